From an optimization exercise on the open Yosys and OpenROAD flow, aimed at small area; shortcuts taken in it are not production practice.
RTL that was checked went through simulation tests only; none was proved equivalent to the original.
Runs are listed by start time; runs that overlapped did not see each other's results, and the first one shown may already differ from the original design.
Some runs may be left out. An edit can pass the tests and still lose a function that they never use.
Function not checked in run 4: the RTL went through the layout flow alone.
The clock port is modelled as an ideal driver; clocking choices that lean on that would not hold on a real chip.
No activity file was given, so power comes from the tool's default toggle rates.

<file path="flow/design.v">
`timescale 1ns / 1ps
module key_debounce #(  
   parameter	DELAY_TIME = 250_000  
)(
		input wire	clk,		
		input wire  rstn,
		input wire	key_in,		
		output reg 	press_on			
);
reg		key_in_r0;		
reg		key_in_r1;		
reg 		key_in_nedge;		
reg	[$clog2(DELAY_TIME)-1:0]delay_cnt;		
reg		delay_flag;		 
always @(posedge clk or negedge rstn)
begin
    if(rstn == 1'b0) begin
        key_in_r0 <= 1'b0	;	
        key_in_r1 <= 1'b0	;	
    end
    else begin
       key_in_r0 <= key_in;
	   key_in_r1 <= key_in_r0;
    end
end
always @(posedge clk or negedge rstn)
begin
    if(rstn == 1'b0) begin
        key_in_nedge <= 1'b0;               
    end
    else begin
        key_in_nedge <= ~key_in_r0 & key_in_r1;
    end 
end
always @(posedge clk or negedge rstn)
begin
    if(rstn == 1'b0) begin
        delay_cnt  <= 'd0;	
    end
    else begin
        if((delay_flag == 1) && (delay_cnt == DELAY_TIME - 1))
				delay_cnt <= 0;
        else if ((delay_flag == 1) && (delay_cnt < DELAY_TIME - 1))
            delay_cnt <= delay_cnt + 1;
        else  
				delay_cnt <= 0;
    end
end
always @(posedge clk or negedge rstn)
begin
    if(rstn == 1'b0) begin
	 delay_flag <= 1'b0;		 
    end
    else begin
        if(key_in_nedge) begin	 
				delay_flag <= 1'b1;	 
        end
        else if (delay_cnt == DELAY_TIME - 1) begin
            delay_flag <= 1'b0;
        end
        else
            delay_flag <= delay_flag;
    end
end
always @(posedge clk or negedge rstn)
begin
    if(rstn == 1'b0) begin
        press_on <= 1'b0;
    end
    else begin
        if((delay_cnt == DELAY_TIME - 1) && (delay_flag == 1'b1)) begin		 
		    press_on <= 1'b1;
        end
        else begin
            press_on <= 1'b0;
        end
    end
end
endmodule
`timescale 1ns / 1ps
module Display(
    input	wire	clk,   
    input   wire  rstn,
    input	wire	[3:0]  sw_in,  
    input   wire  [2:0]  press_on,
    output	wire	[1:0]  reg_ab, 
    output  wire  [7:0]  led_time,
    output	wire 	[3:0]  seg_data_1, 
	 output	wire 	[3:0]  seg_data_2 
    );
localparam COUNT_1S = 12048;  
localparam Quarter_Time = 60; 	 
localparam Quarter_Time_rest = 10;	 
wire clk1h;
reg [13:0] counter ; 
reg [13:0] Qcounter ;
reg [6:0] scorer_A ; 
reg [6:0] scorer_B ; 
reg [6:0] Quarter_Time_Down ;	 
reg [2:0] Quarter_Time_rest_Down ;  
reg [4:0] AttackT_A ; 
reg [4:0] AttackT_B; 
reg [1:0] reg_ab_reg;
reg [7:0] led_time_reg ;
reg [3:0] seg_data_1_reg;
reg [3:0] seg_data_2_reg;
reg [1:0] DownCNT;	 
reg [6:0] countA_1;	 
reg [6:0] countA_2;	 
reg [6:0] countA_3;	 
reg [6:0] countB_1;	 
reg [6:0] countB_2;	 
reg [6:0] countB_3;	 
always @(posedge clk or negedge rstn)
begin
    if(rstn == 1'b0) begin	 
       led_time_reg <= 8'b0000_0000; 
       Qcounter <= 'd0; 
	    Quarter_Time_Down <= Quarter_Time;	
		 Quarter_Time_rest_Down <= Quarter_Time_rest;
	    DownCNT <= 'd0;
    end
    else begin
        if(Qcounter == COUNT_1S - 1) begin  
            Qcounter <= 'd0;
				if(Quarter_Time_Down == 0) begin        
						if(DownCNT == 2'd3) begin
						   DownCNT <= 2'd3;
							Quarter_Time_Down <=  0;
							Quarter_Time_rest_Down <= 0;
							led_time_reg <= {led_time_reg[5:0],1'b1,1'b1}; 
						end
						else begin
							if(Quarter_Time_rest_Down == 0)begin
								DownCNT <= DownCNT + 1'b1;
								Quarter_Time_Down <=  Quarter_Time;
								Quarter_Time_rest_Down <= Quarter_Time_rest;
								led_time_reg <= {led_time_reg[5:0],1'b1,1'b1}; 
							end
							else begin
								Quarter_Time_rest_Down <= Quarter_Time_rest_Down -1'b1;
							end
						end
				 end
				 else begin
					 Quarter_Time_Down <= Quarter_Time_Down - 1'b1;
				 end
        end
        else begin
           Qcounter <= Qcounter + 1; 
        end 
    end
end 
always @(posedge clk or negedge rstn)
begin
    if(rstn == 1'b0) begin
        scorer_A <= 'd0; 
        scorer_B <= 'd0; 
		  countA_1 <= 'd0;countA_2 <= 'd0;countA_3 <= 'd0;
		  countB_1 <= 'd0;countB_2 <= 'd0;countB_3 <= 'd0;
	 end
    else begin
        case(sw_in[3:1])
            3'b011:begin  
              case(press_on)  
                3'b001: begin
                    scorer_A <= scorer_A + 1;
						  countA_1 <= countA_1 + 1;
                end 
                3'b010: begin
                    scorer_A <= scorer_A + 2;
						  countA_2 <= countA_2 + 1;
                end 
                3'b100: begin
                    scorer_A <= scorer_A + 3;
						  countA_3 <= countA_3 + 1;
					 end
                default:begin
                    scorer_A <= scorer_A; 
                end
              endcase  
            end
            3'b111:begin  
               case(press_on)
                3'b001: begin
                    scorer_B <= scorer_B + 1;
						  countB_1 <= countB_1 + 1;
                end 
                3'b010: begin
                    scorer_B <= scorer_B + 2;
						  countB_2 <= countB_2 + 1;
                end 
                3'b100: begin
                    scorer_B <= scorer_B + 3;
						  countB_3 <= countB_3 + 1;
                end
                default:begin
                    scorer_B <= scorer_B; 
                end
              endcase     
            end			 
            default:begin
                scorer_A <= scorer_A; 
                scorer_B <= scorer_B; 
            end
        endcase
    end
end
always @(posedge clk or negedge rstn)
begin
    if(rstn == 1'b0) begin
        AttackT_A <= 5'd24;
        AttackT_B <= 5'd24;
        counter <=  'd0;
    end
    else begin
        case(sw_in[3:1])
		3'b000:begin    
              if(sw_in[0] == 1'b1) begin 
                    if(counter == COUNT_1S - 1) begin  
                            counter <= 'd0;
									 if(AttackT_A == 0) begin  
                                AttackT_A <= 0 ;
                            end
                            else begin
                               AttackT_A <= AttackT_A - 1'b1;
                            end
                    end
                    else begin
                       counter <= counter + 1;
                    end
             end
             else begin   
                counter <= counter;
             end   
		end
		3'b001:begin  
              if(sw_in[0] == 1'b1) begin  
                    if(counter == COUNT_1S - 1) begin  
                            counter <= 'd0;
                            if(AttackT_B == 0) begin 
                                AttackT_B <= 0 ;
                            end
                            else begin
                               AttackT_B <= AttackT_B - 1'b1;
                            end
                    end
                    else begin
                       counter <= counter + 1;
                    end
             end
             else begin   
                counter <= counter;
             end
		end
		3'b011:begin  
           counter <=  counter;
           AttackT_A <= AttackT_A;
		     AttackT_B <= AttackT_B;
		end
		3'b111:begin  
		     counter <=  counter;
           AttackT_A <= AttackT_A;
		     AttackT_B <= AttackT_B;
		end	
		default:begin
            counter <=  'd0;
            AttackT_A <= 5'd24;
		      AttackT_B <= 5'd24;
	    end
	   endcase
    end
end
always @(posedge clk or negedge rstn)
begin
    if(rstn == 1'b0) begin
		  seg_data_1_reg <= 4'd16; 
        seg_data_2_reg <= 4'd16;
		  reg_ab_reg <= 2'b11;
    end
    else begin
        case(sw_in[3:1])
		3'b000:begin    
            seg_data_2_reg <= AttackT_A%10; 
            seg_data_1_reg <= AttackT_A/10; 
			reg_ab_reg <= 2'b10;
		end
		3'b001:begin  
            seg_data_2_reg <= AttackT_B%10;
            seg_data_1_reg <= AttackT_B/10;
			reg_ab_reg <= 2'b01;
		end
		3'b011:begin  
            seg_data_2_reg <= scorer_A%10;
            seg_data_1_reg <= scorer_A/10;
			reg_ab_reg <= 2'b10;
		end
		3'b111:begin  
				seg_data_2_reg <= scorer_B%10;
				seg_data_1_reg <= scorer_B/10;
		   reg_ab_reg <= 2'b01;
		end			 
		3'b110:begin   
				if(Quarter_Time_Down == 0)begin
					seg_data_2_reg <= Quarter_Time_rest_Down%10;
					seg_data_1_reg <= Quarter_Time_rest_Down/10;end
				else begin
					seg_data_2_reg <= Quarter_Time_Down%10;
					seg_data_1_reg <= Quarter_Time_Down/10;end
		    reg_ab_reg <= 2'b00;
		end
		3'b100:begin   
            if(scorer_A > scorer_B) begin
					seg_data_2_reg <= 4'd10;   
					seg_data_1_reg <= scorer_A-scorer_B;   
					reg_ab_reg <= 2'b10;
			   end
				else if(scorer_A < scorer_B) begin
					seg_data_2_reg <= 4'd11;   
					seg_data_1_reg <= scorer_B-scorer_A;   
					reg_ab_reg <= 2'b01;
			   end 
				else begin	 
					seg_data_2_reg <= 4'd00;  
					seg_data_1_reg <= 4'd00;   
					reg_ab_reg <= 2'b00;
				end
		end
	   3'b010:begin
		case(press_on)	 
				3'b001:begin
					seg_data_2_reg <= countA_1%10;
					seg_data_1_reg <= countA_1/10;end
				3'b010:begin
					seg_data_2_reg <= countA_2%10;
					seg_data_1_reg <= countA_2/10;end
				3'b100:begin
					seg_data_2_reg <= countA_3%10;
					seg_data_1_reg <= countA_3/10;end
				endcase
		end
		3'b101:begin
				case(press_on)
				3'b001:begin
					seg_data_2_reg <= countB_1%10;
					seg_data_1_reg <= countB_1/10;end
				3'b010:begin
					seg_data_2_reg <= countB_2%10;
					seg_data_1_reg <= countB_2/10;end
				3'b100:begin
					seg_data_2_reg <= countB_3%10;
					seg_data_1_reg <= countB_3/10;end
				endcase
		end
		default:begin  
			seg_data_2_reg <= 4'd16;
			seg_data_1_reg <= 4'd16;
			reg_ab_reg <= 2'b11;
	    end
	endcase
    end
end    
assign reg_ab = reg_ab_reg;  
assign led_time = led_time_reg;
assign seg_data_1 = seg_data_1_reg;
assign seg_data_2 = seg_data_2_reg;
endmodule
`timescale 1ns / 1ps
module segment(
    input  [3:0] seg_data_1,
    input  [3:0] seg_data_2,
    output [8:0] seg_led_1,
    output [8:0] seg_led_2
);
function [8:0] seg;
    input [3:0] d;
    begin
        case (d)
            4'd0:  seg = 9'h3f;
            4'd1:  seg = 9'h06;
            4'd2:  seg = 9'h5b;
            4'd3:  seg = 9'h4f;
            4'd4:  seg = 9'h66;
            4'd5:  seg = 9'h6d;
            4'd6:  seg = 9'h7d;
            4'd7:  seg = 9'h07;
            4'd8:  seg = 9'h7f;
            4'd9:  seg = 9'h6f;
            4'd10: seg = 9'h77;  
            4'd11: seg = 9'h7c;  
            4'd12: seg = 9'h39;
            4'd13: seg = 9'h5e;
            4'd14: seg = 9'h79;
            default: seg = 9'h71;
        endcase
    end
endfunction
assign seg_led_1 = seg(seg_data_1);
assign seg_led_2 = seg(seg_data_2);
endmodule
`timescale 1ns / 1ps
module BallCompetition(
    input	wire clk,					 
    input   wire rstn,					 
    input	wire	[3:0]  sw_in,  	 
    input   wire  [2:0]  key_in,		 
    output	wire	[1:0]  reg_ab,  	 
    output  wire  [7:0]  led_time,	 
    output  [8:0]  seg_led_1,			 
	 output  [8:0]  seg_led_2			 
);
	localparam DelayTime = 250;   
   wire [2:0]	press_on;				 
	wire [3:0] seg_data_1;				 
	wire [3:0] seg_data_2;				 
    key_debounce	 
    #(.DELAY_TIME  (DelayTime))  
    key0
    (
		.clk(clk),		            
      .rstn(rstn),
      .key_in(key_in[0]),		
      .press_on(press_on[0])	       
    );
    key_debounce
    #(.DELAY_TIME  (DelayTime))  
    key1
    (
      .clk(clk),		           
      .rstn(rstn),
      .key_in(key_in[1]),		
      .press_on(press_on[1])	       
    );
    key_debounce
    #(.DELAY_TIME  (DelayTime))  
    key2
    (
      .clk(clk),		            
      .rstn(rstn),
      .key_in(key_in[2]),		
      .press_on(press_on[2])	      
    ); 
    Display u_Display(
      .clk(clk),  
      .rstn(rstn),
      .sw_in(sw_in),  
      .press_on(press_on),
      .reg_ab(reg_ab), 
      .led_time(led_time),
      .seg_data_1(seg_data_1),  
      .seg_data_2(seg_data_2)      
    );
    segment u_segment(
   .seg_data_1  (seg_data_1),	
	.seg_data_2  (seg_data_2),		
	.seg_led_1   (seg_led_1),		
	.seg_led_2	 (seg_led_2)
    );
endmodule
</file>
<file path="flow/run.sh">
#!/bin/bash
# synth_recipe.tcl (not shown) runs the flow's synth.tcl, then flattens the netlist and writes it again
# the make line also repeats each setting of config.mk as NAME=value (left out here)
make -C /OpenROAD-flow-scripts/flow DESIGN_CONFIG=/design/flow/config.mk WORK_HOME=/design/flow/orfs CLKGATE_MAP_FILE= SYNTH_SCRIPT=/design/flow/synth_recipe.tcl finish
</file>
<file path="flow/config.mk">
export PLATFORM = sky130hd
export DESIGN_NAME = BallCompetition
export DESIGN_NICKNAME = BallCompetition
export VERILOG_FILES = /design/flow/design.v
export SDC_FILE = /design/flow/constraint.sdc
export NUM_CORES = 4
export LEC_CHECK = 0
export CAP_MARGIN = 20
export CORE_MARGIN = 2
export CORE_UTILIZATION = 40
export SLEW_MARGIN = 20
</file>
<file path="flow/constraint.sdc">
create_clock -name core_clock -period 10.0 [get_ports {clk}]
set_input_delay 2.0000 -clock core_clock [delete_from_list [all_inputs] [get_ports {clk}]]
set_output_delay 2.0000 -clock core_clock [all_outputs]
set_load 0.01 [all_outputs]
</file>
==> key figures, run 1 <==
CTS
  – CTS Buf Count: 17
  – Clock root buffer master: clkbuf_16
  – Clk sinks: ~160
  – CTS resizes: 0
  – CTS clock-pin slew for the worst setup and hold paths: ~70 ps
  – CTS Buffer Depth: 2
  – Hold-fix buffers at CTS: 0
  – Clock Latency Late Sink: approximately 440 ps
  – Postcts setup bufs: 0
  – H-tree depth: 4
  – CTS tree: yes

Die
  – FP Rows: 56
  – # IOs: 37
  – Die footprint: roughly 0.025 mm2
  – Die Ht: 159 um
  – DIE WIDTH: between 150 and 200 um
  – Initial core utilization: 40.8%
  – Core box area: 0.0235 mm2

Job
  – # Max-Cap Violations: 0

Routing
  – WL final: between 20000 and 25000 um
  – Wirelength per Cell: 15.2 um
  – DRC: 0
  – Routed Antenna Nets: 0
  – DR iter-0 viols: 514
  – Vias per cell: between 5 and 6
  – DR vias: approximately 7200
  – DRT Pass-1 Iters: 7

Yosys
  – Mapped Cells: 1008
  – Compound-Gate Fraction of Synth Area: between 15 and 20%
  – Synthesized area: ~0.0096 mm2
  – Post-synthesis mux area share: between 2 and 3%
  – Simple-gate share of the synthesized area: between 10% and 20%
  – Post-synth EDFFs: 0
  – Ys async rst share: 100%
  – Main combinational cell family by area after synthesis: simple AND/OR/NAND/NOR gates
  – Area leader, netlist: dfrtp_1
  – Synth top area share: 38.7%
  – Ranking of synthesized cells by area: dfrtp_1, ha_1, nor2_1
  – Post-synthesis adder-cell area fraction: under 10%
  – Synth warn: 7
  – Synthesis-stage register bit count: around 160
  – Area share of xor/xnor cells in the synthesized design: 7.86%
  – Share of the yosys chip area belonging to registers: between 40% and 50%
  – Mean Syn Cell Area: 9.50 um2
  – Unique masters post-synth: 87
  – Ys flop type: dfrtp_1

Power and ir drop
  – Peak supply drop: roughly 120 uV
  – P_sw: around 0.54 mW
  – Clock network power share: a little under two fifths
  – P_int: between 1 and 1.5 mW
  – Power Total: 1.77 mW
  – Sequential group share of total power: between 40% and 50%
  – Pwr/cell area: around 160 mW/mm2
  – Leak: about 4.8 nW
  – Switching share of power: approximately 30%
  – Comb power frac: 19.0%

Worst hold path
  – Hold path depth: 0
  – Worst Hold End: key2.key_in_r1$_DFF_PN0_
  – HP Class: register to register
  – Hold Path Origin: key2.key_in_r0$_DFF_PN0_

Outcome
  – Status: finished clean

Critical path
  – CP max FO: 29
  – WP data arrival: around 7000 ps
  – CP Data Required Time: slightly above 10000 ps
  – Critical path startpoint category: primary input
  – Critical-path cell list: clkdlybuf4s50_1 -> nand3b_2 -> a221oi_1 -> a211o_1 -> nor2_1 -> o21ai_1 -> and2_1 -> ha_1 -> inv_1 -> o31a_1 -> o21bai_1 -> nand2b_2 -> xnor2_1 -> ha_1 -> o21ai_0 -> a211oi_1 -> o2bb2ai_1 -> or4_1 -> o211ai_1
  – CP Buf/Inv Count: 2
  – Slowest cell on crit path: clkdlybuf4s50_1
  – Critical path class: primary input to register
  – Family with the most delay on the worst path: compound AO/OA/AOI/OAI gates
  – Reg-to-reg endpoint: u_Display.seg_data_2_reg[2]$_DFFE_PN0P_
  – Slowest stage delay, CP: around 1100 ps
  – R2R depth: 20
  – Worst path most repeated cell: ha_1
  – Reg2reg setup slack: 4760 ps
  – Reg2reg start: key2.press_on$_DFF_PN0_
  – CP Capture Type: register

Finish
  – Proportion of layout cells with a drive suffix above 1: 9.22%
  – Most common cell after layout, fill and taps aside: dfrtp_1
  – ANT cells: 0
  – Commonest non-fill, non-tap cells in the layout: dfrtp_1, nor2_1, nand2_1, inv_1, ha_1
  – Largest registers: u_Display.Qcounter: 14 flops, u_Display.counter: 14 flops
  – Area Overhead vs Synth: 12.3%
  – NumNets Final: roughly 1100

Global routing
  – Antenna violations before repair: 0
  – Met1 GRT Util: 23.8%
  – Total GRT Usage: between 15 and 20%
  – Largest net degree at the start of global routing: between 90 and 100
  – GRT met2 Usage: 26.8%
  – GR Util met3: slightly above 3%
  – Gr busiest metal: met2
  – First-pass GRT wire length: around 35000 um
  – Grt ovf: 0
  – Number of global-route vias before repair: roughly 6900

Timing
  – Slew of the pin with the lowest slew margin: between 900 and 1000 ps
  – Slew Viols, Final: 0
  – RSZ-0062 raised after global routing: no
  – Endpoints failing hold: 0
  – Clk_skew: ~7 ps
  – Slew Limit Headroom: a little over a third
  – Final setup viols: 0
  – F_max: 147 MHz
  – Final min period: around 6800 ps
  – Fin crit share: 68.0%
  – Fin Setup TNS: 0 ps

Placement
  – Routability cong.: 0.906
  – Post-detail-place hpwl: ~15000 um
  – Port Buf Inserts: 32
==> layout make-up <==
type | count | area [um2]
clock buffers | 17 | 425
clock inverters | 15 | 186
inverters | 59 | 221
flip-flops and latches | 159 | 3990
repair buffers | 38 | 367
well taps | 319 | 399
multi-input cells | 753 | 5160
fillers | 2245 | 12700
==> routing by layer <==
metal  part of all wire [%]  vias to the layer above
met4                    1.9                        0
met3                    4.1                       29
met2                     45                      144
met5                      0                        -
li1                       -                     3582
met1                     49                     3422
==> worst max-delay path by stage <==
stage / cells after the start / to / slack (ps) / from
3_3_place_gp: 20 / u_Display.seg_data_2_reg[2]$_DFFE_PN0P_ / 2980 / sw_in[1]
6_report: 19 / u_Display.seg_data_2_reg[2]$_DFFE_PN0P_ / 3200 / sw_in[1]
2_1_floorplan: 19 / u_Display.seg_data_2_reg[2]$_DFFE_PN0P_ / 4240 / sw_in[2]
5_1_grt: 19 / u_Display.seg_data_2_reg[2]$_DFFE_PN0P_ / 2770 / sw_in[1]
4_1_cts: 20 / u_Display.seg_data_2_reg[2]$_DFFE_PN0P_ / 3320 / sw_in[1]
3_5_place_dp: 20 / u_Display.seg_data_2_reg[2]$_DFFE_PN0P_ / 2880 / sw_in[1]
==> synth_stat cells (all sizes together) (4+ instances only) <==
cell / count
a211oi: 8
a21boi: 5
a21o: 8
a21oi: 47
a221oi: 13
a22o: 5
a22oi: 5
a311oi: 4
a31o: 4
a31oi: 4
and2: 7
and3: 17
and4: 5
buf: 22
clkbuf: 18
dfrtp: 148
dfstp: 11
fa: 4
ha: 53
inv: 59
mux2: 12
mux2i: 8
nand2: 74
nand2b: 15
nand3: 35
nand3b: 6
nand4: 12
nand4b: 4
nor2: 110
nor2b: 20
nor3: 31
nor3b: 11
o211ai: 4
o21a: 6
o21ai: 54
o21bai: 5
o22ai: 5
o31ai: 11
or2: 10
xnor2: 47
xor2: 39
==> power groups by stage <==
| stage | Sequential (mW) | Combinational, mW | Clock, mW |
|---|---|---|---|
| CTS | 0.765 | 0.341 | 0.685 |
| global route | 0.777 | 0.383 | 0.711 |
| detailed placement | 0.777 | 0.340 | 0 |
| floorplan | 0.756 | 0.246 | 0 |
| global placement | 0.776 | 0.332 | 0 |
| finish | 0.765 | 0.337 | 0.667 |
==> kinds of logic (layout without fill, tap and decap cells) <==
group | count (synthesis) | after routing
xor+xnor | 86 | 86
compound gates | 214 | 214
mux | 22 | 22
flops | 159 | 159
fa+ha+maj | 58 | 58
buf+inv | 99 | 129
simple gates | 369 | 369
other cells | 1 | 4
==> worst reg2reg max path, delay by kind of cell, from the launching register on <==
family	cells	cell delay, ps
compound gates	9	2080
simple gates	5	1630
fa+ha+maj	2	410
buf+inv	2	400
flops	1	320
xor+xnor	2	310
==> per-stage QoR <==
stage | instance area (um2) | utilization [%] | setup WS [ps] | hold WS (ps) | instances
2_1_floorplan | 9590 | - | 4240 | 354 | 1011
3_3_place_gp | 10100 | 43.2 | 2980 | 359 | 1328
3_5_place_dp | 10100 | 43.2 | 2880 | 369 | 1328
4_1_cts | 10800 | 45.8 | 3320 | 379 | 1360
5_1_grt | 10800 | 45.8 | 2770 | 395 | 1360
6_report | 10800 | 45.8 | 3200 | 379 | 1360
==> run 2: changes to the inputs <==
==> flow/design.v (replaced) <==
`timescale 1ns / 1ps
module key_debounce #(
    parameter DELAY_TIME = 250
)(
    input  wire clk,
    input  wire rstn,
    input  wire key_in,
    output reg  press_on
);
reg       key_in_r0;
reg       key_in_r1;
reg       key_in_nedge;
reg [7:0] delay_cnt;
wire last = (delay_cnt == DELAY_TIME);
always @(posedge clk or negedge rstn)
begin
    if (rstn == 1'b0) begin
        key_in_r0    <= 1'b0;
        key_in_r1    <= 1'b0;
        key_in_nedge <= 1'b0;
        delay_cnt    <= 8'd0;
        press_on     <= 1'b0;
    end
    else begin
        key_in_r0    <= key_in;
        key_in_r1    <= key_in_r0;
        key_in_nedge <= ~key_in_r0 & key_in_r1;
        if (last || delay_cnt == 8'd0)
            delay_cnt <= {7'd0, key_in_nedge};
        else
            delay_cnt <= delay_cnt + 8'd1;
        press_on     <= last;
    end
end
endmodule
`timescale 1ns / 1ps
module Display(
    input  wire       clk,
    input  wire       rstn,
    input  wire [3:0] sw_in,
    input  wire [2:0] press_on,
    output wire [1:0] reg_ab,
    output wire [7:0] led_time,
    output wire [3:0] seg_data_1,
    output wire [3:0] seg_data_2
);
localparam [13:0] Q_SEED = 14'b10110000001000;
localparam [13:0] Q_LAST = 14'b11011000000100;
localparam [13:0] A_LAST = 14'd12047;
reg [13:0] Qcounter;
reg [13:0] counter;
reg [6:0]  scorer_A, scorer_B;
reg [6:0]  countA_1, countA_2, countA_3;
reg [6:0]  countB_1, countB_2, countB_3;
reg [5:0]  q_val;         
reg        q_rest;        
reg [3:0]  q_led;         
reg [4:0]  AttackT_A, AttackT_B;
reg [1:0]  reg_ab_reg;
reg [3:0]  seg_data_1_reg, seg_data_2_reg;
wire [2:0] mode = sw_in[3:1];
wire q_tick = (Qcounter[11:0] == Q_LAST[11:0]);
always @(posedge clk or negedge rstn)
begin
    if (rstn == 1'b0) begin
        Qcounter <= Q_SEED;
        q_val    <= 6'd60;
        q_rest   <= 1'b0;
        q_led    <= 4'b0000;
    end
    else begin
        Qcounter <= {Qcounter[12:0],
                     Qcounter[13] ^ Qcounter[11] ^ Qcounter[1] ^ Qcounter[0] ^ q_tick};
        if (q_tick) begin
            if (q_rest) begin
                if (q_led[2]) begin           
                    q_val <= 6'd0;
                    q_led <= {q_led[2:0], 1'b1};
                end
                else if (q_val == 6'd0) begin
                    q_val  <= 6'd60;
                    q_rest <= 1'b0;
                    q_led  <= {q_led[2:0], 1'b1};
                end
                else
                    q_val <= q_val - 6'd1;
            end
            else if (q_val == 6'd1) begin     
                q_val  <= 6'd2;
                q_rest <= 1'b1;
            end
            else
                q_val <= q_val - 6'd1;
        end
    end
end
wire one_key = (press_on == 3'b001) | (press_on == 3'b010) | (press_on == 3'b100);
wire team    = sw_in[3];               
wire [6:0] score_sel = team ? scorer_B : scorer_A;
wire [1:0] points    = {press_on[2] | press_on[1], press_on[2] | press_on[0]};
wire [6:0] score_nxt = score_sel + {5'd0, points};
reg  [6:0] count_sel;
always @(*) begin
    case ({team, press_on[2], press_on[1]})
        3'b000:  count_sel = countA_1;
        3'b001:  count_sel = countA_2;
        3'b010:  count_sel = countA_3;
        3'b100:  count_sel = countB_1;
        3'b101:  count_sel = countB_2;
        3'b110:  count_sel = countB_3;
        default: count_sel = 7'd0;
    endcase
end
wire [6:0] count_nxt = count_sel + 7'd1;
wire add_on = (mode[1:0] == 2'b11) & one_key;    
wire add_A  = add_on & ~team;
wire add_B  = add_on &  team;
always @(posedge clk or negedge rstn)
begin
    if (rstn == 1'b0) begin
        scorer_A <= 7'd0; scorer_B <= 7'd0;
        countA_1 <= 7'd0; countA_2 <= 7'd0; countA_3 <= 7'd0;
        countB_1 <= 7'd0; countB_2 <= 7'd0; countB_3 <= 7'd0;
    end
    else begin
        if (add_A) scorer_A <= score_nxt;
        if (add_B) scorer_B <= score_nxt;
        if (add_A & press_on[0]) countA_1 <= count_nxt;
        if (add_A & press_on[1]) countA_2 <= count_nxt;
        if (add_A & press_on[2]) countA_3 <= count_nxt;
        if (add_B & press_on[0]) countB_1 <= count_nxt;
        if (add_B & press_on[1]) countB_2 <= count_nxt;
        if (add_B & press_on[2]) countB_3 <= count_nxt;
    end
end
wire       att_team = sw_in[1];
wire [4:0] att_sel  = att_team ? AttackT_B : AttackT_A;
wire       att_run  = (mode[2:1] == 2'b00) & sw_in[0];           
wire       att_clr  = (mode == 3'b010) | (mode == 3'b100) |
                      (mode == 3'b101) | (mode == 3'b110);
wire       a_last   = ((counter & A_LAST) == A_LAST);
wire       att_dec  = att_run & a_last & (att_sel != 5'd0);
wire [4:0] att_nxt  = att_sel - 5'd1;
always @(posedge clk or negedge rstn)
begin
    if (rstn == 1'b0) begin
        counter   <= 14'd0;
        AttackT_A <= 5'd24;
        AttackT_B <= 5'd24;
    end
    else begin
        if (att_clr) begin
            counter   <= 14'd0;
            AttackT_A <= 5'd24;
            AttackT_B <= 5'd24;
        end
        else if (att_run) begin
            counter <= a_last ? 14'd0 : counter + 14'd1;
            if (att_dec & ~att_team) AttackT_A <= att_nxt;
            if (att_dec &  att_team) AttackT_B <= att_nxt;
        end
    end
end
reg [6:0] disp_val;
always @(*) begin
    casez (mode)
        3'b00?:  disp_val = {2'b00, att_sel};
        3'b?11:  disp_val = score_sel;
        3'b110:  disp_val = {1'b0, q_val};
        default: disp_val = count_sel;
    endcase
end
wire [3:0] disp_tens  = disp_val / 7'd10;
wire [3:0] disp_units = disp_val % 7'd10;
wire [7:0] diff   = {1'b0, scorer_A} - {1'b0, scorer_B};
wire       a_less = diff[7];
wire       a_more = ~diff[7] & (diff[6:0] != 7'd0);
wire [3:0] diff_abs = a_less ? (4'd0 - diff[3:0]) : diff[3:0];
always @(posedge clk or negedge rstn)
begin
    if (rstn == 1'b0) begin
        seg_data_1_reg <= 4'd0;
        seg_data_2_reg <= 4'd0;
        reg_ab_reg     <= 2'b11;
    end
    else begin
        case (mode)
            3'b100: begin
                seg_data_1_reg <= diff_abs;
                seg_data_2_reg <= a_more ? 4'd10 : a_less ? 4'd11 : 4'd0;
                reg_ab_reg     <= {a_more, a_less};
            end
            3'b010, 3'b101: begin
                if (one_key) begin
                    seg_data_1_reg <= disp_tens;
                    seg_data_2_reg <= disp_units;
                end
            end
            default: begin
                seg_data_1_reg <= disp_tens;
                seg_data_2_reg <= disp_units;
                reg_ab_reg <= (mode == 3'b110) ? 2'b00 :
                              (mode[1] ? {~team, team} : {~att_team, att_team});
            end
        endcase
    end
end
assign reg_ab     = reg_ab_reg;
assign led_time   = {q_led[3], q_led[3], q_led[2], q_led[2],
                     q_led[1], q_led[1], q_led[0], q_led[0]};
assign seg_data_1 = seg_data_1_reg;
assign seg_data_2 = seg_data_2_reg;
endmodule
`timescale 1ns / 1ps
module segment(
    input  [3:0] seg_data_1,
    input  [3:0] seg_data_2,
    output [8:0] seg_led_1,
    output [8:0] seg_led_2
);
function [8:0] seg;
    input [3:0] d;
    begin
        case (d)
            4'd0:  seg = 9'h3f;
            4'd1:  seg = 9'h06;
            4'd2:  seg = 9'h5b;
            4'd3:  seg = 9'h4f;
            4'd4:  seg = 9'h66;
            4'd5:  seg = 9'h6d;
            4'd6:  seg = 9'h7d;
            4'd7:  seg = 9'h07;
            4'd8:  seg = 9'h7f;
            4'd9:  seg = 9'h6f;
            4'd10: seg = 9'h77;
            4'd11: seg = 9'h7c;
            4'd12: seg = 9'h39;
            4'd13: seg = 9'h5e;
            4'd14: seg = 9'h79;
            default: seg = 9'h71;
        endcase
    end
endfunction
assign seg_led_1 = seg(seg_data_1);
assign seg_led_2 = seg(seg_data_2);
endmodule
`timescale 1ns / 1ps
module BallCompetition(
    input	wire clk,					 
    input   wire rstn,					 
    input	wire	[3:0]  sw_in,  	 
    input   wire  [2:0]  key_in,		 
    output	wire	[1:0]  reg_ab,  	 
    output  wire  [7:0]  led_time,	 
    output  [8:0]  seg_led_1,			 
	 output  [8:0]  seg_led_2			 
);
	localparam DelayTime = 250;   
   wire [2:0]	press_on;				 
	wire [3:0] seg_data_1;				 
	wire [3:0] seg_data_2;				 
    key_debounce	 
    #(.DELAY_TIME  (DelayTime))  
    key0
    (
		.clk(clk),		            
      .rstn(rstn),
      .key_in(key_in[0]),		
      .press_on(press_on[0])	       
    );
    key_debounce
    #(.DELAY_TIME  (DelayTime))  
    key1
    (
      .clk(clk),		           
      .rstn(rstn),
      .key_in(key_in[1]),		
      .press_on(press_on[1])	       
    );
    key_debounce
    #(.DELAY_TIME  (DelayTime))  
    key2
    (
      .clk(clk),		            
      .rstn(rstn),
      .key_in(key_in[2]),		
      .press_on(press_on[2])	      
    ); 
    Display u_Display(
      .clk(clk),  
      .rstn(rstn),
      .sw_in(sw_in),  
      .press_on(press_on),
      .reg_ab(reg_ab), 
      .led_time(led_time),
      .seg_data_1(seg_data_1),  
      .seg_data_2(seg_data_2)      
    );
    segment u_segment(
   .seg_data_1  (seg_data_1),	
	.seg_data_2  (seg_data_2),		
	.seg_led_1   (seg_led_1),		
	.seg_led_2	 (seg_led_2)
    );
endmodule
--- a/flow/config.mk
+++ b/flow/config.mk
@@ -7,2 +7,3 @@
 export LEC_CHECK = 0
+export ABC_AREA = 1
 export CAP_MARGIN = 20
==> key figures, run 2 <==
Critical path
  – WP data arrival: 5830 ps (-1320 ps)
  – CP Capture Type: register
  – Critical path class: primary input to register
  – CP Data Required Time: 10310 ps (-40 ps)
  – Worst path most repeated cell: nand2_1
  – Critical path startpoint category: primary input
  – CP max FO: 34 (+17%)
  – Slowest stage delay, CP: 450 ps (-620 ps)
  – Slowest cell on crit path: clkdlybuf4s50_1

Timing
  – Slew Viols, Final: 0 (unchanged)
  – Slew Limit Headroom: 32.8% (-3.4 points)
  – Slew of the pin with the lowest slew margin: 1000 ps (+51.6 ps)
  – Clk_skew: 10.8 ps (+3.73 ps)
  – Final setup viols: 0 (unchanged)
  – Endpoints failing hold: 0 (unchanged)
  – RSZ-0062 raised after global routing: no
  – F_max: 181 MHz (+23%)
  – Setup ws final: 4470 ps (+1270 ps)
  – Final min period: 5530 ps (-1270 ps)
  – Fin Setup TNS: 0 ps (unchanged)
  – Fin crit share: 55.3% (-13 points)

Finish
  – Most common cell after layout, fill and taps aside: nand2_1
  – Non-Filler Instances: 1367 (+0.51%)
  – Final instance area: 0.00975 mm2 (-9.3%)
  – Util after Layout: 46.3% (+0.45 points)
  – Largest registers: u_Display.Qcounter: 14 flops, u_Display.counter: 14 flops
  – Proportion of layout cells with a drive suffix above 1: 10.7% (+1.5 points)
  – NumNets Final: 1132 (+3.5%)
  – Area Overhead vs Synth: 13.2%
  – ANT cells: 0 (unchanged)
  – Commonest non-fill, non-tap cells in the layout: nand2_1, dfrtp_1, inv_1, o21ai_0, nor2_1

CTS
  – CTS Buffer Depth: 2 (unchanged)
  – CTS tree: yes
  – CTS Buf Count: 17 (unchanged)
  – H-tree depth: 4 (unchanged)
  – Clock root buffer master: clkbuf_16
  – Clock Latency Late Sink: 430 ps (about the same)
  – Postcts setup bufs: 0 (unchanged)
  – CTS clock-pin slew for the worst setup and hold paths: 70 ps (about the same)
  – CTS resizes: 0 (unchanged)
  – Clk sinks: 151 (-5.0%)
  – Hold-fix buffers at CTS: 0 (unchanged)

Power and ir drop
  – Peak supply drop: 114 uV (-4.1%)
  – Comb power frac: 21.3% (+2.3 points)
  – Clock network power share: 38.3% (+0.6 points)
  – Pwr/cell area: 177 mW/mm2 (+7.8%)
  – Switching share of power: 31.3% (+0.71 points)
  – Leak: 4.69 nW (-1.6%)
  – Sequential group share of total power: 40.4% (-2.9 points)
  – P_sw: 0.542 mW (about the same)
  – P_int: 1.19 mW (-3.2%)

Placement
  – Port Buf Inserts: 32 (unchanged)
  – Dpl cell area: 0.00914 mm2 (-9.9%)
  – Routability cong.: 0.835 (-7.9%)
  – Placed cells: 1335 (+0.53%)
  – Pre-CTS WS: 4090 ps (+1210 ps)
  – Post-detail-place hpwl: 13000 um (-13%)

Routing
  – Routed Antenna Nets: 0 (unchanged)
  – Vias per cell: 4.93 (-6.6%)
  – Wirelength per Cell: 13.2 um (-13%)
  – DR iter-0 viols: 359 (-30%)
  – DRT Pass-1 Iters: 5 (-2)
  – DRC: 0 (unchanged)
  – WL final: 18100 um (-12%)
  – DR vias: 6738 (-6.1%)

Yosys
  – Mapped Cells: 1048 (+4.0%)
  – Share of the yosys chip area belonging to registers: 44.1% (+2.4 points)
  – Mean Syn Cell Area: 8.22 um2 (-13%)
  – Post-synth EDFFs: 0 (unchanged)
  – Ranking of synthesized cells by area: dfrtp_1, nand2_1, o21ai_0
  – Synthesis-stage register bit count: 151 (-5.0%)
  – Synth warn: 3 (-4)
  – Most common cell in the netlist: nand2_1
  – Commonest cells post-synth: nand2_1, dfrtp_1, inv_1
  – Area leader, netlist: dfrtp_1
  – Ys flop type: dfrtp_1
  – Unique masters post-synth: 62 (-29%)
  – Synthesized area: 0.00862 mm2 (-10%)
  – Ys async rst share: 100% (unchanged)
  – Synth top area share: 39.8% (+1.1 points)

Global routing
  – Largest net degree at the start of global routing: 92 (-7.1%)
  – Total GRT Usage: 17.0% (-0.069 points)
  – Number of global-route vias before repair: 6406 (-7.5%)
  – First-pass GRT wire length: 31000 um (-12%)
  – Antenna violations before repair: 0 (unchanged)
  – Grt ovf: 0 (unchanged)

Die
  – Die footprint: 0.0227 mm2 (-9.8%)
  – # IOs: 37 (unchanged)
  – Initial core utilization: 40.9% (+0.052 points)
  – Core box area: 0.0211 mm2 (-10%)
  – Die Ht: 151 um (-5.0%)
  – DIE WIDTH: 151 um (-5.0%)
  – FP Rows: 53 (-5.4%)

Outcome
  – Status: finished clean

Worst hold path
  – HP Class: register to register

Job
  – # Max-Cap Violations: 0 (unchanged)
## run 2: changes by cell type after synthesis, moves of 14 or more
cell      before  now
inv_1         59  123
nand2b_1      14    0
o21ai_0       51  106
xor2_1        39   17
nand2_2        0   14
and3_1        17    1
nor2_1       110   69
nor2b_1       20    0
nand2_1       74  244
xnor2_1       47    6
## run 2: worst max-delay path, delay by kind of cell
kind                     cells  cell delay, ps
AO/OA/AOI/OAI                1              70
AND/OR/NAND/NOR             21            2040
buffers and inverters        5            1110
adder cells (fa/ha/maj)      2             380
XOR/XNOR                     1             190
## run 2: cell families after synthesis
logic type	count (synthesis)	synth area share, %
muxes	5	0.653
DFF	151	44.1
other	1	0.0435
buffers and inverters	164	8.22
AOI/OAI and AO/OA	198	12.9
adders and majority gates	44	6.56
xor gates and xnor gates	24	2.53
and+or+nand+nor	461	25.1
## run 2: cell type report
type / instances / area, um2
fill: 2075 / 11300
multi-input combinational: 736 / 4120
sequential: 151 / 3800
inverter: 137 / 524
clock buffer: 17 / 425
timing repair buffer: 36 / 352
tap: 275 / 344
clock inverter: 15 / 190
## run 2: metal layers
metal | track usage (%) | part of all wire [%]
met5 | 0 | 0
met4 | 5.23 | 1.7
met3 | 3.18 | 3.3
met2 | 27.5 | 47
met1 | 23.2 | 48
## run 2: power by group through the flow
stage / logic (mW) / registers, mW / clock network [mW]
6_report: 0.368 / 0.699 / 0.663
5_1_grt: 0.422 / 0.706 / 0.702
4_1_cts: 0.372 / 0.699 / 0.681
3_5_place_dp: 0.369 / 0.710 / 0
3_3_place_gp: 0.366 / 0.709 / 0
2_1_floorplan: 0.257 / 0.700 / 0
## run 2: worst paths after layout
path                                             startpoint  depth (start not counted)                                      end  slack [ps]
min in group asynchronous                              rstn                          1         u_Display.counter[9]$_DFFE_PN0P_        1650
min                        u_Display.Qcounter[12]$_DFF_PN0_                          0         u_Display.Qcounter[13]$_DFF_PN1_         360
max in group asynchronous                              rstn                          2        u_Display.countB_2[4]$_DFFE_PN0P_        7040
max                                                sw_in[3]                         30  u_Display.seg_data_1_reg[0]$_DFFE_PN0P_        4470
min reg2reg                u_Display.Qcounter[12]$_DFF_PN0_                          0         u_Display.Qcounter[13]$_DFF_PN1_         360
max reg2reg                         key1.press_on$_DFF_PN0_                         29  u_Display.seg_data_1_reg[0]$_DFFE_PN0P_        6160
## run 2: stage by stage
| stage | hold slack [ps] | total power [mW] |
|---|---|---|
| 2_1_floorplan | 333 | 0.957 |
| 3_3_place_gp | 335 | 1.08 |
| 3_5_place_dp | 341 | 1.08 |
| 4_1_cts | 357 | 1.75 |
| 5_1_grt | 361 | 1.83 |
| 6_report | 356 | 1.73 |
==> run 3: changes to the inputs <==
==> flow/flow/run.sh (new file) <==
#!/bin/bash
# Layout flow: the standard ORFS flow, with
#  - synthesis: ORFS's synth.tcl (synth -nofsm -noshare, flatten, rename as the
#    standard synthesis does), but without the full/half-adder extraction and
#    with an area-oriented ABC script (flow/area.abc);
#  - port buffers of the smallest buffer cell;
#  - CTS with small clock buffers and no dummy loads.
set -euo pipefail
HERE=$(pwd)
FLOWDIR=$HERE/flow

# synthesis script: same as synth_recipe.tcl, with abc given our script
sed "s#@ABC_SCRIPT@#$FLOWDIR/area.abc#" $FLOWDIR/synth.tcl > $HERE/my_synth.tcl

# the make command of standard.sh, with our synthesis script
sed "s#SYNTH_SCRIPT=[^ ]*#SYNTH_SCRIPT=$HERE/my_synth.tcl#" standard.sh > $HERE/my_standard.sh

export ADDER_MAP_FILE=
export BUFFER_PORTS_ARGS="-buffer_cell sky130_fd_sc_hd__buf_1"
export CTS_ARGS="$(cat $FLOWDIR/cts_args.txt)"

bash $HERE/my_standard.sh synth > $HERE/synth.log 2>&1
bash standard.sh finish > $HERE/layout.log 2>&1
==> flow/flow/area.abc (new file) <==
strash
&get -n
&st
&dch -f
&nf -a
&put
==> flow/flow/cts_args.txt (new file) <==
-sink_clustering_enable -repair_clock_nets -dont_use_dummy_load -buf_list sky130_fd_sc_hd__clkbuf_8
==> flow/flow/synth.tcl (new file) <==
proc synth {args} { yosys synth -nofsm -noshare {*}$args }
proc abc {args} {
  set i [lsearch -exact $args -script]
  if { $i >= 0 } { lset args [expr {$i + 1}] @ABC_SCRIPT@ }
  yosys abc {*}$args
}
source $::env(SCRIPTS_DIR)/synth.tcl
# left out here: clear keep_hierarchy, flatten, clean up, hide names made inside functions, write 1_2_yosys.v
==> flow/standard.sh (new file) <==
#!/bin/bash
# synth_recipe.tcl (not shown) runs the flow's synth.tcl, then flattens the netlist and writes it again
# the make line also repeats each setting of config.mk as NAME=value (left out here)
make -C /OpenROAD-flow-scripts/flow DESIGN_CONFIG=/design/flow/config.mk WORK_HOME=/design/flow/orfs CLKGATE_MAP_FILE= SYNTH_SCRIPT=/design/flow/synth_recipe.tcl "${@:-finish}"
removed: flow/run.sh
==> key figures, run 3 <==
CTS
  – CTS clock-pin slew for the worst setup and hold paths: 70 ps (about the same)
  – CTS Buf Count: 17 (unchanged)
  – CTS resizes: 0 (unchanged)
  – Hold-fix buffers at CTS: 0 (unchanged)
  – Postcts setup bufs: 0 (unchanged)
  – Clock root buffer master: clkbuf_8
  – CTS tree: yes
  – Clock Latency Late Sink: 440 ps (about the same)
  – Clk sinks: 151 (unchanged)
  – CTS Buffer Depth: 2 (unchanged)
  – H-tree depth: 4 (unchanged)

Finish
  – Most common cell after layout, fill and taps aside: dfrtp_1
  – ANT cells: 0 (unchanged)
  – Area Overhead vs Synth: 8.49%
  – NumNets Final: 833 (-26%)
  – Commonest non-fill, non-tap cells in the layout: dfrtp_1, nand2_1, o21ai_0, nor2_1, a21oi_1
  – Proportion of layout cells with a drive suffix above 1: 4.38% (-6.3 points)
  – Non-Filler Instances: 1051 (-23%)
  – Largest registers: u_Display.Qcounter: 14 flops, u_Display.counter: 14 flops

Power and ir drop
  – Leak: 3.29 nW (-30%)
  – Power Total: 1.31 mW (-25%)
  – Pwr/cell area: 165 mW/mm2 (-7.2%)
  – Peak supply drop: 79.8 uV (-30%)

Die
  – Initial core utilization: 40.7% (-0.17 points)
  – Die Ht: 139 um (-7.7%)
  – Die footprint: 0.0194 mm2 (-15%)
  – # IOs: 37 (unchanged)
  – FP Rows: 49 (-7.5%)
  – DIE WIDTH: 139 um (-7.7%)
  – Core box area: 0.0180 mm2 (-15%)

Placement
  – Post-detail-place hpwl: 10900 um (-17%)
  – Port Buf Inserts: 32 (unchanged)
  – Placed cells: 1034 (-23%)
  – Routability cong.: 0.827 (-0.90%)

Timing
  – Slew of the pin with the lowest slew margin: 918 ps (-86.1 ps)
  – Clk_skew: 15.0 ps (+4.28 ps)
  – Final setup viols: 0 (unchanged)
  – Fin crit share: 56.9% (+1.6 points)
  – Slew Viols, Final: 0 (unchanged)
  – Endpoints failing hold: 0 (unchanged)
  – Slew Limit Headroom: 38.8% (+6.0 points)
  – Final min period: 5690 ps (+163 ps)
  – RSZ-0062 raised after global routing: no
  – Fin Setup TNS: 0 ps (unchanged)
  – Hold slack: 358 ps (+1.83 ps)
  – F_max: 176 MHz (-2.9%)

Routing
  – DRT Pass-1 Iters: 5 (unchanged)
  – DR vias: 5584 (-17%)
  – DRC: 0 (unchanged)
  – WL final: 15200 um (-16%)
  – Routed Antenna Nets: 0 (unchanged)
  – DR iter-0 viols: 331 (-7.8%)
  – Vias per cell: 5.31 (+7.8%)
  – Wirelength per Cell: 14.5 um (+9.4%)

Job
  – # Max-Cap Violations: 0 (unchanged)

Critical path
  – CP Data Required Time: 10350 ps (+40 ps)
  – Critical path startpoint category: primary input
  – WP data arrival: 6040 ps (+210 ps)
  – CP Capture Type: register
  – CP max FO: 15 (-56%)
  – Critical path class: primary input to register

Yosys
  – Ranking of synthesized cells by area: dfrtp_1, o21ai_0, nand2_1
  – Mean Syn Cell Area: 9.43 um2 (+15%)
  – Synthesis-stage register bit count: 151 (unchanged)
  – Post-synth EDFFs: 0 (unchanged)
  – Synthesized area: 0.00731 mm2 (-15%)
  – Area leader, netlist: dfrtp_1
  – Ys flop type: dfrtp_1
  – Unique masters post-synth: 53 (-15%)
  – Share of the yosys chip area belonging to registers: 51.9% (+7.9 points)
  – Mapped Cells: 775 (-26%)
  – Synth warn: 3 (unchanged)
  – Most common cell in the netlist: dfrtp_1
  – Synth top area share: 46.9% (+7.1 points)
  – Ys async rst share: 100% (unchanged)
  – Commonest cells post-synth: dfrtp_1, nand2_1, o21ai_0

Global routing
  – Total GRT Usage: 16.6% (-0.42 points)
  – First-pass GRT wire length: 26200 um (-16%)
  – Largest net degree at the start of global routing: 59 (-36%)
  – Grt ovf: 0 (unchanged)
  – Antenna violations before repair: 0 (unchanged)
  – Number of global-route vias before repair: 5323 (-17%)

Outcome
  – Status: finished clean

Worst hold path
  – HP Class: register to register
## run 3: final timing paths
path	slack (ps)	depth (start not counted)	endpoint	from
max in group asynchronous	6620	3	u_Display.scorer_A[1]$_DFFE_PN0P_	rstn
worst max register to register	5710	13	u_Display.seg_data_2_reg[2]$_DFFE_PN0P_	key2.press_on$_DFF_PN0_
worst min-delay path	360	0	u_Display.Qcounter[13]$_DFF_PN1_	u_Display.Qcounter[12]$_DFF_PN0_
worst max-delay path	4310	14	u_Display.seg_data_2_reg[2]$_DFFE_PN0P_	sw_in[1]
min in group asynchronous	1560	1	key2.delay_cnt[7]$_DFF_PN0_	rstn
worst min register to register	360	0	u_Display.Qcounter[13]$_DFF_PN1_	u_Display.Qcounter[12]$_DFF_PN0_
## run 3: cell families (layout without fill, tap and decap cells)
logic type / Yosys count / count (layout) / share of synthesized area, %
mux: 16 / 16 / 2.29
xor+xnor: 46 / 46 / 5.51
other cells: 1 / 4 / 0.0513
compound gates: 235 / 235 / 19.3
simple gates: 299 / 299 / 18.8
buf+inv: 23 / 67 / 1.59
flops: 151 / 151 / 51.9
fa+ha+maj: 4 / 4 / 0.548
## run 3: final cells by class
type                    instances  area, um2
fillers                      1800      10000
flip-flops and latches        151       3800
multi-input cells             604       3410
well taps                     229        287
clock buffers                  17        234
repair buffers                 35        146
inverters                      15       56.3
## run 3: per-stage QoR
stage               util [%]  area, um2  setup slack, ps
finish                  44.1       7930             4310
floorplan                  -       7320             4830
global route            44.1       7930             3850
detailed placement      42.8       7690             3880
global placement        42.8       7690             3910
CTS                     44.1       7930             4370
## run 3: worst max-delay path: stages
cell and delay, ps:
buf_1 530, nand2_1 310, nand2_1 310, nor2_1 150, a222oi_1 550, nor3b_1 170, or4_1 510, o21ai_0 140
o21ba_1 200, o21a_1 230, xnor2_1 140, o21ai_0 390, a21oi_1 130, o32ai_1 270
## run 3: routing by layer
layer	vias up	global-route usage, %	wire length [um]
li1	2871	-	-
met1	2619	22.4	7460
met2	75	26.4	7050
met3	19	4.14	456
met4	0	5.26	250
met5	-	0	0
## run 3: where the power goes
part | leakage [nW] | total, mW | switching, mW | internal, mW
clock network | 0.122 | 0.340 | 0.190 | 0.150
registers | 1.98 | 0.748 | 0.0695 | 0.678
logic | 1.18 | 0.218 | 0.126 | 0.0915
==> run 4: changes to the inputs <==
--- a/flow/design.v
+++ b/flow/design.v
@@ -9,2 +9,3 @@
 );
+localparam [7:0] D_SEED = 8'b01011000;
 reg       key_in_r0;
@@ -13,3 +14,4 @@
 reg [7:0] delay_cnt;
-wire last = (delay_cnt == DELAY_TIME);
+wire free = (delay_cnt[7:1] == 7'd0);
+wire fb   = delay_cnt[7] ^ delay_cnt[3] ^ delay_cnt[2] ^ delay_cnt[1];
 always @(posedge clk or negedge rstn)
@@ -27,7 +29,7 @@
         key_in_nedge <= ~key_in_r0 & key_in_r1;
-        if (last || delay_cnt == 8'd0)
-            delay_cnt <= {7'd0, key_in_nedge};
+        if (free)
+            delay_cnt <= key_in_nedge ? D_SEED : 8'd0;
         else
-            delay_cnt <= delay_cnt + 8'd1;
-        press_on     <= last;
+            delay_cnt <= {delay_cnt[6:0], fb};
+        press_on     <= free & delay_cnt[0];
     end
@@ -48,3 +50,2 @@
 localparam [13:0] Q_LAST = 14'b11011000000100;
-localparam [13:0] A_LAST = 14'd12047;
 reg [13:0] Qcounter;
@@ -98,5 +99,8 @@
 wire team    = sw_in[3];               
+wire       win       = (mode == 3'b100);
 wire [6:0] score_sel = team ? scorer_B : scorer_A;
 wire [1:0] points    = {press_on[2] | press_on[1], press_on[2] | press_on[0]};
-wire [6:0] score_nxt = score_sel + {5'd0, points};
+wire [6:0] add_y     = win ? ~scorer_A : {5'd0, points};
+wire [7:0] add_sum   = {1'b0, score_sel} + {1'b0, add_y} + {7'd0, win};
+wire [6:0] score_nxt = add_sum[6:0];
 reg  [6:0] count_sel;
@@ -140,3 +144,3 @@
                       (mode == 3'b101) | (mode == 3'b110);
-wire       a_last   = ((counter & A_LAST) == A_LAST);
+wire       a_last   = (counter[11:0] == Q_LAST[11:0]);
 wire       att_dec  = att_run & a_last & (att_sel != 5'd0);
@@ -146,3 +150,3 @@
     if (rstn == 1'b0) begin
-        counter   <= 14'd0;
+        counter   <= Q_SEED;
         AttackT_A <= 5'd24;
@@ -152,3 +156,3 @@
         if (att_clr) begin
-            counter   <= 14'd0;
+            counter   <= Q_SEED;
             AttackT_A <= 5'd24;
@@ -157,3 +161,4 @@
         else if (att_run) begin
-            counter <= a_last ? 14'd0 : counter + 14'd1;
+            counter <= {counter[12:0],
+                        counter[13] ^ counter[11] ^ counter[1] ^ counter[0] ^ a_last};
             if (att_dec & ~att_team) AttackT_A <= att_nxt;
@@ -172,8 +177,9 @@
 end
-wire [3:0] disp_tens  = disp_val / 7'd10;
-wire [3:0] disp_units = disp_val % 7'd10;
-wire [7:0] diff   = {1'b0, scorer_A} - {1'b0, scorer_B};
-wire       a_less = diff[7];
-wire       a_more = ~diff[7] & (diff[6:0] != 7'd0);
-wire [3:0] diff_abs = a_less ? (4'd0 - diff[3:0]) : diff[3:0];
+wire [5:0] disp_half  = disp_val[6:1];
+wire [3:0] disp_tens  = disp_half / 6'd5;
+wire [2:0] disp_rem   = disp_half % 6'd5;
+wire [3:0] disp_units = {disp_rem, disp_val[0]};
+wire       a_more   = ~add_sum[7];
+wire       a_less   = add_sum[7] & (add_sum[6:0] != 7'd0);
+wire [3:0] diff_abs = a_more ? (4'd0 - add_sum[3:0]) : add_sum[3:0];
 always @(posedge clk or negedge rstn)
==> flow/flow/cts_args.txt (replaced) <==
-sink_clustering_enable -repair_clock_nets -dont_use_dummy_load -buf_list sky130_fd_sc_hd__clkbuf_8 -sink_clustering_size 30 -sink_clustering_max_diameter 150
==> key figures, run 4 <==
CTS
  – CTS clock-pin slew for the worst setup and hold paths: 100 ps (+30 ps)
  – Postcts setup bufs: 0 (unchanged)
  – CTS Buffer Depth: 2 (unchanged)
  – CTS Buf Count: 17 (unchanged)
  – Clock root buffer master: clkbuf_8
  – CTS tree: yes
  – Clk sinks: 151 (unchanged)
  – H-tree depth: 4 (unchanged)
  – CTS resizes: 0 (unchanged)
  – Clock Latency Late Sink: 450 ps (about the same)
  – Hold-fix buffers at CTS: 0 (unchanged)

Global routing
  – Number of global-route vias before repair: 5019 (-5.7%)
  – First-pass GRT wire length: 25000 um (-4.6%)
  – GRT met2 Usage: 27.9% (+1.4 points)
  – Largest net degree at the start of global routing: 61 (+3.4%)
  – Total GRT Usage: 17.2% (+0.59 points)
  – Gr busiest metal: met2
  – Met1 GRT Util: 22.4% (about the same)
  – Grt ovf: 0 (unchanged)
  – GR Util met3: 3.65% (-0.49 points)
  – Antenna violations before repair: 0 (unchanged)

Yosys
  – Synthesized area: 0.00698 mm2 (-4.4%)
  – Commonest cells post-synth: dfrtp_1, nand2_1, o21ai_0
  – Unique masters post-synth: 53 (unchanged)
  – Area leader, netlist: dfrtp_1
  – Ys async rst share: 100% (unchanged)
  – Synthesis-stage register bit count: 151 (unchanged)
  – Mapped Cells: 706 (-8.9%)
  – Mean Syn Cell Area: 9.89 um2 (+4.9%)
  – Most common cell in the netlist: dfrtp_1
  – Ranking of synthesized cells by area: dfrtp_1, dfstp_2, o21ai_0
  – Synth warn: 3 (unchanged)
  – Ys flop type: dfrtp_1
  – Post-synth EDFFs: 0 (unchanged)
  – Synth top area share: 47.7% (+0.74 points)
  – Share of the yosys chip area belonging to registers: 54.4% (+2.5 points)

Critical path
  – Critical path class: primary input to register
  – Reg-to-reg endpoint: u_Display.seg_data_2_reg[1]$_DFFE_PN0P_
  – CP max FO: 26 (+11)
  – R2R depth: 13 (unchanged)
  – CP Capture Type: register
  – WP data arrival: 6040 ps (about the same)
  – CP startpoint: sw_in[3]
  – Reg2reg setup slack: 5860 ps (+150 ps)
  – Reg2reg start: key2.press_on$_DFF_PN0_
  – CP Capture Point: u_Display.seg_data_1_reg[2]$_DFFE_PN0P_
  – CP Data Required Time: 10280 ps (-70 ps)
  – Critical path startpoint category: primary input

Timing
  – Fin Setup TNS: 0 ps (unchanged)
  – Final min period: 5760 ps (+69.9 ps)
  – Slew Limit Headroom: 26.5% (-12 points)
  – Slew of the pin with the lowest slew margin: 1090 ps (+177 ps)
  – Endpoints failing hold: 0 (unchanged)
  – Final setup viols: 0 (unchanged)
  – Fin crit share: 57.6% (+0.70 points)
  – F_max: 174 MHz (-1.2%)
  – RSZ-0062 raised after global routing: no
  – Slew Viols, Final: 0 (unchanged)
  – Clk_skew: 30.8 ps (+15.8 ps)

Die
  – # IOs: 37 (unchanged)
  – Initial core utilization: 40.7% (about the same)
  – FP Rows: 48 (-2.0%)
  – Die Ht: 136 um (-2.2%)
  – Die footprint: 0.0185 mm2 (-4.3%)
  – Core box area: 0.0172 mm2 (-4.4%)
  – DIE WIDTH: 136 um (-2.2%)

Finish
  – ANT cells: 0 (unchanged)
  – Largest registers: u_Display.Qcounter: 14 flops, u_Display.counter: 14 flops
  – Proportion of layout cells with a drive suffix above 1: 5.50% (+1.1 points)
  – Non-Filler Instances: 971 (-7.6%)
  – Most common cell after layout, fill and taps aside: dfrtp_1
  – NumNets Final: 757 (-9.1%)
  – Util after Layout: 44.1% (about the same)
  – Area Overhead vs Synth: 8.51% (about the same)
  – Commonest non-fill, non-tap cells in the layout: dfrtp_1, nand2_1, o21ai_0, nor2_1, a21oi_1

Power and ir drop
  – Peak supply drop: 88.2 uV (+10%)
  – Leak: 3.17 nW (-3.5%)
  – Pwr/cell area: 197 mW/mm2 (+20%)

Placement
  – Port Buf Inserts: 32 (unchanged)
  – Routability cong.: 0.894 (+8.1%)
  – Post-detail-place hpwl: 10600 um (-3.0%)
  – Placed cells: 954 (-7.7%)

Job
  – # Max-Cap Violations: 0 (unchanged)

Worst hold path
  – HP Class: register to register

Routing
  – DRC: 0 (unchanged)
  – Routed Antenna Nets: 0 (unchanged)
  – DRT Pass-1 Iters: 9 (+4)
  – Vias per cell: 5.44 (+2.4%)
  – DR vias: 5281 (-5.4%)
  – DR iter-0 viols: 283 (-15%)
  – WL final: 15100 um (-0.63%)
  – Wirelength per Cell: 15.6 um (+7.6%)

Outcome
  – Status: finished clean
[run 4: worst min-delay path by stage]
stage / startpoint / to / slack, ps / depth (start not counted)
2_1_floorplan: u_Display.Qcounter[12]$_DFF_PN0_ / u_Display.Qcounter[13]$_DFF_PN1_ / 330 / 0
3_3_place_gp: u_Display.Qcounter[12]$_DFF_PN0_ / u_Display.Qcounter[13]$_DFF_PN1_ / 340 / 0
3_5_place_dp: u_Display.Qcounter[12]$_DFF_PN0_ / u_Display.Qcounter[13]$_DFF_PN1_ / 340 / 0
4_1_cts: u_Display.Qcounter[10]$_DFF_PN1_ / u_Display.Qcounter[11]$_DFF_PN1_ / 330 / 0
5_1_grt: u_Display.Qcounter[10]$_DFF_PN1_ / u_Display.Qcounter[11]$_DFF_PN1_ / 330 / 0
6_report: u_Display.Qcounter[10]$_DFF_PN1_ / u_Display.Qcounter[11]$_DFF_PN1_ / 330 / 0
[run 4: final cells by class]
| type | instances | area (um2) |
|---|---|---|
| Multi-Input combinational cell | 531 | 3060 |
| Sequential cell | 151 | 3800 |
| Inverter | 10 | 37.5 |
| Fill cell | 1656 | 9600 |
| Clock buffer | 17 | 234 |
| Tap cell | 225 | 282 |
| Timing Repair Buffer | 37 | 161 |
[run 4: kinds of logic (layout without fill, tap and decap cells)]
family | after synthesis | in the layout | share of synthesized area [%]
AND/OR/NAND/NOR | 259 | 259 | 17.3
AO/OA/AOI/OAI | 203 | 203 | 17.8
flip-flops | 151 | 151 | 54.4
XOR/XNOR | 44 | 44 | 5.52
buffers and inverters | 27 | 64 | 1.88
multiplexers | 19 | 19 | 2.79
adder cells (fa/ha/maj) | 2 | 2 | 0.287
other | 1 | 4 | 0.0537
[run 4: report_power, final]
group | switching [mW] | internal (mW)
Sequential | 0.0796 | 0.709
Clock | 0.193 | 0.150
Combinational | 0.211 | 0.152
Total | 0.484 | 1.01
[run 4: worst max-delay path, stage by stage]
cell	delay [ps]
buf_1	80
buf_4	290
or3b_1	650
mux2_1	450
maj3_1	380
maj3_1	400
nand2b_1	190
o21ba_1	210
o21ai_0	250
a32oi_1	130
o21bai_1	440
o21ai_0	140
o311a_1	150
a211oi_1	210
a21oi_1	60
[run 4: layer usage]
| layer | share of wire, % | wire length, um |
|---|---|---|
| met1 | 47 | 7040 |
| met4 | 2.4 | 358 |
| met5 | 0 | 0 |
| met2 | 47 | 7150 |
| met3 | 3.9 | 587 |
[run 4: stage by stage]
step / cell area (um2) / hold slack (ps) / worst slack (ps) / power [mW]
4_1_cts: 7580 / 331 / 4320 / 1.51
5_1_grt: 7580 / 332 / 3990 / 1.60
6_report: 7580 / 332 / 4240 / 1.49
3_3_place_gp: 7340 / 339 / 3970 / 1.14
3_5_place_dp: 7340 / 343 / 3870 / 1.16
2_1_floorplan: 7000 / 333 / 4620 / 1.06
==> run 5: changes to the inputs <==
--- a/flow/design.v
+++ b/flow/design.v
@@ -56,3 +56,2 @@
 reg [5:0]  q_val;         
-reg        q_rest;        
 reg [3:0]  q_led;         
@@ -63,2 +62,4 @@
 wire q_tick = (Qcounter[11:0] == Q_LAST[11:0]);
+wire q_rest = (q_val == 6'd0) | (q_val[5:1] == 5'b11111);
+wire [5:0] q_disp = q_rest ? {4'd0, ~q_val[1], q_val[0]} : q_val;
 always @(posedge clk or negedge rstn)
@@ -68,3 +69,2 @@
         q_val    <= 6'd60;
-        q_rest   <= 1'b0;
         q_led    <= 4'b0000;
@@ -75,18 +75,9 @@
         if (q_tick) begin
-            if (q_rest) begin
-                if (q_led[2]) begin           
-                    q_val <= 6'd0;
-                    q_led <= {q_led[2:0], 1'b1};
-                end
-                else if (q_val == 6'd0) begin
-                    q_val  <= 6'd60;
-                    q_rest <= 1'b0;
-                    q_led  <= {q_led[2:0], 1'b1};
-                end
-                else
-                    q_val <= q_val - 6'd1;
+            if (q_rest & q_led[2]) begin           
+                q_val <= 6'd62;
+                q_led <= {q_led[2:0], 1'b1};
             end
-            else if (q_val == 6'd1) begin     
-                q_val  <= 6'd2;
-                q_rest <= 1'b1;
+            else if (q_val == 6'd62) begin         
+                q_val <= 6'd60;
+                q_led <= {q_led[2:0], 1'b1};
             end
@@ -173,3 +164,3 @@
         3'b?11:  disp_val = score_sel;
-        3'b110:  disp_val = {1'b0, q_val};
+        3'b110:  disp_val = {1'b0, q_disp};
         default: disp_val = count_sel;
@@ -249,4 +240,16 @@
 endfunction
+function [8:0] seg_units;
+    input [3:0] d;
+    begin
+        case (d)
+            4'd12:   seg_units = 9'h7c;
+            4'd13:   seg_units = 9'h77;
+            4'd14:   seg_units = 9'h74;
+            4'd15:   seg_units = 9'h7c;
+            default: seg_units = seg(d);
+        endcase
+    end
+endfunction
 assign seg_led_1 = seg(seg_data_1);
-assign seg_led_2 = seg(seg_data_2);
+assign seg_led_2 = seg_units(seg_data_2);
 endmodule
--- a/flow/flow/run.sh
+++ b/flow/flow/run.sh
@@ -6,3 +6,4 @@
 #  - port buffers of the smallest buffer cell;
-#  - CTS with small clock buffers and no dummy loads.
+#  - a hand-built two-level clock tree (flow/pre_cts.tcl) in place of
+#    ORFS's CTS, which uses fewer and smaller clock buffers.
 set -euo pipefail
@@ -19,3 +20,6 @@
 export BUFFER_PORTS_ARGS="-buffer_cell sky130_fd_sc_hd__buf_1"
-export CTS_ARGS="$(cat $FLOWDIR/cts_args.txt)"
+export FLOW_DIR_OWN=$FLOWDIR
+export PRE_CTS_TCL=$FLOWDIR/pre_cts.tcl
+read MCTS_K MCTS_LEAF MCTS_ROOT < $FLOWDIR/mcts.txt
+export MCTS_K MCTS_LEAF MCTS_ROOT
 
==> flow/flow/area.abc (replaced) <==
strash
dch -f
amap
==> flow/flow/manual_cts.tcl (new file) <==
# split the points idx into k groups of near-equal size, cutting the longer side
proc bisect { pts idx k } {
  if {$k <= 1} { return [list $idx] }
  set xs {}; set ys {}
  foreach i $idx { lappend xs [lindex $pts $i 0]; lappend ys [lindex $pts $i 1] }
  set xs [lsort -real $xs]; set ys [lsort -real $ys]
  set dim [expr {([lindex $xs end]-[lindex $xs 0]) >= ([lindex $ys end]-[lindex $ys 0]) ? 0 : 1}]
  set srt {}
  foreach i $idx { lappend srt [list $i [lindex $pts $i $dim]] }
  set srt [lsort -real -index 1 $srt]
  set k1 [expr {$k / 2}]
  set n1 [expr {int(round([llength $idx] * double($k1) / $k))}]
  set a {}; set b {}
  set j 0
  foreach e $srt { if {$j < $n1} { lappend a [lindex $e 0] } else { lappend b [lindex $e 0] }; incr j }
  return [concat [bisect $pts $a $k1] [bisect $pts $b [expr {$k - $k1}]]]
}
# manual clock tree: clk -> one root buffer -> K leaf buffers, flops clustered by location
proc manual_cts { K leafcell rootcell } {
  set block [ord::get_db_block]
  set db [ord::get_db]
  set clknet [$block findNet clk]
  # sinks: all iterms on clk net except the port
  set sinks {}
  foreach it [$clknet getITerms] { lappend sinks $it }
  set pts {}
  foreach it $sinks {
    set inst [$it getInst]
    set bb [$inst getBBox]
    lappend pts [list [expr {([$bb xMin]+[$bb xMax])/2.0}] [expr {([$bb yMin]+[$bb yMax])/2.0}]]
  }
  set n [llength $pts]
  # balanced recursive bisection of the sinks into K groups
  set idx {}
  for {set i 0} {$i < $n} {incr i} { lappend idx $i }
  set groups [bisect $pts $idx $K]
  set asg [lrepeat $n 0]
  set cents {}
  set k 0
  foreach g $groups {
    set sx 0; set sy 0
    foreach i $g { lset asg $i $k; set sx [expr {$sx+[lindex $pts $i 0]}]; set sy [expr {$sy+[lindex $pts $i 1]}] }
    lappend cents [list [expr {$sx/[llength $g]}] [expr {$sy/[llength $g]}]]
    incr k
  }
  set leafm [$db findMaster $leafcell]
  if {$rootcell == ""} {
    set rootnet $clknet
  } else {
    set rootm [$db findMaster $rootcell]
    set rootnet [odb::dbNet_create $block clknet_root]
    $rootnet setSigType CLOCK
    # root buffer at the mean of the centroids
    set rx 0; set ry 0
    foreach c $cents { set rx [expr {$rx+[lindex $c 0]}]; set ry [expr {$ry+[lindex $c 1]}] }
    set rx [expr {int($rx/$K)}]; set ry [expr {int($ry/$K)}]
    set rinst [odb::dbInst_create $block $rootm clkbuf_root]
    $rinst setLocation $rx $ry
    $rinst setPlacementStatus PLACED
    [$rinst findITerm A] connect $clknet
    [$rinst findITerm X] connect $rootnet
  }
  for {set k 0} {$k < $K} {incr k} {
    set c [lindex $cents $k]
    set linst [odb::dbInst_create $block $leafm clkbuf_leaf_$k]
    $linst setLocation [expr {int([lindex $c 0])}] [expr {int([lindex $c 1])}]
    $linst setPlacementStatus PLACED
    set lnet [odb::dbNet_create $block clknet_leaf_$k]
    $lnet setSigType CLOCK
    [$linst findITerm A] connect $rootnet
    [$linst findITerm X] connect $lnet
    foreach it $sinks a $asg {
      if {$a == $k} { $it disconnect; $it connect $lnet }
    }
  }
  puts "manual_cts: $n sinks, $K leaves"
}
==> flow/flow/mcts.txt (new file) <==
6 sky130_fd_sc_hd__clkbuf_16 sky130_fd_sc_hd__clkbuf_8
==> flow/flow/pre_cts.tcl (new file) <==
# Clock tree built by hand before ORFS's CTS step: the clock port drives one
# small root buffer, which drives a few large leaf buffers, each driving the
# flip-flops of one placement cluster. ORFS's clock_tree_synthesis is then
# told to skip these nets, so it adds nothing.
source $::env(FLOW_DIR_OWN)/manual_cts.tcl
manual_cts $::env(MCTS_K) $::env(MCTS_LEAF) $::env(MCTS_ROOT)
set skip {}
foreach n [[ord::get_db_block] getNets] {
  if {[string match clknet_* [$n getName]]} { lappend skip [$n getName] }
}
set_cts_config -skip_nets $skip
removed: flow/flow/cts_args.txt
==> key figures, run 5 <==
Yosys
  – Mapped Cells: 724 (+2.5%)
  – Area leader, netlist: dfrtp_1
  – Share of the yosys chip area belonging to registers: 55.4% (+1.0 points)
  – Compound-Gate Fraction of Synth Area: 23.5% (+5.7 points)
  – Commonest cells post-synth: dfrtp_1, nor2_1, clkinv_1
  – Mean Syn Cell Area: 9.41 um2 (-4.9%)
  – Post-synth EDFFs: 0 (unchanged)
  – Area share of xor/xnor cells in the synthesized design: 0.386% (-5.1 points)
  – Synth top area share: 48.5% (+0.83 points)
  – Ranking of synthesized cells by area: dfrtp_1, dfstp_2, nor2_1
  – Most common cell in the netlist: dfrtp_1
  – Synth warn: 3 (unchanged)
  – Post-synthesis adder-cell area fraction: 0% (-0.29 points)
  – Main combinational cell family by area after synthesis: compound AO/OA/AOI/OAI gates
  – Synthesis-stage register bit count: 150 (-0.66%)
  – Ys async rst share: 100% (unchanged)
  – Synthesized area: 0.00681 mm2 (-2.5%)
  – Post-synthesis mux area share: 0% (-2.8 points)
  – Ys flop type: dfrtp_1
  – Simple-gate share of the synthesized area: 14.7% (-2.6 points)
  – Unique masters post-synth: 37 (-30%)

Finish
  – Multi-input logic area: 0.00264 mm2 (-14%)
  – Most common cell after layout, fill and taps aside: dfrtp_1
  – FF+latch area: 0.00378 mm2 (-0.66%)
  – Proportion of layout cells with a drive suffix above 1: 3.98% (-1.5 points)
  – Largest registers: u_Display.Qcounter: 14 flops, u_Display.counter: 14 flops
  – FILL cells: 1591 (-3.9%)
  – Area Overhead vs Synth: 7.49%
  – ANT cells: 0 (unchanged)
  – Commonest non-fill, non-tap cells in the layout: dfrtp_1, nor2_1, clkinv_1, nand2_1, a21oi_1
  – NumNets Final: 764 (+0.92%)

Die
  – # IOs: 37 (unchanged)
  – FP Rows: 47 (-2.1%)
  – DIE WIDTH: 135 um (-1.2%)
  – Initial core utilization: 40.9% (+0.28 points)
  – Die Ht: 135 um (-1.2%)
  – Die footprint: 0.0181 mm2 (-2.4%)
  – Core box area: 0.0166 mm2 (-3.1%)

Routing
  – DRT Pass-1 Iters: 6 (-3)
  – Routed wl met2: 7130 um (-0.29%)
  – Wirelength per Cell: 15.9 um (+2.0%)
  – Routed Antenna Nets: 0 (unchanged)
  – DRC: 0 (unchanged)
  – Met3 routed WL: 836 um (+42%)
  – DR iter-0 viols: 409 (+45%)
  – Vias per cell: 5.48 (+0.81%)
  – Met1 wire length: 7270 um (+3.3%)
  – Top sig layer: met4
  – DR vias: 5335 (+1.0%)
  – WL final: 15500 um (+2.2%)

Job
  – # Max-Cap Violations: 0 (unchanged)

Global routing
  – Total GRT Usage: 16.9% (-0.29 points)
  – First-pass GRT wire length: 25700 um (+2.9%)
  – Grt ovf: 0 (unchanged)
  – Number of global-route vias before repair: 5105 (+1.7%)
  – Antenna violations before repair: 0 (unchanged)
  – Largest net degree at the start of global routing: 80 (+31%)

CTS
  – Clock Latency Late Sink: 410 ps (-40 ps)
  – Hold-fix buffers at CTS: 0 (unchanged)
  – Postcts setup bufs: 0 (unchanged)
  – CTS resizes: 0 (unchanged)
  – CTS clock-pin slew for the worst setup and hold paths: 90 ps (about the same)

Timing
  – Final min period: 7130 ps (+1370 ps)
  – Slew Limit Headroom: 34.6% (+8.1 points)
  – F_max: 140 MHz (-19%)
  – Fin crit share: 71.3% (+14 points)
  – Hold slack: 369 ps (+37.1 ps)
  – Clk_skew: 11.3 ps (-19.6 ps)
  – Slew of the pin with the lowest slew margin: 982 ps (-113 ps)
  – RSZ-0062 raised after global routing: no
  – Endpoints failing hold: 0 (unchanged)
  – Final setup viols: 0 (unchanged)
  – Slew Viols, Final: 0 (unchanged)
  – Fin Setup TNS: 0 ps (unchanged)

Critical path
  – Critical path startpoint category: primary input
  – CP max FO: 22 (-15%)
  – CP Data Required Time: 10280 ps (about the same)
  – Slowest cell on crit path: nor3_1
  – WP data arrival: 7410 ps (+1370 ps)
  – Critical path class: primary input to register
  – CP Capture Type: register
  – Worst path most repeated cell: nor2_1
  – Slowest stage delay, CP: 580 ps (-70 ps)

Placement
  – Routability cong.: 0.960 (+7.4%)
  – Post-detail-place hpwl: 11300 um (+6.6%)
  – Port Buf Inserts: 32 (unchanged)

Power and ir drop
  – Pwr/cell area: 206 mW/mm2 (+4.4%)
  – Peak supply drop: 107 uV (+22%)
  – Leak: 2.98 nW (-5.9%)

Worst hold path
  – HP Class: register to register

Outcome
  – Status: finished clean
==> run 5: changes by cell type in the layout (fill, tap and decap cells not counted), moves of 38 or more <==
cell      delta
nor2_1      +69
nand2_1     -69
clkinv_1    +73
o22a_1      +47
o21ai_0     -43
o22ai_1     +38
==> run 5: layer usage <==
metal | up-vias | track usage [%]
li1 | 2640 | -
met1 | 2537 | 24.3
met2 | 142 | 28.4
met3 | 16 | 2.14
met4 | 0 | 1.93
met5 | - | 0
==> run 5: worst max-delay path: cells and delay by family <==
kind / cells / cell delay [ps]
AND/OR/NAND/NOR: 12 / 2000
buffers and inverters: 7 / 940
AO/OA/AOI/OAI: 12 / 2440
==> run 5: layout make-up <==
type,count,area share [%]
Sequential cell,150,51.6
Timing Repair Buffer,36,2.10
Tap cell,220,3.76
Multi-Input combinational cell,477,36.1
Buffer,7,2.24
Inverter,83,4.25
==> run 5: kinds of logic after synthesis <==
family                 after synthesis
XOR/XNOR                             3
flip-flops                         150
other                                1
buffers and inverters              100
AND/OR/NAND/NOR                    230
AO/OA/AOI/OAI                      240
==> run 5: worst paths after layout <==
kind	from	end	slack, ps	depth (start not counted)
worst max register to register	key2.press_on$_DFF_PN0_	u_Display.seg_data_2_reg[1]$_DFFE_PN0P_	4050	29
min in group asynchronous	rstn	key0.key_in_nedge$_DFF_PN0_	1760	1
worst max-delay path	sw_in[3]	u_Display.seg_data_2_reg[1]$_DFFE_PN0P_	2870	31
worst min register to register	u_Display.Qcounter[12]$_DFF_PN0_	u_Display.Qcounter[13]$_DFF_PN1_	370	0
max in group asynchronous	rstn	u_Display.countA_2[5]$_DFFE_PN0P_	6690	2
worst min-delay path	u_Display.Qcounter[12]$_DFF_PN0_	u_Display.Qcounter[13]$_DFF_PN1_	370	0
==> run 5: report_power, final <==
group	switching (mW)	internal, mW
Combinational	0.265	0.154
Clock	0.172	0.117
Sequential	0.0810	0.719
Total	0.518	0.989
==> run 5: stage by stage <==
| stage | total power [mW] | std cells | utilization (%) | worst slack (ps) | area, um2 |
|---|---|---|---|---|---|
| 4_1_cts | 1.45 | 973 | 44.0 | 2580 | 7320 |
| 2_1_floorplan | 1.11 | 727 | - | 3500 | 6820 |
| 6_report | 1.51 | 973 | 44.0 | 2870 | 7320 |
| 3_5_place_dp | 1.23 | 966 | 43.0 | 2610 | 7160 |
| 3_3_place_gp | 1.21 | 966 | 43.0 | 2880 | 7160 |
| 5_1_grt | 1.61 | 973 | 44.0 | 2220 | 7320 |
==> run 6: changes to the inputs <==
==> flow/flow/mcts.txt (replaced) <==
10 sky130_fd_sc_hd__clkbuf_8 sky130_fd_sc_hd__clkbuf_8
==> key figures, run 6 <==
Yosys
  – Ys flop type: dfrtp_1
  – Unique masters post-synth: 37 (unchanged)
  – Commonest cells post-synth: dfrtp_1, nor2_1, clkinv_1
  – Area leader, netlist: dfrtp_1
  – Mean Syn Cell Area: 9.41 um2 (unchanged)
  – Synth warn: 3 (unchanged)
  – Most common cell in the netlist: dfrtp_1
  – Synth top area share: 48.5% (unchanged)
  – Ys async rst share: 100% (unchanged)
  – Mapped Cells: 724 (unchanged)
  – Share of the yosys chip area belonging to registers: 55.4% (unchanged)
  – Synthesis-stage register bit count: 150 (unchanged)
  – Ranking of synthesized cells by area: dfrtp_1, dfstp_2, nor2_1
  – Synthesized area: 0.00681 mm2 (unchanged)
  – Post-synth EDFFs: 0 (unchanged)

Global routing
  – Largest net degree at the start of global routing: 80 (unchanged)
  – Number of global-route vias before repair: 5124 (+0.37%)
  – Antenna violations before repair: 0 (unchanged)
  – First-pass GRT wire length: 25800 um (+0.62%)
  – Met1 GRT Util: 24.6% (+0.23 points)
  – Total GRT Usage: 17.0% (+0.11 points)
  – GR Util met3: 2.14% (unchanged)
  – GRT met2 Usage: 28.3% (-0.14 points)
  – Gr busiest metal: met2
  – Grt ovf: 0 (unchanged)

Routing
  – WL final: 15600 um (+0.78%)
  – Vias per cell: 5.51 (+0.58%)
  – DRT Pass-1 Iters: 5 (-1)
  – DRC: 0 (unchanged)
  – Wirelength per Cell: 16.0 um (+0.37%)
  – DR iter-0 viols: 361 (-12%)
  – DR vias: 5388 (+0.99%)
  – Routed Antenna Nets: 0 (unchanged)

Die
  – # IOs: 37 (unchanged)
  – Die Ht: 135 um (unchanged)
  – FP Rows: 47 (unchanged)
  – DIE WIDTH: 135 um (unchanged)
  – Die footprint: 0.0181 mm2 (unchanged)
  – Initial core utilization: 40.9% (unchanged)
  – Core box area: 0.0166 mm2 (unchanged)

Timing
  – Slew Viols, Final: 0 (unchanged)
  – Fin crit share: 70.8% (-0.54 points)
  – Endpoints failing hold: 0 (unchanged)
  – Final setup viols: 0 (unchanged)
  – Fin Setup TNS: 0 ps (unchanged)
  – Setup ws final: 2920 ps (+54.2 ps)
  – Final min period: 7080 ps (-54.2 ps)
  – Slew Limit Headroom: 34.5% (-0.037 points)
  – F_max: 141 MHz (+0.77%)
  – Slew of the pin with the lowest slew margin: 982 ps (+0.551 ps)
  – RSZ-0062 raised after global routing: no
  – Clk_skew: 13.1 ps (+1.79 ps)

Finish
  – Most common cell after layout, fill and taps aside: dfrtp_1
  – Largest registers: u_Display.Qcounter: 14 flops, u_Display.counter: 14 flops
  – Commonest non-fill, non-tap cells in the layout: dfrtp_1, nor2_1, clkinv_1, nand2_1, a21oi_1
  – Area Overhead vs Synth: 7.31%
  – FILL cells: 1595 (+0.25%)
  – Final instance area: 0.00731 mm2 (-0.17%)
  – Multi-input logic area: 0.00264 mm2 (unchanged)
  – Proportion of layout cells with a drive suffix above 1: 4.49% (+0.51 points)
  – FF+latch area: 0.00378 mm2 (unchanged)
  – ANT cells: 0 (unchanged)
  – NumNets Final: 768 (+0.52%)

Power and ir drop
  – Leak: 2.98 nW (about the same)
  – Pwr/cell area: 205 mW/mm2 (-0.32%)
  – Peak supply drop: 99.2 uV (-7.4%)

CTS
  – CTS resizes: 0 (unchanged)
  – Hold-fix buffers at CTS: 0 (unchanged)
  – Clock Latency Late Sink: 440 ps (+30 ps)
  – CTS clock-pin slew for the worst setup and hold paths: 100 ps (about the same)
  – Postcts setup bufs: 0 (unchanged)

Critical path
  – Slowest stage delay, CP: 600 ps (+20 ps)
  – CP Capture Type: register
  – Worst path most repeated cell: nor2_1
  – WP data arrival: 7390 ps (-20 ps)
  – Critical path startpoint category: primary input
  – CP max FO: 22 (unchanged)
  – Slowest cell on crit path: nor3_1
  – Critical path class: primary input to register
  – CP Data Required Time: 10310 ps (+30 ps)

Worst hold path
  – HP Class: register to register

Placement
  – Pre-CTS WS: 2610 ps (unchanged)
  – Routability cong.: 0.960 (unchanged)
  – Port Buf Inserts: 32 (unchanged)
  – Dpl cell area: 0.00716 mm2 (unchanged)
  – Post-detail-place hpwl: 11300 um (unchanged)

Job
  – # Max-Cap Violations: 0 (unchanged)

Outcome
  – Status: finished clean
[run 6: per-layer routing]
metal | part of all wire, % | vias to the layer above | wire, um
li1 | - | 2644 | -
met1 | 47 | 2566 | 7260
met3 | 5.7 | 20 | 886
met5 | 0 | - | 0
met2 | 46 | 158 | 7160
met4 | 1.8 | 0 | 280
[run 6: kinds of logic after synthesis]
family,share of synthesized area [%]
flops,55.4
xor+xnor,0.386
other cells,0.0550
simple gates,14.7
buf+inv,5.95
compound gates,23.5
[run 6: worst max-delay path: cells and delay by family]
| kind | cells | cell delay (ps) |
|---|---|---|
| AOI/OAI and AO/OA | 12 | 2400 |
| and+or+nand+nor | 12 | 2020 |
| buffers and inverters | 7 | 940 |
[run 6: cell type report]
type	instances	area share [%]
multi-input combinational	477	36.1
buffer	11	2.07
sequential	150	51.7
inverter	83	4.26
timing repair buffer	36	2.11
tap	220	3.77
[run 6: path summary, 6_finish.rpt]
kind / startpoint / endpoint / slack (ps) / cells after the start
worst max register to register: key2.press_on$_DFF_PN0_ / u_Display.seg_data_2_reg[1]$_DFFE_PN0P_ / 4090 / 29
worst min-delay path: u_Display.Qcounter[12]$_DFF_PN0_ / u_Display.Qcounter[13]$_DFF_PN1_ / 370 / 0
worst max-delay path: sw_in[3] / u_Display.seg_data_2_reg[1]$_DFFE_PN0P_ / 2920 / 31
max in group asynchronous: rstn / u_Display.AttackT_A[1]$_DFFE_PN0P_ / 6720 / 2
worst min register to register: u_Display.Qcounter[12]$_DFF_PN0_ / u_Display.Qcounter[13]$_DFF_PN1_ / 370 / 0
min in group asynchronous: rstn / key0.key_in_nedge$_DFF_PN0_ / 1730 / 1
[run 6: report_power, final]
group	leakage [nW]	internal [mW]	switching (mW)
sequential	1.91	0.719	0.0812
clock	0.0791	0.0987	0.183
combinational	0.994	0.154	0.265
total	2.98	0.971	0.529
[run 6: stage by stage]
stage	std cells	util [%]	power (mW)	hold slack (ps)
CTS	977	43.9	1.43	348
finish	977	43.9	1.50	367
global route	977	43.9	1.60	379
detailed placement	966	43.0	1.23	351
floorplan	727	-	1.11	333
global placement	966	43.0	1.21	337
==> run 7: changes to the inputs <==
==> flow/flow/mcts.txt (replaced) <==
8 sky130_fd_sc_hd__clkbuf_8 sky130_fd_sc_hd__clkbuf_8
==> key figures, run 7 <==
Timing
  – Hold slack: 368 ps (+1.19 ps)
  – Slew Viols, Final: 0 (unchanged)
  – Fin crit share: 70.9% (+0.17 points)
  – Endpoints failing hold: 0 (unchanged)
  – RSZ-0062 raised after global routing: no
  – Clk_skew: 16.2 ps (+3.12 ps)
  – Slew Limit Headroom: 33.5% (-1.1 points)
  – F_max: 141 MHz (-0.23%)
  – Final setup viols: 0 (unchanged)
  – Final min period: 7090 ps (+16.6 ps)
  – Fin Setup TNS: 0 ps (unchanged)
  – Slew of the pin with the lowest slew margin: 994 ps (+12.2 ps)

Critical path
  – WP data arrival: 7390 ps (about the same)
  – CP max FO: 22 (unchanged)
  – Reg2reg start: key2.press_on$_DFF_PN0_
  – Slowest stage delay, CP: 600 ps (about the same)
  – Reg-to-reg endpoint: u_Display.seg_data_2_reg[1]$_DFFE_PN0P_
  – Slowest cell on crit path: nor3_1
  – Critical path class: primary input to register
  – Worst path most repeated cell: nor2_1
  – Critical path startpoint category: primary input
  – CP Data Required Time: 10290 ps (-20 ps)
  – CP Capture Type: register
  – Reg2reg setup slack: 4080 ps (about the same)
  – R2R depth: 29 (unchanged)

Job
  – # Max-Cap Violations: 0 (unchanged)

Yosys
  – Ys async rst share: 100% (unchanged)
  – Mapped Cells: 724 (unchanged)
  – Synthesized area: 0.00681 mm2 (unchanged)
  – Commonest cells post-synth: dfrtp_1, nor2_1, clkinv_1
  – Unique masters post-synth: 37 (unchanged)
  – Area leader, netlist: dfrtp_1
  – Compound-Gate Fraction of Synth Area: 23.5% (unchanged)
  – Main combinational cell family by area after synthesis: compound AO/OA/AOI/OAI gates
  – Ys flop type: dfrtp_1
  – Synth warn: 3 (unchanged)
  – Post-synthesis mux area share: 0% (unchanged)
  – Synthesis-stage register bit count: 150 (unchanged)
  – Synth top area share: 48.5% (unchanged)
  – Simple-gate share of the synthesized area: 14.7% (unchanged)
  – Share of the yosys chip area belonging to registers: 55.4% (unchanged)
  – Post-synth EDFFs: 0 (unchanged)
  – Post-synthesis adder-cell area fraction: 0% (unchanged)
  – Mean Syn Cell Area: 9.41 um2 (unchanged)
  – Ranking of synthesized cells by area: dfrtp_1, dfstp_2, nor2_1
  – Area share of xor/xnor cells in the synthesized design: 0.386% (unchanged)
  – Most common cell in the netlist: dfrtp_1

Die
  – Die footprint: 0.0181 mm2 (unchanged)
  – DIE WIDTH: 135 um (unchanged)
  – # IOs: 37 (unchanged)
  – Initial core utilization: 40.9% (unchanged)
  – FP Rows: 47 (unchanged)
  – Die Ht: 135 um (unchanged)
  – Core box area: 0.0166 mm2 (unchanged)

Worst hold path
  – HP Class: register to register
  – Worst Hold End: u_Display.Qcounter[13]$_DFF_PN1_
  – Hold path depth: 0 (unchanged)
  – Hold Path Origin: u_Display.Qcounter[12]$_DFF_PN0_

Routing
  – DRT Pass-1 Iters: 6 (+1)
  – Wirelength per Cell: 15.9 um (-0.52%)
  – DR vias: 5372 (-0.30%)
  – Routed Antenna Nets: 0 (unchanged)
  – WL final: 15500 um (-0.73%)
  – DR iter-0 viols: 426 (+18%)
  – DRC: 0 (unchanged)
  – Vias per cell: 5.51 (about the same)

Global routing
  – Grt ovf: 0 (unchanged)
  – Total GRT Usage: 17.0% (about the same)
  – Number of global-route vias before repair: 5111 (-0.25%)
  – Largest net degree at the start of global routing: 80 (unchanged)
  – Antenna violations before repair: 0 (unchanged)
  – First-pass GRT wire length: 25800 um (-0.16%)

Finish
  – Commonest non-fill, non-tap cells in the layout: dfrtp_1, nor2_1, clkinv_1, nand2_1, a21oi_1
  – Proportion of layout cells with a drive suffix above 1: 4.24% (-0.25 points)
  – Final instance area: 0.00728 mm2 (-0.38%)
  – Area Overhead vs Synth: 6.91%
  – NumNets Final: 766 (-0.26%)
  – ANT cells: 0 (unchanged)
  – Most common cell after layout, fill and taps aside: dfrtp_1
  – Largest registers: u_Display.Qcounter: 14 flops, u_Display.counter: 14 flops

Power and ir drop
  – Peak supply drop: 90.2 uV (-9.1%)
  – Pwr/cell area: 202 mW/mm2 (-1.4%)
  – Leak: 2.97 nW (-0.48%)
  – Power Total: 1.47 mW (-1.7%)

CTS
  – Hold-fix buffers at CTS: 0 (unchanged)
  – CTS resizes: 0 (unchanged)
  – CTS clock-pin slew for the worst setup and hold paths: 110 ps (about the same)
  – Postcts setup bufs: 0 (unchanged)
  – Clock Latency Late Sink: 420 ps (-20 ps)

Placement
  – Dpl cell area: 0.00716 mm2 (unchanged)
  – Routability cong.: 0.960 (unchanged)
  – Post-detail-place hpwl: 11300 um (unchanged)
  – Port Buf Inserts: 32 (unchanged)

Outcome
  – Status: finished clean
-- run 7: worst max-delay path by stage --
| stage | from | to |
|---|---|---|
| 2_1_floorplan | sw_in[3] | u_Display.seg_data_2_reg[1]$_DFFE_PN0P_ |
| 3_3_place_gp | sw_in[3] | u_Display.seg_data_2_reg[1]$_DFFE_PN0P_ |
| 3_5_place_dp | sw_in[3] | u_Display.seg_data_2_reg[1]$_DFFE_PN0P_ |
| 4_1_cts | sw_in[3] | u_Display.seg_data_2_reg[1]$_DFFE_PN0P_ |
| 5_1_grt | sw_in[3] | u_Display.seg_data_2_reg[1]$_DFFE_PN0P_ |
| 6_report | sw_in[3] | u_Display.seg_data_2_reg[1]$_DFFE_PN0P_ |
-- run 7: critical path: cells and delay by family --
kind | cells | cell delay (ps)
and+or+nand+nor | 12 | 2000
AOI/OAI and AO/OA | 12 | 2390
buffers and inverters | 7 | 950
-- run 7: cell type report --
type,instances,area [um2]
Sequential cell,150,3780
Fill cell,1599,9360
Buffer,9,124
Multi-Input combinational cell,477,2640
Timing Repair Buffer,36,154
Tap cell,220,275
Inverter,83,312
-- run 7: kinds of logic after synthesis --
kind of cell | count (synthesis)
DFF | 150
and+or+nand+nor | 230
other | 1
xor gates and xnor gates | 3
AOI/OAI and AO/OA | 240
buffers and inverters | 100
-- run 7: routing by layer --
layer	share of wire [%]	vias up	track usage [%]
met1	47	2543	24.6
met3	5.7	21	2.14
met5	0	-	0
met2	46	171	28.3
met4	1.7	0	2.63
li1	-	2637	-
-- run 7: metrics by stage --
stage	utilization [%]	cells	setup WS, ps
after global placement	43.0	966	2880
after global routing	43.8	975	2220
final	43.8	975	2910
after detailed placement	43.0	966	2610
after floorplan	-	727	3500
after CTS	43.8	975	2580
-- run 7: where the power goes --
part	leakage [nW]	internal (mW)	switching [mW]
clock network	0.0647	0.0820	0.174
registers	1.91	0.718	0.0807
logic	0.994	0.154	0.265
==> run 8: changes to the inputs <==
==> flow/flow/mcts.txt (replaced) <==
5 sky130_fd_sc_hd__clkbuf_16 sky130_fd_sc_hd__clkbuf_8
==> key figures, run 8 <==
Die
  – FP Rows: 47 (unchanged)
  – Initial core utilization: 40.9% (unchanged)
  – # IOs: 37 (unchanged)
  – Core box area: 0.0166 mm2 (unchanged)
  – Die Ht: 135 um (unchanged)
  – DIE WIDTH: 135 um (unchanged)
  – Die footprint: 0.0181 mm2 (unchanged)

Routing
  – Wirelength per Cell: 15.9 um (+0.24%)
  – DRT Pass-1 Iters: 5 (-1)
  – Routed Antenna Nets: 0 (unchanged)
  – DR iter-0 viols: 425 (-0.23%)
  – DRC: 0 (unchanged)
  – DR vias: 5404 (+0.60%)
  – WL final: 15500 um (about the same)
  – Vias per cell: 5.56 (+0.91%)

Yosys
  – Mean Syn Cell Area: 9.41 um2 (unchanged)
  – Synth warn: 3 (unchanged)
  – Synth top area share: 48.5% (unchanged)
  – Unique masters post-synth: 37 (unchanged)
  – Post-synth EDFFs: 0 (unchanged)
  – Area leader, netlist: dfrtp_1
  – Commonest cells post-synth: dfrtp_1, nor2_1, clkinv_1
  – Synthesis-stage register bit count: 150 (unchanged)
  – Synthesized area: 0.00681 mm2 (unchanged)
  – Ys flop type: dfrtp_1
  – Share of the yosys chip area belonging to registers: 55.4% (unchanged)
  – Ys async rst share: 100% (unchanged)
  – Ranking of synthesized cells by area: dfrtp_1, dfstp_2, nor2_1
  – Most common cell in the netlist: dfrtp_1
  – Mapped Cells: 724 (unchanged)

Placement
  – Post-detail-place hpwl: 11300 um (unchanged)
  – Pre-CTS WS: 2610 ps (unchanged)
  – Port Buf Inserts: 32 (unchanged)
  – Routability cong.: 0.960 (unchanged)

Timing
  – Clk_skew: 13.4 ps (-2.75 ps)
  – Endpoints failing hold: 0 (unchanged)
  – F_max: 141 MHz (-0.29%)
  – Fin crit share: 71.1% (+0.21 points)
  – Setup ws final: 2890 ps (-20.6 ps)
  – Fin Setup TNS: 0 ps (unchanged)
  – Final setup viols: 0 (unchanged)
  – Final min period: 7110 ps (+20.6 ps)
  – Slew Limit Headroom: 34.7% (+1.2 points)
  – RSZ-0062 raised after global routing: no
  – Slew Viols, Final: 0 (unchanged)
  – Slew of the pin with the lowest slew margin: 976 ps (-18.4 ps)

Job
  – # Max-Cap Violations: 0 (unchanged)

CTS
  – CTS resizes: 0 (unchanged)
  – Hold-fix buffers at CTS: 0 (unchanged)
  – CTS clock-pin slew for the worst setup and hold paths: 110 ps (about the same)
  – Clock Latency Late Sink: 410 ps (about the same)
  – Postcts setup bufs: 0 (unchanged)

Critical path
  – Reg-to-reg endpoint: u_Display.seg_data_2_reg[1]$_DFFE_PN0P_
  – Slowest cell on crit path: nor3_1
  – Critical path startpoint category: primary input
  – Critical path class: primary input to register
  – Reg2reg setup slack: 4030 ps (-50 ps)
  – CP Data Required Time: 10280 ps (about the same)
  – Reg2reg start: key2.press_on$_DFF_PN0_
  – WP data arrival: 7390 ps (about the same)
  – Slowest stage delay, CP: 580 ps (-20 ps)
  – CP Capture Type: register
  – CP max FO: 22 (unchanged)
  – R2R depth: 29 (unchanged)
  – Worst path most repeated cell: nor2_1

Finish
  – ANT cells: 0 (unchanged)
  – Most common cell after layout, fill and taps aside: dfrtp_1
  – Area Overhead vs Synth: 7.13%
  – Proportion of layout cells with a drive suffix above 1: 3.86% (-0.38 points)
  – Multi-input logic area: 0.00264 mm2 (unchanged)
  – FF+latch area: 0.00378 mm2 (unchanged)
  – Commonest non-fill, non-tap cells in the layout: dfrtp_1, nor2_1, clkinv_1, nand2_1, a21oi_1
  – FILL cells: 1587 (-0.75%)
  – NumNets Final: 763 (-0.39%)
  – Largest registers: u_Display.Qcounter: 14 flops, u_Display.counter: 14 flops

Power and ir drop
  – Peak supply drop: 114 uV (+26%)
  – Leak: 2.97 nW (+0.14%)
  – Pwr/cell area: 204 mW/mm2 (+1.0%)

Global routing
  – Grt ovf: 0 (unchanged)
  – Largest net degree at the start of global routing: 80 (unchanged)
  – Total GRT Usage: 16.9% (-0.16 points)
  – Number of global-route vias before repair: 5092 (-0.37%)
  – Antenna violations before repair: 0 (unchanged)
  – First-pass GRT wire length: 25600 um (-0.56%)

Worst hold path
  – Worst Hold End: u_Display.Qcounter[13]$_DFF_PN1_
  – Hold path depth: 0 (unchanged)
  – Hold Path Origin: u_Display.Qcounter[12]$_DFF_PN0_
  – HP Class: register to register

Outcome
  – Status: finished clean
-- run 8: cell counts after synthesis --
No cell type changed its count.
-- run 8: critical path, delay by kind of cell --
family	cells	cell delay [ps]
AOI/OAI and AO/OA	12	2390
buffers and inverters	7	940
and+or+nand+nor	12	2020
-- run 8: cell families after synthesis --
logic type / synth area share (%)
DFF: 55.4
buffers and inverters: 5.95
and+or+nand+nor: 14.7
xor gates and xnor gates: 0.386
other: 0.0550
AOI/OAI and AO/OA: 23.5
-- run 8: power breakdown --
part	switching (mW)	total (mW)	internal [mW]
logic	0.266	0.419	0.154
registers	0.0813	0.800	0.718
clock network	0.173	0.273	0.100
-- run 8: cell type report --
class / count / share of cell area [%]
tap: 220 / 3.77
buffer: 6 / 1.90
timing repair buffer: 36 / 2.11
multi-input combinational: 477 / 36.2
inverter: 83 / 4.27
sequential: 150 / 51.7
-- run 8: per-layer routing --
metal  vias up  wire, um  track usage (%)
li1       2635         -                -
met2       163      7110             28.2
met5         -         0                0
met1      2585      7280             24.4
met3        21       806             2.03
met4         0       267             2.11
-- run 8: how the worst max path moves through the flow --
stage	start	end	slack, ps	cells past startpoint
detailed placement	sw_in[3]	u_Display.seg_data_2_reg[1]$_DFFE_PN0P_	2610	31
global route	sw_in[3]	u_Display.seg_data_2_reg[1]$_DFFE_PN0P_	2210	31
CTS	sw_in[3]	u_Display.seg_data_2_reg[1]$_DFFE_PN0P_	2580	31
global placement	sw_in[3]	u_Display.seg_data_2_reg[1]$_DFFE_PN0P_	2880	31
finish	sw_in[3]	u_Display.seg_data_2_reg[1]$_DFFE_PN0P_	2890	31
floorplan	sw_in[3]	u_Display.seg_data_2_reg[1]$_DFFE_PN0P_	3500	29
-- run 8: per-stage QoR --
stage | util (%) | cell area [um2] | instances | hold WS (ps) | power [mW]
after CTS | 43.9 | 7300 | 972 | 348 | 1.43
after detailed placement | 43.0 | 7160 | 966 | 351 | 1.23
after floorplan | - | 6820 | 727 | 333 | 1.11
after global placement | 43.0 | 7160 | 966 | 337 | 1.21
after global routing | 43.9 | 7300 | 972 | 382 | 1.59
final | 43.9 | 7300 | 972 | 373 | 1.49
==> run 9: changes to the inputs <==
--- a/flow/design.v
+++ b/flow/design.v
@@ -162,6 +162,6 @@
     casez (mode)
-        3'b00?:  disp_val = {2'b00, att_sel};
-        3'b?11:  disp_val = score_sel;
-        3'b110:  disp_val = {1'b0, q_disp};
-        default: disp_val = count_sel;
+        3'b000, 3'b001, 3'b100: disp_val = {2'b00, att_sel};
+        3'b011, 3'b111:         disp_val = score_sel;
+        3'b110:                 disp_val = {1'b0, q_disp};
+        default:                disp_val = count_sel;
     endcase
--- a/flow/flow/run.sh
+++ b/flow/flow/run.sh
@@ -4,3 +4,4 @@
 #    standard synthesis does), but without the full/half-adder extraction and
-#    with an area-oriented ABC script (flow/area.abc);
+#    with an area-oriented ABC script (flow/area.abc), plain adders and
+#    buf_1 for the buffers between output ports;
 #  - port buffers of the smallest buffer cell;
@@ -19,2 +20,4 @@
 export ADDER_MAP_FILE=
+# plain ripple adders (no Kogge-Stone -extra-map); -nofsm is already set
+export SYNTH_OPERATIONS_ARGS="-nofsm"
 export BUFFER_PORTS_ARGS="-buffer_cell sky130_fd_sc_hd__buf_1"
==> flow/flow/mcts.txt (replaced) <==
10 sky130_fd_sc_hd__clkbuf_8 sky130_fd_sc_hd__clkbuf_8
--- a/flow/flow/synth.tcl
+++ b/flow/flow/synth.tcl
@@ -4,4 +4,7 @@
   if { $i >= 0 } { lset args [expr {$i + 1}] @ABC_SCRIPT@ }
+  puts "own abc script: [lindex $args [expr {$i + 1}]]"
   yosys abc {*}$args
 }
+# buffers between output ports that carry the same signal: smallest buffer
+proc insbuf {args} { yosys insbuf -buf sky130_fd_sc_hd__buf_1 A X }
 source $::env(SCRIPTS_DIR)/synth.tcl
--- a/flow/config.mk
+++ b/flow/config.mk
@@ -8,5 +8,5 @@
 export ABC_AREA = 1
-export CAP_MARGIN = 20
+export CAP_MARGIN = 0
 export CORE_MARGIN = 2
 export CORE_UTILIZATION = 40
-export SLEW_MARGIN = 20
+export SLEW_MARGIN = 0
==> key figures, run 9 <==
Placement
  – Dpl cell area: 0.00710 mm2 (-0.79%)
  – Port Buf Inserts: 32 (unchanged)
  – Pre-CTS WS: 2390 ps (-223 ps)
  – Placed cells: 942 (-2.5%)
  – Routability cong.: 0.884 (-8.0%)
  – Post-detail-place hpwl: 11000 um (-2.5%)

Yosys
  – Most common cell in the netlist: dfrtp_1
  – Ys async rst share: 100% (unchanged)
  – Synthesized area: 0.00673 mm2 (-1.3%)
  – Synthesis-stage register bit count: 150 (unchanged)
  – Ranking of synthesized cells by area: dfrtp_1, dfstp_2, o22a_1
  – Synth warn: 3 (unchanged)
  – Ys flop type: dfrtp_1
  – Area leader, netlist: dfrtp_1
  – Post-synth EDFFs: 0 (unchanged)
  – Mapped Cells: 700 (-3.3%)
  – Mean Syn Cell Area: 9.61 um2 (+2.1%)
  – Unique masters post-synth: 39 (+5.4%)
  – Synth top area share: 49.1% (+0.62 points)
  – Commonest cells post-synth: dfrtp_1, nor2_1, clkinv_1
  – Share of the yosys chip area belonging to registers: 56.1% (+0.71 points)

CTS
  – CTS resizes: 0 (unchanged)
  – Hold-fix buffers at CTS: 0 (unchanged)
  – CTS clock-pin slew for the worst setup and hold paths: 110 ps (about the same)
  – Postcts setup bufs: 0 (unchanged)
  – Clock Latency Late Sink: 430 ps (+20 ps)

Global routing
  – First-pass GRT wire length: 25700 um (about the same)
  – Largest net degree at the start of global routing: 80 (unchanged)
  – Total GRT Usage: 17.1% (+0.20 points)
  – Number of global-route vias before repair: 5150 (+1.1%)
  – Grt ovf: 0 (unchanged)
  – Antenna violations before repair: 0 (unchanged)

Critical path
  – Critical path startpoint category: primary input
  – Critical path class: primary input to register
  – CP max FO: 19 (-14%)
  – WP data arrival: 7600 ps (+210 ps)
  – CP Data Required Time: 10290 ps (about the same)
  – CP startpoint: sw_in[3]
  – Reg2reg start: key2.press_on$_DFF_PN0_
  – CP Capture Type: register

Routing
  – Vias per cell: 5.52 (-0.78%)
  – DRC: 0 (unchanged)
  – DRT Pass-1 Iters: 5 (unchanged)
  – Wirelength per Cell: 15.8 um (-0.52%)
  – DR vias: 5257 (-2.7%)
  – DR iter-0 viols: 453 (+6.6%)
  – Routed Antenna Nets: 0 (unchanged)
  – WL final: 15100 um (-2.5%)

Timing
  – Endpoints failing hold: 0 (unchanged)
  – Clk_skew: 21.4 ps (+7.93 ps)
  – Hold slack: 364 ps (-8.42 ps)
  – Setup ws final: 2700 ps (-191 ps)
  – Final min period: 7300 ps (+191 ps)
  – Slew Viols, Final: 0 (unchanged)
  – RSZ-0062 raised after global routing: no
  – Final setup viols: 0 (unchanged)
  – Fin crit share: 73.0% (+1.9 points)
  – Slew of the pin with the lowest slew margin: 982 ps (+5.66 ps)
  – F_max: 137 MHz (-2.6%)
  – Slew Limit Headroom: 32.9% (-1.8 points)
  – Fin Setup TNS: 0 ps (unchanged)

Finish
  – Util after Layout: 43.9% (+0.047 points)
  – Area Overhead vs Synth: 7.85%
  – FILL cells: 1604 (+1.1%)
  – Non-Filler Instances: 953 (-2.0%)
  – Final instance area: 0.00725 mm2 (-0.60%)
  – NumNets Final: 744 (-2.5%)
  – Most common cell after layout, fill and taps aside: dfrtp_1
  – Multi-input logic area: 0.00259 mm2 (-1.8%)
  – FF+latch area: 0.00378 mm2 (unchanged)
  – Largest registers: u_Display.Qcounter: 14 flops, u_Display.counter: 14 flops
  – Commonest non-fill, non-tap cells in the layout: dfrtp_1, nor2_1, clkinv_1, o21ai_0, o22a_1
  – ANT cells: 0 (unchanged)
  – Proportion of layout cells with a drive suffix above 1: 4.64% (+0.78 points)

Power and ir drop
  – Comb power frac: 28.8% (+0.7 points)
  – Peak supply drop: 105 uV (-7.8%)
  – Pwr/cell area: 208 mW/mm2 (+1.8%)
  – Power Total: 1.51 mW (+1.2%)
  – Sequential group share of total power: 53.0% (-0.6 points)
  – Switching share of power: 35.0% (+0.23 points)
  – Leak: 2.93 nW (-1.3%)
  – Clock network power share: 18.2% (about the same)
  – P_sw: 0.529 mW (+1.9%)
  – P_int: 0.981 mW (+0.88%)

Die
  – # IOs: 37 (unchanged)
  – Die Ht: 134 um (-0.62%)
  – Initial core utilization: 40.7% (-0.23 points)
  – DIE WIDTH: 134 um (-0.62%)
  – FP Rows: 47 (unchanged)
  – Core box area: 0.0165 mm2 (-0.71%)
  – Die footprint: 0.0179 mm2 (-1.2%)

Worst hold path
  – Hold Path Origin: u_Display.Qcounter[12]$_DFF_PN0_
  – HP Class: register to register

Outcome
  – Status: finished clean

Job
  – # Max-Cap Violations: 0 (unchanged)
## run 9: final timing paths
kind | slack (ps) | cells past startpoint | to
setup / recovery | 2700 | 25 | u_Display.seg_data_2_reg[2]$_DFFE_PN0P_
hold / removal | 360 | 0 | u_Display.Qcounter[13]$_DFF_PN1_
setup reg to reg | 4870 | 27 | u_Display.seg_data_2_reg[2]$_DFFE_PN0P_
hold reg to reg | 360 | 0 | u_Display.Qcounter[13]$_DFF_PN1_
max in group asynchronous | 6750 | 2 | u_Display.counter[0]$_DFFE_PN0P_
min in group asynchronous | 1730 | 1 | u_Display.scorer_B[0]$_DFFE_PN0P_
## run 9: area by class of cell
cell class	instances	share of cell area, %
flip-flops and latches	150	52.1
plain buffers	11	2.09
well taps	220	3.79
repair buffers	36	2.12
multi-input cells	455	35.8
inverters	81	4.19
## run 9: routing by layer
metal	GRT usage [%]	routed length (um)	up-vias
met5	0	0	-
met4	2.54	262	0
met3	1.94	737	24
met2	29.0	7080	123
met1	24.1	7000	2535
li1	-	-	2575
## run 9: kinds of logic after synthesis
logic type | Yosys count | synth area share (%)
compound gates | 249 | 24.9
simple gates | 199 | 13.0
flops | 150 | 56.1
buf+inv | 98 | 5.47
xor+xnor | 3 | 0.391
other cells | 1 | 0.0558
## run 9: power groups by stage
stage / combinational [mW] / clock [mW] / sequential (mW)
5_1_grt: 0.498 / 0.319 / 0.815
3_3_place_gp: 0.415 / 0 / 0.806
3_5_place_dp: 0.432 / 0 / 0.812
2_1_floorplan: 0.333 / 0 / 0.791
4_1_cts: 0.434 / 0.204 / 0.813
6_report: 0.435 / 0.275 / 0.801
## run 9: worst max-delay path, cell delays in order
cell and delay (ps):
buf_1 520, clkinv_1 670, nor3_1 620, clkinv_1 240
nand3_1 350, clkinv_1 190, a22oi_1 200, a21oi_1 100
o21ai_0 290, nor2_1 100, o21ai_0 340, nand2_1 140
o21ai_0 150, nor2_1 110, nor2_1 100, nor2_1 80
nor2_1 150, a21oi_1 90, nor2b_1 170, o21ai_0 310
clkinv_1 140, nor2_1 190, nor2_1 80, a21oi_1 140
o32ai_1 90
==> run 10: changes to the inputs <==
==> flow/flow/mcts.txt (replaced) <==
9 sky130_fd_sc_hd__clkbuf_8 sky130_fd_sc_hd__clkbuf_4
==> key figures, run 10 <==
Outcome
  – Status: finished clean

Timing
  – Fin Setup TNS: 0 ps (unchanged)
  – Final setup viols: 0 (unchanged)
  – Endpoints failing hold: 0 (unchanged)
  – Final min period: 7170 ps (-137 ps)
  – Slew of the pin with the lowest slew margin: 964 ps (-17.6 ps)
  – RSZ-0062 raised after global routing: no
  – Clk_skew: 29.6 ps (+8.22 ps)
  – Fin crit share: 71.7% (-1.4 points)
  – Hold slack: 366 ps (+1.90 ps)
  – Slew Viols, Final: 0 (unchanged)
  – Slew Limit Headroom: 34.1% (+1.2 points)
  – F_max: 140 MHz (+1.9%)

Worst hold path
  – HP Class: register to register

Critical path
  – CP Data Required Time: 10430 ps (+140 ps)
  – Critical path startpoint category: primary input
  – WP data arrival: 7590 ps (about the same)
  – CP max FO: 19 (unchanged)
  – Critical path class: primary input to register
  – CP Capture Type: register

Placement
  – Post-detail-place hpwl: 11000 um (unchanged)
  – Port Buf Inserts: 32 (unchanged)
  – Placed cells: 942 (unchanged)
  – Routability cong.: 0.884 (unchanged)
  – Dpl cell area: 0.00710 mm2 (unchanged)

Routing
  – Wirelength per Cell: 15.9 um (+0.23%)
  – Vias per cell: 5.55 (+0.70%)
  – DRC: 0 (unchanged)
  – DR iter-0 viols: 431 (-4.9%)
  – DR vias: 5288 (+0.59%)
  – DRT Pass-1 Iters: 5 (unchanged)
  – Routed Antenna Nets: 0 (unchanged)
  – WL final: 15100 um (+0.13%)

Yosys
  – Synthesized area: 0.00673 mm2 (unchanged)
  – Ranking of synthesized cells by area: dfrtp_1, dfstp_2, o22a_1
  – Ys flop type: dfrtp_1
  – Mapped Cells: 700 (unchanged)
  – Unique masters post-synth: 39 (unchanged)
  – Commonest cells post-synth: dfrtp_1, nor2_1, clkinv_1
  – Synth warn: 3 (unchanged)
  – Synthesis-stage register bit count: 150 (unchanged)
  – Share of the yosys chip area belonging to registers: 56.1% (unchanged)
  – Post-synth EDFFs: 0 (unchanged)
  – Ys async rst share: 100% (unchanged)
  – Most common cell in the netlist: dfrtp_1
  – Area leader, netlist: dfrtp_1
  – Synth top area share: 49.1% (unchanged)
  – Mean Syn Cell Area: 9.61 um2 (unchanged)

CTS
  – Hold-fix buffers at CTS: 0 (unchanged)
  – CTS clock-pin slew for the worst setup and hold paths: 120 ps (about the same)
  – CTS resizes: 0 (unchanged)
  – Postcts setup bufs: 0 (unchanged)
  – Clock Latency Late Sink: 560 ps (+130 ps)

Finish
  – ANT cells: 0 (unchanged)
  – FILL cells: 1606 (+0.12%)
  – Area Overhead vs Synth: 7.55%
  – Commonest non-fill, non-tap cells in the layout: dfrtp_1, nor2_1, clkinv_1, o21ai_0, o22a_1
  – Non-Filler Instances: 952 (-0.10%)
  – NumNets Final: 743 (-0.13%)
  – Largest registers: u_Display.Qcounter: 14 flops, u_Display.counter: 14 flops
  – Most common cell after layout, fill and taps aside: dfrtp_1
  – Proportion of layout cells with a drive suffix above 1: 4.51% (-0.13 points)
  – Util after Layout: 43.8% (-0.12 points)
  – Final instance area: 0.00723 mm2 (-0.28%)

Power and ir drop
  – Pwr/cell area: 207 mW/mm2 (-0.67%)
  – Clock network power share: 17.4% (-0.8 points)
  – P_int: 0.966 mW (-1.5%)
  – Leak: 2.92 nW (-0.33%)
  – Sequential group share of total power: 53.6% (+0.6 points)
  – P_sw: 0.530 mW (about the same)
  – Comb power frac: 29.0% (+0.2 points)
  – Switching share of power: 35.4% (+0.35 points)
  – Peak supply drop: 135 uV (+28%)

Die
  – Initial core utilization: 40.7% (unchanged)
  – DIE WIDTH: 134 um (unchanged)
  – FP Rows: 47 (unchanged)
  – Die Ht: 134 um (unchanged)
  – # IOs: 37 (unchanged)
  – Core box area: 0.0165 mm2 (unchanged)
  – Die footprint: 0.0179 mm2 (unchanged)

Global routing
  – Number of global-route vias before repair: 5129 (-0.41%)
  – GRT met2 Usage: 28.9% (-0.057 points)
  – First-pass GRT wire length: 25600 um (-0.19%)
  – Met1 GRT Util: 24.2% (+0.074 points)
  – GR Util met3: 1.90% (-0.038 points)
  – Largest net degree at the start of global routing: 80 (unchanged)
  – Gr busiest metal: met2
  – Grt ovf: 0 (unchanged)
  – Total GRT Usage: 17.1% (about the same)
  – Antenna violations before repair: 1 (+1)

Job
  – # Max-Cap Violations: 0 (unchanged)
-- run 10: critical path, stage by stage --
cell and delay, ps:
buf_1 540, clkinv_1 680, nor3_1 600, clkinv_1 230, nand3_1 350, clkinv_1 190, a22oi_1 200, a21oi_1 100
o21ai_0 290, nor2_1 100, o21ai_0 340, nand2_1 150, o21ai_0 150, nor2_1 110, nor2_1 100, nor2_1 80
nor2_1 150, a21oi_1 90, nor2b_1 170, o21ai_0 310, clkinv_1 140, nor2_1 190, nor2_1 80, a21oi_1 140
o32ai_1 90
-- run 10: final timing paths --
kind	start	endpoint	slack [ps]	cells after the start
max	sw_in[3]	u_Display.seg_data_2_reg[2]$_DFFE_PN0P_	2830	25
min	u_Display.Qcounter[12]$_DFF_PN0_	u_Display.Qcounter[13]$_DFF_PN1_	370	0
max reg2reg	key2.press_on$_DFF_PN0_	u_Display.seg_data_2_reg[2]$_DFFE_PN0P_	4850	25
min reg2reg	u_Display.Qcounter[12]$_DFF_PN0_	u_Display.Qcounter[13]$_DFF_PN1_	370	0
max in group asynchronous	rstn	u_Display.counter[0]$_DFFE_PN0P_	6870	2
min in group asynchronous	rstn	u_Display.scorer_B[0]$_DFFE_PN0P_	1600	1
-- run 10: cell families (layout without fill, tap and decap cells) --
group,Yosys count,in the layout,synth area share (%)
simple gates,199,199,13.0
flops,150,150,56.1
xor+xnor,3,3,0.391
other cells,1,4,0.0558
buf+inv,98,127,5.47
compound gates,249,249,24.9
-- run 10: area by class of cell --
class	count	area, um2	area share (%)
sequential	150	3780	52.2
multi-input combinational	455	2590	35.9
inverter	81	304	4.20
tap	220	275	3.80
timing repair buffer	36	154	2.13
buffer	10	131	1.82
-- run 10: stage by stage --
stage	total power, mW	worst slack, ps
final	1.50	2830
after floorplan	1.12	3480
after global routing	1.62	2080
after global placement	1.22	2740
after CTS	1.44	2380
after detailed placement	1.24	2390
-- run 10: routing by layer --
layer | wire length [um] | vias to the layer above
li1 | - | 2579
met1 | 6990 | 2532
met2 | 7040 | 149
met3 | 775 | 26
met4 | 277 | 2
met5 | 16 | -
-- run 10: power by group through the flow --
stage               Sequential (mW)  Clock [mW]  Combinational, mW
floorplan                     0.791           0              0.333
global placement              0.806           0              0.415
detailed placement            0.812           0              0.432
CTS                           0.813       0.190              0.434
global route                  0.815       0.303              0.498
finish                        0.801       0.261              0.434
==> run 11: changes to the inputs <==
==> flow/flow/mcts.txt (replaced) <==
10 sky130_fd_sc_hd__clkbuf_8 sky130_fd_sc_hd__clkbuf_8
--- a/flow/config.mk
+++ b/flow/config.mk
@@ -10,3 +10,3 @@
 export CORE_MARGIN = 2
-export CORE_UTILIZATION = 40
+export CORE_UTILIZATION = 65
 export SLEW_MARGIN = 0
==> key figures, run 11 <==
Job
  – # Max-Cap Violations: 0 (unchanged)

Timing
  – Fin Setup TNS: 0 ps (unchanged)
  – Slew of the pin with the lowest slew margin: 1050 ps (+85.0 ps)
  – Endpoints failing hold: 0 (unchanged)
  – Setup ws final: 2690 ps (-140 ps)
  – Final min period: 7310 ps (+140 ps)
  – Slew Limit Headroom: 28.3% (-5.8 points)
  – RSZ-0062 raised after global routing: no
  – F_max: 137 MHz (-1.9%)
  – Final setup viols: 0 (unchanged)
  – Clk_skew: 8.28 ps (-21.3 ps)
  – Fin crit share: 73.1% (+1.4 points)
  – Slew Viols, Final: 0 (unchanged)
  – Hold slack: 358 ps (-7.64 ps)

CTS
  – CTS resizes: 0 (unchanged)
  – CTS clock-pin slew for the worst setup and hold paths: 90 ps (-30 ps)
  – Hold-fix buffers at CTS: 0 (unchanged)
  – Postcts setup bufs: 0 (unchanged)
  – Clock Latency Late Sink: 420 ps (-140 ps)

Yosys
  – Post-synth EDFFs: 0 (unchanged)
  – Share of the yosys chip area belonging to registers: 56.1% (unchanged)
  – Most common cell in the netlist: dfrtp_1
  – Mean Syn Cell Area: 9.61 um2 (unchanged)
  – Ranking of synthesized cells by area: dfrtp_1, dfstp_2, o22a_1
  – Commonest cells post-synth: dfrtp_1, nor2_1, clkinv_1
  – Ys async rst share: 100% (unchanged)
  – Ys flop type: dfrtp_1
  – Synthesized area: 0.00673 mm2 (unchanged)
  – Synthesis-stage register bit count: 150 (unchanged)
  – Synth top area share: 49.1% (unchanged)
  – Area leader, netlist: dfrtp_1
  – Unique masters post-synth: 39 (unchanged)
  – Synth warn: 3 (unchanged)
  – Mapped Cells: 700 (unchanged)

Routing
  – Vias per cell: 6.24 (+12%)
  – DRT Pass-1 Iters: 5 (unchanged)
  – DR vias: 5433 (+2.7%)
  – Wirelength per Cell: 16.4 um (+3.5%)
  – Routed Antenna Nets: 0 (unchanged)
  – DR iter-0 viols: 497 (+15%)
  – WL final: 14300 um (-5.4%)
  – DRC: 0 (unchanged)

Global routing
  – Grt ovf: 0 (unchanged)
  – Total GRT Usage: 26.6% (+9.5 points)
  – Number of global-route vias before repair: 5161 (+0.62%)
  – First-pass GRT wire length: 24700 um (-3.4%)
  – Largest net degree at the start of global routing: 64 (-20%)
  – Antenna violations before repair: 0 (-1)

Die
  – DIE WIDTH: 106 um (-21%)
  – # IOs: 37 (unchanged)
  – Initial core utilization: 66.0% (+25 points)
  – Die Ht: 106 um (-21%)
  – Core box area: 0.0102 mm2 (-38%)
  – FP Rows: 37 (-21%)
  – Die footprint: 0.0112 mm2 (-37%)

Critical path
  – WP data arrival: 7620 ps (+30 ps)
  – CP Capture Point: u_Display.seg_data_2_reg[2]$_DFFE_PN0P_
  – Critical path class: primary input to register
  – Reg-to-reg endpoint: u_Display.seg_data_2_reg[2]$_DFFE_PN0P_
  – CP Capture Type: register
  – R2R depth: 24 (-4.0%)
  – Critical path startpoint category: primary input
  – CP Data Required Time: 10310 ps (-120 ps)
  – CP max FO: 19 (unchanged)
  – Reg2reg start: key2.press_on$_DFF_PN0_
  – CP startpoint: sw_in[3]
  – Reg2reg setup slack: 4750 ps (-100 ps)

Placement
  – Post-detail-place hpwl: 10400 um (-5.6%)
  – Pre-CTS WS: 2450 ps (+67.5 ps)
  – Placed cells: 859 (-8.8%)
  – Routability cong.: 0.911 (+3.1%)
  – Port Buf Inserts: 32 (unchanged)
  – Dpl cell area: 0.00701 mm2 (-1.4%)

Power and ir drop
  – P_sw: 0.529 mW (-0.14%)
  – Leak: 2.94 nW (+0.50%)
  – Pwr/cell area: 211 mW/mm2 (+2.0%)
  – P_int: 0.981 mW (+1.5%)
  – Comb power frac: 28.9% (about the same)
  – Switching share of power: 35.0% (-0.38 points)
  – Clock network power share: 18.1% (+0.7 points)
  – Power Total: 1.51 mW (+0.95%)
  – Peak supply drop: 169 uV (+26%)
  – Sequential group share of total power: 52.9% (-0.7 points)

Finish
  – FILL cells: 762 (-53%)
  – ANT cells: 0 (unchanged)
  – Proportion of layout cells with a drive suffix above 1: 4.77% (+0.26 points)
  – Most common cell after layout, fill and taps aside: dfrtp_1
  – NumNets Final: 745 (+0.27%)
  – Commonest non-fill, non-tap cells in the layout: dfrtp_1, nor2_1, clkinv_1, o21ai_0, o22a_1
  – Non-Filler Instances: 870 (-8.6%)
  – Area Overhead vs Synth: 6.40%
  – Largest registers: u_Display.Qcounter: 14 flops, u_Display.counter: 14 flops
  – Final instance area: 0.00716 mm2 (-1.1%)
  – Util after Layout: 70.3% (+26 points)

Outcome
  – Status: finished clean

Worst hold path
  – Hold path depth: 0 (unchanged)
  – HP Class: register to register
[run 11: worst min-delay path by stage]
stage                                                 from                                to  slack (ps)
final                     u_Display.Qcounter[12]$_DFF_PN0_  u_Display.Qcounter[13]$_DFF_PN1_         360
after CTS                 u_Display.Qcounter[12]$_DFF_PN0_  u_Display.Qcounter[13]$_DFF_PN1_         340
after floorplan           u_Display.Qcounter[12]$_DFF_PN0_  u_Display.Qcounter[13]$_DFF_PN1_         330
after global routing      u_Display.Qcounter[12]$_DFF_PN0_  u_Display.Qcounter[13]$_DFF_PN1_         380
after detailed placement  u_Display.Qcounter[12]$_DFF_PN0_  u_Display.Qcounter[13]$_DFF_PN1_         340
after global placement    u_Display.Qcounter[12]$_DFF_PN0_  u_Display.Qcounter[13]$_DFF_PN1_         340
[run 11: area by class of cell]
class	instances	area, um2	area share (%)
sequential	150	3780	52.8
multi-input combinational	455	2590	36.2
inverter	81	304	4.25
tap	136	170	2.38
timing repair buffer	37	161	2.26
buffer	11	151	2.12
[run 11: power by group through the flow]
stage                     sequential, mW  combinational [mW]  clock [mW]
after detailed placement           0.811               0.430           0
final                              0.799               0.437       0.274
after CTS                          0.812               0.434       0.204
after floorplan                    0.791               0.333           0
after global routing               0.816               0.495       0.300
after global placement             0.806               0.412           0
[run 11: metal layers]
layer | GRT usage, % | routed length (um) | vias up
met5 | 0 | 0 | -
met4 | 7.80 | 479 | 0
met3 | 2.47 | 721 | 41
met2 | 42.6 | 6580 | 175
met1 | 39.2 | 6500 | 2624
li1 | - | - | 2593
[run 11: cells by family (layout without fill, tap and decap cells)]
group	after synthesis	count (layout)	share of synthesized area (%)
AND/OR/NAND/NOR	199	199	13.0
other	1	4	0.0558
XOR/XNOR	3	3	0.391
flip-flops	150	150	56.1
AO/OA/AOI/OAI	249	249	24.9
buffers and inverters	98	129	5.47
[run 11: critical path, stage by stage]
cell and delay [ps]:
buf_1 530, clkinv_1 650, nor3_1 580, clkinv_1 210, nand3_1 320, clkinv_1 180, a22oi_1 220, a21oi_1 110
o21ai_0 300, nor2_1 120, o21ai_0 370, nand2_1 150, o21ai_0 160, nor2_1 110, nor2_1 100, nor2_1 80
nor2_1 160, a21oi_1 90, nor2b_1 170, o21ai_0 320, clkinv_1 140, nor2_1 180, a21oi_1 110, o32ai_1 260
==> run 12: changes to the inputs <==
==> flow/flow/mcts.txt (replaced) <==
8 sky130_fd_sc_hd__clkbuf_8 sky130_fd_sc_hd__clkbuf_8
--- a/flow/config.mk
+++ b/flow/config.mk
@@ -10,3 +10,3 @@
 export CORE_MARGIN = 2
-export CORE_UTILIZATION = 65
+export CORE_UTILIZATION = 80
 export SLEW_MARGIN = 0
==> key figures, run 12 <==
Global routing
  – Number of global-route vias before repair: 5621 (+8.9%)
  – First-pass GRT wire length: 27200 um (+10%)
  – Grt ovf: 0 (unchanged)
  – Largest net degree at the start of global routing: 89 (+39%)
  – Antenna violations before repair: 0 (unchanged)
  – Total GRT Usage: 38.1% (+11 points)

Timing
  – Clk_skew: 14.4 ps (+6.15 ps)
  – Slew Limit Headroom: 25.2% (-3.0 points)
  – Final min period: 7360 ps (+49.5 ps)
  – Final setup viols: 0 (unchanged)
  – Fin Setup TNS: 0 ps (unchanged)
  – F_max: 136 MHz (-0.67%)
  – Fin crit share: 73.6% (+0.49 points)
  – Slew of the pin with the lowest slew margin: 1090 ps (+44.4 ps)
  – Slew Viols, Final: 0 (unchanged)
  – RSZ-0062 raised after global routing: no
  – Endpoints failing hold: 0 (unchanged)

Placement
  – Routability cong.: 0.956 (+5.0%)
  – Dpl cell area: 0.00697 mm2 (-0.55%)
  – Port Buf Inserts: 32 (unchanged)
  – Post-detail-place hpwl: 11500 um (+11%)

CTS
  – Postcts setup bufs: 0 (unchanged)
  – CTS resizes: 0 (unchanged)
  – Clock Latency Late Sink: 400 ps (-20 ps)
  – CTS clock-pin slew for the worst setup and hold paths: 110 ps (+20 ps)
  – Hold-fix buffers at CTS: 0 (unchanged)

Routing
  – DRT Pass-1 Iters: 9 (+4)
  – Wirelength per Cell: 19.8 um (+21%)
  – Routed Antenna Nets: 0 (unchanged)
  – Top sig layer: met4
  – Routed wl met2: 8070 um (+23%)
  – Met1 wire length: 6210 um (-4.4%)
  – Met3 routed WL: 1390 um (+93%)
  – WL final: 16600 um (+16%)
  – Vias per cell: 6.98 (+12%)
  – DR iter-0 viols: 585 (+18%)
  – DRC: 0 (unchanged)
  – DR vias: 5841 (+7.5%)

Finish
  – Final instance area: 0.00709 mm2 (-0.93%)
  – Proportion of layout cells with a drive suffix above 1: 4.51% (-0.26 points)
  – Most common cell after layout, fill and taps aside: dfrtp_1
  – Commonest non-fill, non-tap cells in the layout: dfrtp_1, nor2_1, clkinv_1, o21ai_0, o22a_1
  – Largest registers: u_Display.Qcounter: 14 flops, u_Display.counter: 14 flops
  – Util after Layout: 86.7% (+16 points)
  – Area Overhead vs Synth: 5.41%
  – ANT cells: 0 (unchanged)
  – NumNets Final: 743 (-0.27%)
  – Multi-input logic area: 0.00259 mm2 (unchanged)
  – FILL cells: 408 (-46%)
  – FF+latch area: 0.00378 mm2 (unchanged)

Yosys
  – Ranking of synthesized cells by area: dfrtp_1, dfstp_2, o22a_1
  – Post-synth EDFFs: 0 (unchanged)
  – Area leader, netlist: dfrtp_1
  – Synth top area share: 49.1% (unchanged)
  – Ys flop type: dfrtp_1
  – Unique masters post-synth: 39 (unchanged)
  – Most common cell in the netlist: dfrtp_1
  – Commonest cells post-synth: dfrtp_1, nor2_1, clkinv_1
  – Mean Syn Cell Area: 9.61 um2 (unchanged)
  – Ys async rst share: 100% (unchanged)
  – Mapped Cells: 700 (unchanged)
  – Synthesis-stage register bit count: 150 (unchanged)
  – Share of the yosys chip area belonging to registers: 56.1% (unchanged)
  – Synthesized area: 0.00673 mm2 (unchanged)
  – Synth warn: 3 (unchanged)

Die
  – Die footprint: 0.00916 mm2 (-18%)
  – # IOs: 37 (unchanged)
  – DIE WIDTH: 95.7 um (-9.5%)
  – FP Rows: 33 (-11%)
  – Initial core utilization: 82.3% (+16 points)
  – Die Ht: 95.7 um (-9.5%)
  – Core box area: 0.00818 mm2 (-20%)

Critical path
  – Reg2reg setup slack: 4560 ps (-190 ps)
  – Worst path most repeated cell: nor2_1
  – CP Capture Type: register
  – Slowest stage delay, CP: 650 ps (about the same)
  – CP Capture Point: u_Display.seg_data_2_reg[2]$_DFFE_PN0P_
  – CP Data Required Time: 10290 ps (-20 ps)
  – Reg2reg start: key2.press_on$_DFF_PN0_
  – Slowest cell on crit path: clkinv_1
  – Reg-to-reg endpoint: u_Display.seg_data_2_reg[2]$_DFFE_PN0P_
  – Critical-path cell list: buf_1 -> clkinv_1 -> nor2_1 -> a32o_1 -> a221o_1 -> a221oi_1 -> o21ai_0 -> clkinv_1 -> a21oi_1 -> nand2_1 -> o21ai_0 -> nor2_1 -> o21ai_0 -> nand2_1 -> a21oi_1 -> nor2_1 -> nor2_1 -> a21oi_1 -> nor2b_1 -> o21ai_0 -> clkinv_1 -> nor2_1 -> a21oi_1 -> o32ai_1
  – R2R depth: 24 (unchanged)
  – CP Buf/Inv Count: 4 (-1)
  – WP data arrival: 7650 ps (+30 ps)
  – CP max FO: 19 (unchanged)
  – Critical path startpoint category: primary input
  – Critical path depth: 24 (unchanged)
  – Family with the most delay on the worst path: compound AO/OA/AOI/OAI gates
  – CP startpoint: sw_in[3]
  – Critical path class: primary input to register

Power and ir drop
  – Leak: 2.92 nW (-0.49%)
  – Pwr/cell area: 215 mW/mm2 (+1.7%)
  – Peak supply drop: 195 uV (+15%)

Worst hold path
  – HP Class: register to register

Outcome
  – Status: finished clean

Job
  – # Max-Cap Violations: 0 (unchanged)
run 12: cell counts after synthesis:
Identical to the previous run, type by type.
run 12: cell type report:
class,instances,share of cell area (%)
buffer,9,1.75
inverter,81,4.29
multi-input combinational,455,36.6
sequential,150,53.3
tap,105,1.85
timing repair buffer,37,2.28
run 12: worst min path at each step:
stage,from,to,slack (ps),cells past startpoint
2_1_floorplan,u_Display.Qcounter[12]$_DFF_PN0_,u_Display.Qcounter[13]$_DFF_PN1_,330,0
3_3_place_gp,u_Display.Qcounter[12]$_DFF_PN0_,u_Display.Qcounter[13]$_DFF_PN1_,340,0
3_5_place_dp,u_Display.Qcounter[4]$_DFF_PN0_,u_Display.Qcounter[5]$_DFF_PN0_,360,0
4_1_cts,u_Display.Qcounter[10]$_DFF_PN1_,u_Display.Qcounter[11]$_DFF_PN1_,360,0
5_1_grt,u_Display.Qcounter[10]$_DFF_PN1_,u_Display.Qcounter[11]$_DFF_PN1_,390,0
6_report,u_Display.Qcounter[10]$_DFF_PN1_,u_Display.Qcounter[11]$_DFF_PN1_,380,0
run 12: cells by family (layout without fill, tap and decap cells):
logic type | Yosys count | count (layout) | share of synthesized area, %
other cells | 1 | 4 | 0.0558
simple gates | 199 | 199 | 13.0
xor+xnor | 3 | 3 | 0.391
flops | 150 | 150 | 56.1
buf+inv | 98 | 127 | 5.47
compound gates | 249 | 249 | 24.9
run 12: power breakdown:
| part | leakage, nW | internal, mW | switching [mW] |
|---|---|---|---|
| logic | 0.964 | 0.161 | 0.296 |
| clock network | 0.0647 | 0.0821 | 0.169 |
| registers | 1.89 | 0.721 | 0.0921 |
| total | 2.92 | 0.964 | 0.557 |
run 12: metal layers:
layer | global-route usage (%) | vias up
met5 | 0 | -
met4 | 19.5 | 0
met3 | 6.11 | 107
met2 | 63.0 | 403
met1 | 49.1 | 2751
li1 | - | 2580
run 12: metrics by stage:
| stage | power (mW) | hold WS (ps) | std cells | setup slack (ps) |
|---|---|---|---|---|
| floorplan | 1.12 | 333 | 703 | 3480 |
| global route | 1.61 | 387 | 837 | 1890 |
| detailed placement | 1.26 | 358 | 828 | 2460 |
| CTS | 1.45 | 364 | 837 | 2500 |
| finish | 1.52 | 383 | 837 | 2640 |
| global placement | 1.21 | 335 | 828 | 2880 |
run 12: worst reg2reg max path: stages, from the launching register on:
cell and delay, ps:
dfrtp_1 480, clkinv_1 170, nor2_1 460, nand2_1 230
clkinv_1 210, a221o_1 200, a221oi_1 80, o21ai_0 320
clkinv_1 100, a21oi_1 260, nand2_1 100, o21ai_0 150
nor2_1 110, o21ai_0 360, nand2_1 160, a21oi_1 270
nor2_1 80, nor2_1 240, a21oi_1 160, nor2b_1 180
o21ai_0 360, clkinv_1 150, nor2_1 180, a21oi_1 100
o32ai_1 240
==> run 13: changes to the inputs <==
--- a/flow/config.mk
+++ b/flow/config.mk
@@ -10,3 +10,3 @@
 export CORE_MARGIN = 2
-export CORE_UTILIZATION = 80
+export CORE_UTILIZATION = 65
 export SLEW_MARGIN = 0
==> key figures, run 13 <==
Job
  – # Max-Cap Violations: 0 (unchanged)

Finish
  – FF+latch area: 0.00378 mm2 (unchanged)
  – Non-Filler Instances: 868 (+3.7%)
  – Commonest non-fill, non-tap cells in the layout: dfrtp_1, nor2_1, clkinv_1, o21ai_0, o22a_1
  – Most common cell after layout, fill and taps aside: dfrtp_1
  – Multi-input logic area: 0.00259 mm2 (unchanged)
  – FILL cells: 764 (+87%)
  – Largest registers: u_Display.Qcounter: 14 flops, u_Display.counter: 14 flops
  – NumNets Final: 743 (unchanged)
  – Proportion of layout cells with a drive suffix above 1: 4.51% (unchanged)
  – Area Overhead vs Synth: 5.99%
  – Final instance area: 0.00713 mm2 (+0.55%)
  – ANT cells: 0 (unchanged)

Power and ir drop
  – Peak supply drop: 178 uV (-9.2%)
  – Pwr/cell area: 208 mW/mm2 (-2.9%)
  – Power Total: 1.49 mW (-2.4%)
  – Leak: 2.92 nW (unchanged)

Routing
  – DRC: 0 (unchanged)
  – Routed Antenna Nets: 0 (unchanged)
  – Wirelength per Cell: 16.3 um (-18%)
  – Vias per cell: 6.22 (-11%)
  – DR iter-0 viols: 463 (-21%)
  – DRT Pass-1 Iters: 5 (-4)
  – DR vias: 5399 (-7.6%)
  – WL final: 14100 um (-15%)

Timing
  – Slew Limit Headroom: 27.7% (+2.5 points)
  – F_max: 136 MHz (+0.29%)
  – RSZ-0062 raised after global routing: no
  – Fin crit share: 73.4% (-0.21 points)
  – Slew of the pin with the lowest slew margin: 1060 ps (-35.9 ps)
  – Clk_skew: 13.0 ps (-1.42 ps)
  – Hold slack: 362 ps (-20.4 ps)
  – Final min period: 7340 ps (-21.1 ps)
  – Endpoints failing hold: 0 (unchanged)
  – Slew Viols, Final: 0 (unchanged)
  – Final setup viols: 0 (unchanged)
  – Fin Setup TNS: 0 ps (unchanged)

Yosys
  – Synth top area share: 49.1% (unchanged)
  – Area leader, netlist: dfrtp_1
  – Share of the yosys chip area belonging to registers: 56.1% (unchanged)
  – Post-synth EDFFs: 0 (unchanged)
  – Synth warn: 3 (unchanged)
  – Ys async rst share: 100% (unchanged)
  – Ys flop type: dfrtp_1
  – Mean Syn Cell Area: 9.61 um2 (unchanged)
  – Mapped Cells: 700 (unchanged)
  – Most common cell in the netlist: dfrtp_1
  – Synthesis-stage register bit count: 150 (unchanged)
  – Synthesized area: 0.00673 mm2 (unchanged)
  – Commonest cells post-synth: dfrtp_1, nor2_1, clkinv_1
  – Unique masters post-synth: 39 (unchanged)
  – Ranking of synthesized cells by area: dfrtp_1, dfstp_2, o22a_1

Critical path
  – CP Data Required Time: 10290 ps (about the same)
  – R2R depth: 24 (unchanged)
  – WP data arrival: 7620 ps (-30 ps)
  – Reg2reg start: key2.press_on$_DFF_PN0_
  – Reg-to-reg endpoint: u_Display.seg_data_2_reg[2]$_DFFE_PN0P_
  – CP max FO: 19 (unchanged)
  – CP Capture Type: register
  – Critical path class: primary input to register
  – Reg2reg setup slack: 4740 ps (+180 ps)
  – Critical path startpoint category: primary input

Die
  – FP Rows: 37 (+12%)
  – Die footprint: 0.0112 mm2 (+22%)
  – Core box area: 0.0102 mm2 (+25%)
  – Die Ht: 106 um (+10%)
  – Initial core utilization: 66.0% (-16 points)
  – DIE WIDTH: 106 um (+10%)
  – # IOs: 37 (unchanged)

Global routing
  – GRT met2 Usage: 42.9% (-20 points)
  – Met1 GRT Util: 38.6% (-11 points)
  – Largest net degree at the start of global routing: 64 (-28%)
  – Number of global-route vias before repair: 5116 (-9.0%)
  – Total GRT Usage: 26.2% (-12 points)
  – Grt ovf: 0 (unchanged)
  – First-pass GRT wire length: 24500 um (-10%)
  – Gr busiest metal: met2
  – Antenna violations before repair: 0 (unchanged)
  – GR Util met3: 2.29% (-3.8 points)

Worst hold path
  – HP Class: register to register
  – Worst Hold End: u_Display.Qcounter[13]$_DFF_PN1_
  – Hold path depth: 0 (unchanged)
  – Hold Path Origin: u_Display.Qcounter[12]$_DFF_PN0_

Placement
  – Post-detail-place hpwl: 10400 um (-9.9%)
  – Routability cong.: 0.911 (-4.7%)
  – Placed cells: 859 (+3.7%)
  – Dpl cell area: 0.00701 mm2 (+0.56%)
  – Port Buf Inserts: 32 (unchanged)

CTS
  – CTS clock-pin slew for the worst setup and hold paths: 100 ps (about the same)
  – CTS resizes: 0 (unchanged)
  – Postcts setup bufs: 0 (unchanged)
  – Hold-fix buffers at CTS: 0 (unchanged)
  – Clock Latency Late Sink: 400 ps (about the same)

Outcome
  – Status: finished clean
run 13: stage by stage:
step,utilization [%],setup slack (ps)
3_3_place_gp,68.8,2920
3_5_place_dp,68.8,2450
6_report,70.0,2660
5_1_grt,70.0,1930
4_1_cts,70.0,2450
2_1_floorplan,-,3480
run 13: worst max path at each step:
| stage | from | end | slack, ps |
|---|---|---|---|
| 2_1_floorplan | sw_in[3] | u_Display.seg_data_2_reg[2]$_DFFE_PN0P_ | 3480 |
| 3_3_place_gp | sw_in[3] | u_Display.seg_data_2_reg[2]$_DFFE_PN0P_ | 2920 |
| 3_5_place_dp | sw_in[3] | u_Display.seg_data_2_reg[2]$_DFFE_PN0P_ | 2450 |
| 4_1_cts | sw_in[3] | u_Display.seg_data_2_reg[2]$_DFFE_PN0P_ | 2450 |
| 5_1_grt | sw_in[3] | u_Display.seg_data_2_reg[2]$_DFFE_PN0P_ | 1930 |
| 6_report | sw_in[3] | u_Display.seg_data_2_reg[2]$_DFFE_PN0P_ | 2660 |
run 13: cell families (layout without fill, tap and decap cells):
group | after synthesis | after routing | synth area share (%)
AOI/OAI and AO/OA | 249 | 249 | 24.9
and+or+nand+nor | 199 | 199 | 13.0
DFF | 150 | 150 | 56.1
buffers and inverters | 98 | 127 | 5.47
xor gates and xnor gates | 3 | 3 | 0.391
other | 1 | 4 | 0.0558
run 13: routing by layer:
layer,up-vias,part of all wire [%]
li1,2584,-
met1,2591,46
met2,189,46
met3,35,5.1
met4,0,2.5
met5,-,0
run 13: area by class of cell:
class	count	share of cell area, %
plain buffers	9	1.74
inverters	81	4.26
multi-input cells	455	36.4
flip-flops and latches	150	53.0
well taps	136	2.39
repair buffers	37	2.26
run 13: report_power, final:
group | total [mW] | switching, mW | internal, mW
Sequential | 0.799 | 0.0783 | 0.721
Combinational | 0.437 | 0.275 | 0.161
Clock | 0.249 | 0.167 | 0.0820
Total | 1.49 | 0.521 | 0.964
run 13: critical path: stages:
cell and delay (ps):
buf_1 520, clkinv_1 640, nor3_1 590, clkinv_1 210, nand3_1 320, clkinv_1 180, a22oi_1 220, a21oi_1 120
o21ai_0 300, nor2_1 110, o21ai_0 380, nand2_1 150, o21ai_0 160, nor2_1 110, nor2_1 100, nor2_1 80
nor2_1 160, a21oi_1 90, nor2b_1 170, o21ai_0 320, clkinv_1 140, nor2_1 180, a21oi_1 110, o32ai_1 260

[separate check: timing with driven ports]
The results above use ideal ports. As a check the final layouts listed here were re-extracted and re-timed, cells and wires unchanged. Step 1 (the two cells are an assumption about what drives the block):
set clk [get_ports {clk}]
set_driving_cell -lib_cell sky130_fd_sc_hd__clkbuf_16 $clk
set_driving_cell -lib_cell sky130_fd_sc_hd__buf_2 [delete_from_list [all_inputs] $clk]
Step 2 also shifts input and output timing later by t, the mid clock arrival at the registers, as if the neighbouring blocks saw the same clock. Three values: ideal, step 1, step 2; two values: the first two.
| run | t, ns | setup WS [ns] | worst hold slack (ns) | slew at the worst register clock pin (ns) | worst data-port slew with drivers (ns) |
|---|---|---|---|---|---|
| run 1 | 0.477 | 3.200 / 3.205 / 2.728 | 0.379 / 0.379 / 0.379 | 0.07 / 0.07 | 0.05 |
| run 2 | 0.466 | 4.473 / 4.495 / 4.029 | 0.356 / 0.356 / 0.356 | 0.07 / 0.07 | 0.04 |
| run 3 | 0.473 | 4.310 / 4.308 / 3.836 | 0.358 / 0.358 / 0.358 | 0.07 / 0.07 | 0.04 |
| run 4 | 0.471 | 4.240 / 4.255 / 3.784 | 0.332 / 0.332 / 0.332 | 0.10 / 0.10 | 0.04 |
| run 5 | 0.440 | 2.870 / 2.871 / 2.432 | 0.369 / 0.369 / 0.369 | 0.10 / 0.10 | 0.03 |
| run 6 | 0.468 | 2.924 / 2.925 / 2.458 | 0.367 / 0.367 / 0.367 | 0.10 / 0.10 | 0.04 |
| run 7 | 0.444 | 2.907 / 2.909 / 2.465 | 0.368 / 0.368 / 0.368 | 0.12 / 0.12 | 0.03 |
| run 8 | 0.437 | 2.887 / 2.888 / 2.451 | 0.373 / 0.373 / 0.373 | 0.11 / 0.11 | 0.03 |
| run 9 | 0.453 | 2.695 / 2.682 / 2.230 | 0.364 / 0.364 / 0.364 | 0.11 / 0.11 | 0.04 |
| run 10 | 0.576 | 2.833 / 2.819 / 2.243 | 0.366 / 0.366 / 0.366 | 0.12 / 0.12 | 0.04 |
| run 11 | 0.445 | 2.693 / 2.692 / 2.248 | 0.358 / 0.358 / 0.358 | 0.09 / 0.09 | 0.03 |
| run 12 | 0.425 | 2.643 / 2.636 / 2.211 | 0.383 / 0.383 / 0.383 | 0.12 / 0.12 | 0.04 |
| run 13 | 0.427 | 2.664 / 2.666 / 2.239 | 0.362 / 0.362 / 0.362 | 0.11 / 0.11 | 0.03 |
After both steps every run listed still meets setup and hold. For run 10, which loses most, drivers alone change the setup slack by -0.014 ns; drivers and shift together by -0.590 ns.
